Background: an optimization exercise with open tools, aiming at small area. Do not read the settings as production practice. Where RTL was checked, it was by simulation tests only, not by an equivalence proof against the original. The runs stand in the order in which they began. Some may have run side by side, so a run need not build on the results above it, and the first need not be the original design. Some runs may be left out. An edit can pass the tests and still lose a function that they never use. The RTL of runs 1 to 4, 7, 12, 13 and 15 was laid out without a check of its function.

<file path="flow/config.mk">
export PLATFORM = sky130hd
export DESIGN_NAME = impl_top
export DESIGN_NICKNAME = impl_top
export VERILOG_FILES = /design/flow/design.v
export SDC_FILE = /design/flow/constraint.sdc
export NUM_CORES = 4
export LEC_CHECK = 0
export CAP_MARGIN = 20
export CORE_MARGIN = 2
export CORE_UTILIZATION = 40
export SLEW_MARGIN = 20
</file>
<file path="flow/constraint.sdc">
create_clock -name core_clock -period 10.0 [get_ports {clk}]
set_input_delay 2.0000 -clock core_clock [delete_from_list [all_inputs] [get_ports {clk}]]
set_output_delay 2.0000 -clock core_clock [all_outputs]
set_load 0.01 [all_outputs]
</file>
<file path="flow/design.v">
module uart_rx(
input  wire       clk          ,  
input  wire       resetn       ,  
input  wire       uart_rxd     ,  
input  wire       uart_rx_en   ,  
output wire       uart_rx_break,  
output wire       uart_rx_valid,  
output wire       uart_rx_fe,		 
output reg			uart_rx_pe,		 
output reg  [PAYLOAD_BITS-1:0] uart_rx_data  
);
parameter   BIT_RATE        = 100_000;  
localparam  BIT_P           = 1_000_000_000 * 1/BIT_RATE;  
parameter   CLK_HZ          =    50_000_000;
localparam  CLK_P           = 1_000_000_000 * 1/CLK_HZ;  
localparam INVERTED  = 0;
localparam DATA_BITS = 8;
localparam PARITY_BIT = 1;
localparam STOP_BITS  = 2;
parameter PAYLOAD_BITS = DATA_BITS+PARITY_BIT+STOP_BITS;
localparam       CYCLES_PER_BIT     = BIT_P / CLK_P;
localparam       COUNT_REG_LEN      = 1+$clog2(CYCLES_PER_BIT);
reg rxd_reg;
reg rxd_reg_0;
wire uart_rxd_inv;
assign uart_rxd_inv = (INVERTED) ? ~uart_rxd : uart_rxd;
reg [PAYLOAD_BITS-1:0] recieved_data;
reg [COUNT_REG_LEN-1:0] cycle_counter;
reg [3:0] bit_counter;
reg bit_sample;
reg [2:0] fsm_state;
reg [2:0] n_fsm_state;
localparam FSM_IDLE = 0;
localparam FSM_START= 1;
localparam FSM_RECV = 2;
localparam FSM_STOP = 3;
assign uart_rx_break = uart_rx_valid && ~|recieved_data;
assign uart_rx_valid = fsm_state == FSM_STOP && n_fsm_state == FSM_IDLE;
always @(posedge clk) begin
    if(!resetn) begin
        uart_rx_data  <= {PAYLOAD_BITS{1'b0}};
    end else if (fsm_state == FSM_STOP) begin
        uart_rx_data  <= recieved_data;
    end
end
wire next_bit     = cycle_counter == CYCLES_PER_BIT ||
                        fsm_state       == FSM_STOP && 
                        cycle_counter   == CYCLES_PER_BIT/2;
wire payload_done = bit_counter   == PAYLOAD_BITS  ;
always @(*) begin : p_n_fsm_state
    case(fsm_state)
        FSM_IDLE : n_fsm_state = rxd_reg      ? FSM_IDLE : FSM_START;
        FSM_START: n_fsm_state = next_bit     ? FSM_RECV : FSM_START;
        FSM_RECV : n_fsm_state = payload_done ? FSM_STOP : FSM_RECV ;
        FSM_STOP : n_fsm_state = next_bit     ? FSM_IDLE : FSM_STOP ;
        default  : n_fsm_state = FSM_IDLE;
    endcase
end
integer i;
always @(posedge clk) begin : p_recieved_data
    if(!resetn) begin
        recieved_data <= {PAYLOAD_BITS{1'b0}};
    end else if(fsm_state == FSM_IDLE             ) begin
        recieved_data <= {PAYLOAD_BITS{1'b0}};
    end else if(fsm_state == FSM_RECV && next_bit ) begin
        recieved_data[PAYLOAD_BITS-1] <= bit_sample;
        for ( i = PAYLOAD_BITS-2; i >= 0; i = i - 1) begin
            recieved_data[i] <= recieved_data[i+1];
        end
    end
end
always @(posedge clk) begin : p_bit_counter
    if(!resetn) begin
        bit_counter <= 4'b0;
    end else if(fsm_state != FSM_RECV) begin
        bit_counter <= {COUNT_REG_LEN{1'b0}};
    end else if(fsm_state == FSM_RECV && next_bit) begin
        bit_counter <= bit_counter + 1'b1;
    end
end
always @(posedge clk) begin : p_bit_sample
    if(!resetn) begin
        bit_sample <= 1'b0;
    end else if (cycle_counter == CYCLES_PER_BIT/2) begin
        bit_sample <= rxd_reg;
    end
end
always @(posedge clk) begin : p_cycle_counter
    if(!resetn) begin
        cycle_counter <= {COUNT_REG_LEN{1'b0}};
    end else if(next_bit) begin
        cycle_counter <= {COUNT_REG_LEN{1'b0}};
    end else if(fsm_state == FSM_START || 
                fsm_state == FSM_RECV  || 
                fsm_state == FSM_STOP   ) begin
        cycle_counter <= cycle_counter + 1'b1;
    end
end
always @(posedge clk) begin : p_fsm_state
    if(!resetn) begin
        fsm_state <= FSM_IDLE;
    end else begin
        fsm_state <= n_fsm_state;
    end
end
always @(posedge clk) begin : p_rxd_reg
    if(!resetn) begin
        rxd_reg     <= 1'b1;
        rxd_reg_0   <= 1'b1;
    end else if(uart_rx_en) begin
        rxd_reg     <= rxd_reg_0;
        rxd_reg_0   <= uart_rxd_inv;
    end
end
wire parity;
assign parity = ^(uart_rx_data[PAYLOAD_BITS-STOP_BITS-PARITY_BIT-1:0]);
always @(uart_rx_data) begin
    if (parity == uart_rx_data[PAYLOAD_BITS-STOP_BITS-1])
        uart_rx_pe <= 1'b0;  
    else 
        uart_rx_pe <= PARITY_BIT ? 1'b1 : 1'b0;  
end
assign uart_rx_fe = STOP_BITS-1 ? ~&uart_rx_data[PAYLOAD_BITS-1:PAYLOAD_BITS-2] : ~uart_rx_data[PAYLOAD_BITS-1];
endmodule
module uart_tx(
input  wire         clk         ,  
input  wire         resetn      ,  
output wire         uart_txd    ,  
output wire         uart_tx_busy,  
input  wire         uart_tx_en  ,  
input  wire [PAYLOAD_BITS-1:0]   uart_tx_data   
);
parameter   BIT_RATE        = 100_000;  
localparam  BIT_P           = 1_000_000_000 * 1/BIT_RATE;  
parameter   CLK_HZ          =    50_000_000;
localparam  CLK_P           = 1_000_000_000 * 1/CLK_HZ;  
parameter   PAYLOAD_BITS    = 0;  
parameter   STOP_BITS       = 0;  
localparam       CYCLES_PER_BIT     = BIT_P / CLK_P;
localparam       COUNT_REG_LEN      = 1+$clog2(CYCLES_PER_BIT);
reg txd_reg;
reg [PAYLOAD_BITS-1:0] data_to_send;
reg [COUNT_REG_LEN-1:0] cycle_counter;
reg [3:0] bit_counter;
reg [2:0] fsm_state;
reg [2:0] n_fsm_state;
localparam FSM_IDLE = 0;
localparam FSM_START= 1;
localparam FSM_SEND = 2;
localparam FSM_STOP = 3;
assign uart_tx_busy = fsm_state != FSM_IDLE;
assign uart_txd     = txd_reg;
wire next_bit     = cycle_counter == CYCLES_PER_BIT;
wire payload_done = bit_counter   == PAYLOAD_BITS  ;
wire stop_done    = bit_counter   == STOP_BITS && fsm_state == FSM_STOP;
always @(*) begin : p_n_fsm_state
    case(fsm_state)
        FSM_IDLE : n_fsm_state = uart_tx_en   ? FSM_START: FSM_IDLE ;
        FSM_START: n_fsm_state = next_bit     ? FSM_SEND : FSM_START;
        FSM_SEND : n_fsm_state = payload_done ? FSM_STOP : FSM_SEND ;
        FSM_STOP : n_fsm_state = stop_done    ? FSM_IDLE : FSM_STOP ;
        default  : n_fsm_state = FSM_IDLE;
    endcase
end
integer i;
always @(posedge clk) begin : p_data_to_send
    if(!resetn) begin
        data_to_send <= {PAYLOAD_BITS{1'b0}};
    end else if(fsm_state == FSM_IDLE && uart_tx_en) begin
        data_to_send <= uart_tx_data;
    end else if(fsm_state       == FSM_SEND       && next_bit ) begin
        for ( i = PAYLOAD_BITS-2; i >= 0; i = i - 1) begin
            data_to_send[i] <= data_to_send[i+1];
        end
    end
end
always @(posedge clk) begin : p_bit_counter
    if(!resetn) begin
        bit_counter <= 4'b0;
    end else if(fsm_state != FSM_SEND && fsm_state != FSM_STOP) begin
        bit_counter <= {COUNT_REG_LEN{1'b0}};
    end else if(fsm_state == FSM_SEND && n_fsm_state == FSM_STOP) begin
        bit_counter <= {COUNT_REG_LEN{1'b0}};
    end else if(fsm_state == FSM_STOP&& next_bit) begin
        bit_counter <= bit_counter + 1'b1;
    end else if(fsm_state == FSM_SEND && next_bit) begin
        bit_counter <= bit_counter + 1'b1;
    end
end
always @(posedge clk) begin : p_cycle_counter
    if(!resetn) begin
        cycle_counter <= {COUNT_REG_LEN{1'b0}};
    end else if(next_bit) begin
        cycle_counter <= {COUNT_REG_LEN{1'b0}};
    end else if(fsm_state == FSM_START || 
                fsm_state == FSM_SEND  || 
                fsm_state == FSM_STOP   ) begin
        cycle_counter <= cycle_counter + 1'b1;
    end
end
always @(posedge clk) begin : p_fsm_state
    if(!resetn) begin
        fsm_state <= FSM_IDLE;
    end else begin
        fsm_state <= n_fsm_state;
    end
end
always @(posedge clk) begin : p_txd_reg
    if(!resetn) begin
        txd_reg <= 1'b1;
    end else if(fsm_state == FSM_IDLE) begin
        txd_reg <= 1'b1;
    end else if(fsm_state == FSM_START) begin
        txd_reg <= 1'b0;
    end else if(fsm_state == FSM_SEND) begin
        txd_reg <= data_to_send[0];
    end else if(fsm_state == FSM_STOP) begin
        txd_reg <= 1'b1;
    end
end
endmodule
module monitor_rx (
input  wire       clk        ,  
input  wire       sw_0       ,  
input  wire [PAYLOAD_BITS-1:0] uart_rx_data, 
input  wire       uart_rx_break,  
input  wire       uart_rx_valid,  
input  wire       uart_tx_busy,	 
output wire [7:0] led				 
);
parameter   PAYLOAD_BITS    = 0;
parameter   STOP_BITS       = 0;
reg  [PAYLOAD_BITS-1:0]  led_reg;
assign      led = led_reg;
always @(posedge clk) begin
    if(!sw_0) begin
        led_reg <= 8'hF0;
    end else if(uart_rx_valid) begin
        led_reg <= uart_rx_data[PAYLOAD_BITS-1:0];
    end
end
endmodule
module sbus_puzzle (
   input wire clk,						 
   input wire resetn,					 
   input wire uart_rx_valid,			 
   input wire uart_rx_fe,				 
   input wire uart_rx_pe,				 
   input wire [7:0] uart_rx_data,	 
	output reg [SHIFT_REG_LEN-1:0] sbus_frame,  
   output reg sbus_frame_valid		 
);
   localparam SHIFT_REG_LEN = 200;
   reg [SHIFT_REG_LEN-1:0] sbus_reg;
   always @(posedge clk or negedge resetn) begin
      if (!resetn) begin
         sbus_reg <= {SHIFT_REG_LEN{1'b1}};
      end else if (uart_rx_valid) begin
         sbus_reg <= {uart_rx_data, sbus_reg[SHIFT_REG_LEN-1:8]};
		end
	end
   always @(posedge clk or negedge resetn) begin
      if (!resetn) begin
         sbus_frame <= {SHIFT_REG_LEN{1'b1}};
         sbus_frame_valid <= 1'b1;  
      end else if
			((sbus_reg[7:0]==8'b11110000) 
			&& (sbus_reg[SHIFT_REG_LEN-1:SHIFT_REG_LEN-8]==8'b0))
		begin
				sbus_frame <= sbus_reg;
            sbus_frame_valid <= 1'b0;
		end else begin
            sbus_frame_valid <= 1'b1;
		end
   end
endmodule
module impl_top (
input               clk     ,  
input               sw_0    ,  
input   wire        uart_rxd,  
output  wire        uart_txd,  
output  wire [7:0]  led,		 
output  wire uart_rx_break,	 
output  wire uart_rx_valid,	 
output  wire uart_tx_busy,		 
output  wire uart_rx_fe,		 
output  wire uart_rx_pe,		 
output  wire [PAYLOAD_BITS-1:0] uart_rx_data,  
output  wire [SHIFT_REG_LEN-1:0] sbus_frame,  
output  wire sbus_frame_valid	 
);
parameter CLK_HZ = 50000000;
parameter BIT_RATE =   100000;
parameter PAYLOAD_BITS = 11;  
parameter SHIFT_REG_LEN = 200;  
parameter STOP_BITS = 0; 		 
wire [PAYLOAD_BITS-1:0]  uart_tx_data;
wire        uart_tx_en;
assign uart_tx_data = uart_rx_data;
assign uart_tx_en   = uart_rx_valid;
uart_rx #(
.BIT_RATE(BIT_RATE),
.PAYLOAD_BITS(PAYLOAD_BITS),
.CLK_HZ  (CLK_HZ  )
) i_uart_rx(
.clk          (clk          ),  
.resetn       (sw_0         ),  
.uart_rxd     (uart_rxd     ),  
.uart_rx_en   (1'b1         ),  
.uart_rx_break(uart_rx_break),  
.uart_rx_valid(uart_rx_valid),  
.uart_rx_fe(uart_rx_fe),		 
.uart_rx_pe(uart_rx_pe),		 
.uart_rx_data (uart_rx_data )   
);
uart_tx #(
.BIT_RATE(BIT_RATE),
.PAYLOAD_BITS(PAYLOAD_BITS),
.CLK_HZ  (CLK_HZ  )
) i_uart_tx(
.clk          (clk          ),
.resetn       (sw_0         ),
.uart_txd     (uart_txd     ),
.uart_tx_en   (uart_tx_en   ),
.uart_tx_busy (uart_tx_busy ),
.uart_tx_data (uart_tx_data ) 
);
monitor_rx #(
.PAYLOAD_BITS(PAYLOAD_BITS),
.STOP_BITS(STOP_BITS)
) i_monitor_rx(
.clk			(clk          ),  
.sw_0			(sw_0         ),  
.uart_rx_break(uart_rx_break),  
.uart_rx_valid(uart_rx_valid),  
.uart_rx_data (uart_rx_data ),  
.uart_tx_busy (uart_tx_busy),  
.led (led)							 
);
sbus_puzzle i_sbus_puzzle(
.clk				(clk          ),  
.resetn			(sw_0         ),  
.uart_rx_valid(uart_rx_valid),  
.uart_rx_fe(uart_rx_fe),		 
.uart_rx_pe(uart_rx_pe),		 
.uart_rx_data(uart_rx_data),	 
.sbus_frame(sbus_frame),				 
.sbus_frame_valid(sbus_frame_valid)	 
);
endmodule
</file>
<file path="flow/run.sh">
#!/bin/bash
# synth_recipe.tcl (not shown) runs the flow's synth.tcl, then flattens the netlist and writes it again
# the make line also repeats each setting of config.mk as NAME=value (left out here)
make -C /OpenROAD-flow-scripts/flow DESIGN_CONFIG=/design/flow/config.mk WORK_HOME=/design/flow/orfs CLKGATE_MAP_FILE= SYNTH_SCRIPT=/design/flow/synth_recipe.tcl finish
</file>
==> run_results.csv, run 1 <==
group,metric,value,unit
global_routing,grt_pass1_vias,12200,
floorplanning,core-area,46600,sq um
floorplanning,chip_width,221,um
placement,hpwl,25.5,mm
timing,fin_skew,18.7,ps
global_routing,grt-ovfl-total,0,
cts,cts.htree.levels,2,
route,drt-initial-drc-count,752,
critical_path,count_of_buffering_cells_on_the_critical_path_with_inverters_included,4,
yosys,simple_gate_share_of_the_synthesized_area,16.4,%
finish,post_route_cells_drive_above_1_share,36.3,%
yosys,dominant_combinational_cell_family_by_area_after_synthesis,"simple AND/OR/NAND/NOR gates",
status,run_status,"complete, no violations",
critical_path,endpoint,"uart_rx_valid",
floorplanning,io_pins,229,
timing,timing_worst_slew_pin_value,896,ps
cts,cts_buffer_depth,3,
global_routing,grt_start_max_net_pins,167,
yosys,synth_cells,1647,
yosys,ys_async_sr_fraction,83.9,%
yosys,post_synth_xor_area_fraction,1.30,%
timing,slew_headroom,40.2,%
floorplanning,floorplan.die.height,221,um
critical_path,r2r_start,"i_uart_rx.cycle_counter[0]",
finish,antenna_cells_inserted,0,
yosys,yosys-mux-area-fraction,12.3,%
placement,dpl-instance-area,21500,sq um
cts,cts_buffers,51,
critical_path,crit_path_max_incr_delay,760,ps
route,via_per_inst,4.80,
critical_path,worst_ep_arrival_time,3790,ps
finish,stdcell_area,23200,sq um
timing,fin_setup_tns,0,ps
finish,area.growth.synth_to_final,22.9,%
critical_path,r2r.worst_path.cells,9,
cts,tritoncts,"done",
timing,period_minus_slack,5790,ps
critical_path,cp.required,8000,ps
timing,fin_crit_sh,57.9,%
timing,finalMaxSlewViolations,0,
timing,final-setup-viol-count,0,
worst_hold_path,min-delay-path-class,"reg -> reg",
critical_path,critPathSlowestCell,"buf_4",
yosys,library_cell_with_the_largest_summed_area_after_synthesis,"dfstp_2",
cts,cts_resized,0,
finish,footprint_of_the_multi_input_gates,6200,sq um
critical_path,critPathLaunchType,"flip-flop",
critical_path,worstSetupPathType,"reg -> out",
critical_path,crit_cells,7,
timing,rsz0062_at_grt,"false",
route,detail_route.first_pass.iterations,5,
yosys,unique_cell_type_count_in_the_yosys_netlist,55,
global_routing,antenna_found_initial,0,
yosys,synth_seq_area_share,64.1,%
route,dr_total_vias,12000,
timing,worst_hold_margin,451,ps
cts,cts_root_buffer,"clkbuf_16",
cts,cts_hold_repair.buffers,0,
critical_path,timing.critical_path.cells,"inv_1 -> ha_1 -> nand4b_4 -> a211o_4 -> buf_4 -> inv_6 -> clkdlybuf4s50_1",
yosys,synth_seq_cells,478,
critical_path,crit_path_end_kind,"output port",
cts,clk_transition_reported_paths,60,ps
yosys,avg_inst_size_synth,11.4,sq um
critical_path,critical-path-top-delay-family,"buffers and inverters",
placement,gpl.final_weighted_congestion,0.775,
finish,fin_cells,2501,
run,cap_violations,0,
critical_path,crit_path_max_fanout,74,
cts,cts.sink_count,478,
critical_path,worst-r2r-setup-slack,6220,ps
global_routing,global_route.usage.total,16.8,%
cts,insertion_delay,580,ps
placement,placed_cells,2407,
finish,finish.net_count,1865,
yosys,ys_warn_count,5,
critical_path,cp-startpoint,"i_uart_rx.cycle_counter[0]",
placement,io_buffers,228,
timing,max_freq,173,MHz
route,drt-wirelength-per-cell,16.4,um
yosys,synth.top_cells.by_area,"dfstp_2 56%, nand2_1 13%, mux2_2 11%",
global_routing,grt_pass1_wl,67.4,mm
route,post_detailed_route_drc_marker_count,0,
floorplanning,start_util,40.5,%
yosys,syn-cell-area,18900,sq um
yosys,synth-compound-area-share,2.32,%
finish,sequential_cell_area,12100,sq um
floorplanning,rows,79,
cts,post-cts-setup-buffer-count,0,
yosys,synthAdderAreaFrac,0.531,%
yosys,synth_top_area_share,55.9,%
route,ant_nets,0,
floorplanning,dieArea,48900,sq um
timing,finalHoldViolations,0,
yosys,synth_edf_count,0,
critical_path,r2r_end,"i_monitor_rx.led_reg[5]",
yosys,ys.flop_type,"dfstp_2",
finish,num-fill-cells,4183,
route,aggregate_routed_wire_length,41.0,mm
## synth_stat cells (2+ instances only)
library cell,number
xor2_1,9
nor2b_1,4
clkbuf_1,18
and4_1,3
nand3_1,11
o2111ai_1,2
buf_6,21
inv_1,14
dfxtp_1,77
nor3_1,5
dfstp_2,401
and2_1,13
a21boi_1,5
or3_1,2
a21oi_1,17
xnor2_1,19
nor4_1,5
nor2_1,43
and3_1,3
nand3b_1,2
nand2b_1,9
nand4_1,7
o21ai_0,18
a21boi_0,11
nand2_1,645
mux2_2,184
ha_1,8
mux2i_1,23
buf_2,42
## layout make-up
| cell class | count | share of cell area (%) |
|---|---|---|
| Tap cell | 607 | 3.28 |
| Clock buffer | 75 | 6.56 |
| Timing Repair Buffer | 237 | 10.3 |
| Sequential cell | 478 | 52.1 |
| Clock inverter | 18 | 0.659 |
| Multi-Input combinational cell | 1071 | 26.8 |
| Inverter | 15 | 0.265 |
## per-stage QoR
| step | setup WS [ps] | utilization (%) |
|---|---|---|
| after floorplan | 6410 | - |
| after global placement | 4810 | 46.1 |
| after detailed placement | 4800 | 46.1 |
| after CTS | 4130 | 49.7 |
| after global routing | 3910 | 49.8 |
| final | 4210 | 49.8 |
## cell usage in the layout (no fill, tap or decap), types with 3 or more instances in the layout
| cell | netlist | routed |
|---|---|---|
| nand2_1 | 645 | 645 |
| dfstp_2 | 401 | 401 |
| clkdlybuf4s50_1 | 0 | 227 |
| mux2_2 | 184 | 184 |
| dfxtp_1 | 77 | 77 |
| clkbuf_16 | 0 | 53 |
| nor2_1 | 43 | 43 |
| mux2i_1 | 23 | 23 |
| xnor2_1 | 19 | 19 |
| o21ai_0 | 18 | 17 |
| a21oi_1 | 17 | 17 |
| inv_1 | 14 | 14 |
| and2_1 | 13 | 13 |
| clkinv_2 | 0 | 12 |
| nand3_1 | 11 | 11 |
| a21boi_0 | 11 | 11 |
| clkbuf_8 | 0 | 11 |
| clkbuf_1 | 18 | 11 |
| xor2_1 | 9 | 9 |
| nand2b_1 | 9 | 9 |
| ha_1 | 8 | 8 |
| nand4_1 | 7 | 7 |
| nor3_1 | 5 | 5 |
| nor4_1 | 5 | 5 |
| a21boi_1 | 5 | 5 |
| buf_4 | 1 | 5 |
| nor2b_1 | 4 | 4 |
| and3_1 | 3 | 3 |
| and4_1 | 3 | 3 |
| buf_12 | 0 | 3 |
## worst min path at each step
stage | cells past startpoint | from | to
floorplan | 1 | i_uart_rx.rxd_reg_0 | i_uart_rx.rxd_reg
global placement | 1 | i_uart_rx.rxd_reg_0 | i_uart_rx.rxd_reg
detailed placement | 1 | i_uart_rx.rxd_reg_0 | i_uart_rx.rxd_reg
CTS | 1 | i_uart_rx.rxd_reg_0 | i_uart_rx.rxd_reg
global route | 1 | i_uart_rx.rxd_reg_0 | i_uart_rx.rxd_reg
finish | 1 | i_uart_rx.rxd_reg_0 | i_uart_rx.rxd_reg
## logic make-up after synthesis
family	count (synthesis)
simple gates	760
flops	478
mux	208
buf+inv	98
compound gates	67
xor+xnor	28
fa+ha+maj	8
## routing by layer
metal  wire length [um]  up-vias  track usage, %
met5                  0        -               0
met4                768        0            4.31
met3               1760       55            3.57
met2              19400      213            26.8
met1              19100     5976            23.2
li1                   -     5763               -
Power of run 1 is not shown: the default activity estimate is doubtful for this run.
==> run 2, diff against run 1 <==
==> flow/design.v (replaced) <==
module impl_top (
input               clk     ,
input               sw_0    ,
input   wire        uart_rxd,
output  wire        uart_txd,
output  wire [7:0]  led,
output  wire uart_rx_break,
output  wire uart_rx_valid,
output  wire uart_tx_busy,
output  wire uart_rx_fe,
output  wire uart_rx_pe,
output  wire [10:0] uart_rx_data,
output  wire [199:0] sbus_frame,
output  wire sbus_frame_valid
);
wire rst = !sw_0;
reg rxd_0, rxd_1;
always @(posedge clk) begin
    if (rst) begin
        rxd_0 <= 1'b1;
        rxd_1 <= 1'b1;
    end else begin
        rxd_0 <= uart_rxd;
        rxd_1 <= rxd_0;
    end
end
reg [9:0] r_cnt;
reg [3:0] r_ph;
wire r_idle = r_ph == 4'd0;
wire r_stop = r_ph == 4'd14;
wire r_c500 = r_cnt == 10'd500;
wire r_c250 = r_cnt == 10'd250;
wire r_valid = r_stop && r_c250;
always @(posedge clk) begin
    if (rst || r_idle || r_c500 || r_valid)
        r_cnt <= 10'd0;
    else
        r_cnt <= r_cnt + 1'b1;
end
always @(posedge clk) begin
    if (rst)
        r_ph <= 4'd0;
    else if (r_idle) begin
        if (!rxd_1) r_ph <= 4'd1;
    end else if (r_ph == 4'd13)
        r_ph <= 4'd14;
    else if (r_stop) begin
        if (r_c250) r_ph <= 4'd0;
    end else if (r_c500)
        r_ph <= r_ph + 1'b1;
end
reg [10:0] r_sr;
always @(posedge clk) begin
    if (r_c250 && !r_stop)
        r_sr <= {rxd_1, r_sr[10:1]};
end
reg r_sel;
always @(posedge clk) begin
    r_sel <= sw_0 && r_stop;
end
reg seen;
always @(posedge clk) begin
    if (rst)
        seen <= 1'b0;
    else if (r_valid)
        seen <= 1'b1;
end
reg [10:0] d_reg;
always @(posedge clk) begin
    if (rst)
        d_reg <= 11'h0F0;
    else if (r_valid)
        d_reg <= r_sr;
end
assign uart_rx_data = r_sel ? r_sr
                            : {d_reg[10:8], d_reg[7:4] & {4{seen}}, d_reg[3:0]};
assign led = d_reg[7:0];
assign uart_rx_valid = r_valid;
assign uart_rx_break = r_valid && ~|r_sr;
assign uart_rx_pe = ^uart_rx_data[8:0];
assign uart_rx_fe = ~&uart_rx_data[10:9];
reg [9:0] t_cnt;
reg [3:0] t_ph;
wire t_idle = t_ph == 4'd0;
wire t_c500 = t_cnt == 10'd500;
always @(posedge clk) begin
    if (rst || t_c500)
        t_cnt <= 10'd0;
    else
        t_cnt <= t_cnt + !t_idle;
end
always @(posedge clk) begin
    if (rst)
        t_ph <= 4'd0;
    else if (t_idle) begin
        if (r_valid) t_ph <= 4'd1;
    end else if (t_ph == 4'd13)
        t_ph <= 4'd14;
    else if (t_ph == 4'd14)
        t_ph <= 4'd0;
    else if (t_c500)
        t_ph <= t_ph + 1'b1;
end
reg t_bit;
always @(*) begin
    case (t_ph)
        4'd2 : t_bit = d_reg[0];
        4'd3 : t_bit = d_reg[1];
        4'd4 : t_bit = d_reg[2];
        4'd5 : t_bit = d_reg[3];
        4'd6 : t_bit = d_reg[4];
        4'd7 : t_bit = d_reg[5];
        4'd8 : t_bit = d_reg[6];
        4'd9 : t_bit = d_reg[7];
        4'd10: t_bit = d_reg[8];
        4'd11: t_bit = d_reg[9];
        4'd12: t_bit = d_reg[10];
        4'd13: t_bit = d_reg[10];
        4'd1 : t_bit = 1'b0;
        default: t_bit = 1'b1;
    endcase
end
reg txd_reg;
always @(posedge clk) begin
    if (rst)
        txd_reg <= 1'b1;
    else
        txd_reg <= t_bit;
end
assign uart_txd = txd_reg;
assign uart_tx_busy = !t_idle;
wire [183:0] w_n;     
reg         w_hdr;    
reg [183:0] f_n;      
reg         f_cap;    
reg         f_vld_n;
wire [7:0] w_in_n = ~{d_reg[7:1], d_reg[0] | !seen};
reg [22:0]  w0_n;     
reg [160:0] wx_n;     
always @(posedge clk or negedge sw_0) begin
    if (!sw_0)
        w0_n <= 23'd0;
    else if (r_valid)
        w0_n <= {w_in_n[0], w0_n[22:1]};
end
always @(posedge clk) begin
    if (r_valid)
        wx_n <= {w_in_n[7:1], wx_n[160:7]};
end
genvar k;
generate
    for (k = 0; k < 23; k = k + 1) begin : g_win
        assign w_n[8*k+7:8*k] = {wx_n[7*k+6:7*k], w0_n[k]};
    end
endgenerate
always @(posedge clk) begin
    if (rst)
        w_hdr <= 1'b0;
    else if (r_valid)
        w_hdr <= w_n[7:0] == 8'h0F;
end
wire match = w_hdr && d_reg[7:0] == 8'h00;
always @(posedge clk) begin
    if (match)
        f_n <= w_n;
end
always @(posedge clk) begin
    if (rst) begin
        f_cap   <= 1'b0;
        f_vld_n <= 1'b1;
    end else begin
        f_cap   <= f_cap | match;
        f_vld_n <= !match;
    end
end
assign sbus_frame = {{8{!f_cap}}, ~(f_n & {184{f_cap}}), 4'hF, {4{!f_cap}}};
assign sbus_frame_valid = f_vld_n;
endmodule
==> run_results.csv, run 2 <==
group,metric,value,unit
status,run_status,"complete, no violations",
yosys,yosysMostFrequentCell,"edfxtp_1",
critical_path,crit_path_max_fanout,43,
floorplanning,io_pins,229,
timing,worst_hold_margin,407,ps
placement,io_buffers,224,
cts,cts_root_buffer,"clkbuf_16",
timing,timing_worst_slew_pin_value,938,ps
route,ant_nets,0,
finish,most_frequent_cells_in_the_layout,"356 x edfxtp_1, 299 x nand2_1, 223 x clkdlybuf4s50_1",
finish,antenna_cells_inserted,0,
critical_path,crit_path_end_kind,"output port",
global_routing,global_route.usage.total,14.6,%
global_routing,grt_pass1_wl,44.2,mm
route,aggregate_routed_wire_length,28.8,mm
timing,finalMaxSlewViolations,0,
finish,post_route_cells_drive_above_1_share,6.90,%
route,dr_total_vias,8081,
finish,finish.net_count,1205,
critical_path,critPathSlowestCell,"and3_4",
route,drt-initial-drc-count,612,
yosys,syn-cell-area,15000,sq um
yosys,synth_seq_cells,426,
yosys,avg_inst_size_synth,15.3,sq um
yosys,dominant_combinational_cell_family_by_area_after_synthesis,"simple AND/OR/NAND/NOR gates",
finish,footprint_of_the_multi_input_gates,2400,sq um
critical_path,timing.critical_path.cells,"inv_1 -> ha_1 -> nand4bb_1 -> nor2_1 -> and3_4 -> and4_1 -> clkdlybuf4s50_1",
yosys,synth_cells,983,
timing,slew_headroom,37.5,%
timing,final-setup-viol-count,0,
critical_path,worst_ep_arrival_time,3110,ps
yosys,synth_top_area_share,71.3,%
finish,most_common_cell_after_layout_fill_and_taps_aside,"edfxtp_1",
global_routing,grt-ovfl-total,0,
yosys,library_cell_with_the_largest_summed_area_after_synthesis,"edfxtp_1",
route,via_per_inst,4.76,
yosys,unique_cell_type_count_in_the_yosys_netlist,56,
cts,cts.sink_count,426,
critical_path,crit_path_max_incr_delay,640,ps
floorplanning,chip_width,198,um
finish,max_flop_register,"f_n",
global_routing,antenna_found_initial,0,
yosys,synth.top_cells.by_area,"edfxtp_1 71%, nand2_1 7.5%, dfxtp_1 6.3%",
yosys,ys_async_sr_fraction,5.40,%
timing,max_freq,196,MHz
critical_path,worstSetupPathType,"reg -> out",
floorplanning,start_util,40.8,%
cts,tritoncts,"done",
timing,fin_setup_tns,0,ps
critical_path,critPathLaunchType,"flip-flop",
yosys,synthAdderAreaFrac,0.417,%
cts,insertion_delay,530,ps
yosys,yosys-mux-area-fraction,0.843,%
placement,hpwl,17.5,mm
run,cap_violations,0,
floorplanning,dieArea,39100,sq um
critical_path,count_of_buffering_cells_on_the_critical_path_with_inverters_included,2,
floorplanning,core-area,36800,sq um
yosys,synth-compound-area-share,2.23,%
yosys,simple_gate_share_of_the_synthesized_area,10.8,%
cts,cts.htree.levels,2,
finish,area.growth.synth_to_final,26.2,%
finish,largest_reg_flops,184,
worst_hold_path,min-delay-path-class,"reg -> reg",
cts,cts_resized,0,
floorplanning,floorplan.die.height,198,um
yosys,synth_seq_area_share,81.4,%
placement,gpl.final_weighted_congestion,0.794,
route,drt-wirelength-per-cell,17.0,um
timing,period_minus_slack,5110,ps
timing,final_critical_path_setup_slack,4890,ps
yosys,synth_edf_count,356,
yosys,ys_warn_count,1,
global_routing,grt_pass1_vias,7894,
timing,fin_crit_sh,51.1,%
floorplanning,rows,70,
cts,cts_hold_repair.buffers,0,
finish,num-fill-cells,3095,
yosys,ys.flop_type,"edfxtp_1",
route,detail_route.first_pass.iterations,5,
global_routing,grt_start_max_net_pins,187,
critical_path,cp.required,8000,ps
finish,sequential_cell_area,12200,sq um
cts,clk_transition_reported_paths,60,ps
yosys,synth_common_cells,"356 x edfxtp_1, 299 x nand2_1, 47 x dfxtp_1",
timing,rsz0062_at_grt,"false",
critical_path,critical-path-top-delay-family,"simple AND/OR/NAND/NOR gates",
cts,cts_buffer_depth,3,
yosys,post_synth_xor_area_fraction,1.43,%
placement,place_worst_setup_slack,5120,ps
timing,finalHoldViolations,0,
cts,post-cts-setup-buffer-count,0,
route,post_detailed_route_drc_marker_count,0,
timing,fin_skew,14.4,ps
cts,cts_buffers,43,
-- run 2: kinds of logic after synthesis --
kind of cell / after synthesis
XOR/XNOR: 23
buffers and inverters: 85
flip-flops: 426
AND/OR/NAND/NOR: 386
adder cells (fa/ha/maj): 5
other: 1
multiplexers: 9
AO/OA/AOI/OAI: 48
-- run 2: final cells by class --
cell class                 instances  area share (%)
multi-input combinational        475            12.7
clock inverter                    19           0.760
sequential                       426            64.5
timing repair buffer             233            12.5
tap                              468            3.09
inverter                          18           0.357
clock buffer                      60            6.13
-- run 2: worst reg2reg max path, stage by stage, from the launching register on --
cell       delay (ps)
dfxtp_1           350
inv_1              90
ha_1              150
nand4bb_1         160
nor2_1            300
and3_4            640
buf_4             790
-- run 2: through the flow --
step / std cells / cell area (sq um) / util, %
6_report: 1699 / 18900 / 51.4
5_1_grt: 1699 / 18900 / 51.4
3_5_place_dp: 1618 / 17600 / 47.7
2_1_floorplan: 986 / 15000 / -
4_1_cts: 1697 / 18900 / 51.3
3_3_place_gp: 1618 / 17600 / 47.7
-- run 2: layer usage --
layer  track usage (%)  vias up  wire [um]  part of all wire, %
met5                 0        -          0                    0
met4              4.43        0        665                  2.3
met3              3.19       47       1870                  6.5
met2              22.7      279      13000                   45
met1              20.7     3899      13300                   46
li1                  -     3856          -                    -
-- run 2: path summary, 6_finish.rpt --
check                           slack (ps)  cells past startpoint     start             to
worst min register to register         410                      1     rxd_0          rxd_1
worst max register to register        7070                      6  r_cnt[0]       wx_n[53]
max in group asynchronous             7990                      2      sw_0        w0_n[6]
worst min-delay path                   410                      1     rxd_0          rxd_1
worst max-delay path                  4890                      7  r_cnt[0]  uart_rx_break
min in group asynchronous             1590                      2      sw_0       w0_n[21]
Power of run 2 is not shown: the default activity estimate is doubtful for this run.
==> run 3, diff against run 2 <==
==> flow/flow/run.sh (new file) <==
#!/bin/bash
# Standard ORFS flow with smaller port buffers and a lighter clock tree.
set -euo pipefail
bash standard.sh \
  "BUFFER_PORTS_ARGS=-buffer_cell sky130_fd_sc_hd__buf_1" \
  "CTS_ARGS=-sink_clustering_enable -repair_clock_nets -dont_use_dummy_load -buf_list {sky130_fd_sc_hd__clkbuf_2 sky130_fd_sc_hd__clkbuf_4 sky130_fd_sc_hd__clkbuf_8}" \
  finish > flow.log 2>&1
==> flow/standard.sh (new file) <==
#!/bin/bash
# synth_recipe.tcl (not shown) runs the flow's synth.tcl, then flattens the netlist and writes it again
# the make line also repeats each setting of config.mk as NAME=value (left out here)
make -C /OpenROAD-flow-scripts/flow DESIGN_CONFIG=/design/flow/config.mk WORK_HOME=/design/flow/orfs CLKGATE_MAP_FILE= SYNTH_SCRIPT=/design/flow/synth_recipe.tcl "${@:-finish}"
removed: flow/run.sh
==> run_results.csv, run 3 <==
group,metric,value,unit
status,run_status,"complete, no violations",
cts,cts_buffers,69,
yosys,synth.top_cells.by_area,"edfxtp_1 71%, nand2_1 7.5%, dfxtp_1 6.3%",
yosys,synth_seq_cells,426,
route,detail_route.first_pass.iterations,5,
yosys,synth_cells,983,
timing,slew_headroom,34.5,%
critical_path,cp-startpoint,"r_cnt[0]",
finish,post_route_cells_drive_above_1_share,7.95,%
worst_hold_path,min-delay-path-class,"reg -> reg",
critical_path,critPathSlowestCell,"and3_4",
cts,cts_root_buffer,"clkbuf_8",
yosys,syn-cell-area,15000,sq um
yosys,synth_common_cells,"356 x edfxtp_1, 299 x nand2_1, 47 x dfxtp_1",
cts,clk_transition_reported_paths,50,ps
floorplanning,chip_width,198,um
placement,hpwl,17.3,mm
yosys,synth_edf_count,356,
critical_path,crit_path_max_fanout,56,
cts,cts_resized,0,
route,via_per_inst,4.83,
global_routing,antenna_found_initial,0,
critical_path,r2r_end,"wx_n[132]",
timing,worst_hold_margin,409,ps
global_routing,grt-ovfl-total,0,
finish,area.growth.synth_to_final,14.3,%
floorplanning,floorplan.die.height,198,um
worst_hold_path,cell_count_of_the_worst_hold_path,1,
critical_path,worst-r2r-setup-slack,6370,ps
floorplanning,core-area,36800,sq um
floorplanning,io_pins,229,
global_routing,grt_pass1_vias,7936,
worst_hold_path,min_from,"rxd_0",
timing,period_minus_slack,5600,ps
timing,fin_setup_tns,0,ps
critical_path,r2r.worst_path.cells,7,
route,dr_total_vias,8161,
yosys,library_cell_with_the_largest_summed_area_after_synthesis,"edfxtp_1",
yosys,ys_warn_count,1,
floorplanning,dieArea,39100,sq um
yosys,synth_seq_area_share,81.4,%
route,aggregate_routed_wire_length,28.6,mm
route,post_detailed_route_drc_marker_count,0,
finish,largest_reg_flops,184,
placement,gpl.final_weighted_congestion,0.793,
critical_path,critPathLaunchType,"flip-flop",
yosys,avg_inst_size_synth,15.3,sq um
floorplanning,rows,70,
floorplanning,start_util,40.8,%
yosys,ys_async_sr_fraction,5.40,%
timing,fin_crit_sh,56.0,%
placement,io_buffers,224,
critical_path,worstSetupPathType,"reg -> out",
global_routing,grt_start_max_net_pins,187,
worst_hold_path,min_to,"rxd_1",
route,drt-initial-drc-count,534,
cts,cts_buffer_depth,3,
critical_path,timing.critical_path.cells,"inv_1 -> ha_1 -> nand4bb_1 -> nor2_1 -> and3_4 -> buf_4 -> and4_1 -> buf_1",
global_routing,grt_pass1_wl,43.8,mm
critical_path,worst_ep_arrival_time,3600,ps
timing,timing_worst_slew_pin_value,982,ps
timing,fin_skew,57.7,ps
critical_path,crit_path_max_incr_delay,720,ps
yosys,yosysMostFrequentCell,"edfxtp_1",
timing,final-setup-viol-count,0,
route,drt-wirelength-per-cell,16.9,um
cts,tritoncts,"done",
yosys,ys.flop_type,"edfxtp_1",
yosys,unique_cell_type_count_in_the_yosys_netlist,56,
global_routing,global_route.usage.total,14.7,%
route,ant_nets,0,
finish,fin_cells,1688,
cts,post-cts-setup-buffer-count,0,
timing,finalHoldViolations,0,
critical_path,r2r_start,"r_cnt[0]",
cts,cts.htree.levels,3,
timing,rsz0062_at_grt,"false",
critical_path,crit_path_end_kind,"output port",
timing,finalMaxSlewViolations,0,
placement,placed_cells,1618,
finish,finish.net_count,1230,
run,cap_violations,0,
timing,max_freq,178,MHz
finish,most_frequent_cells_in_the_layout,"356 x edfxtp_1, 299 x nand2_1, 223 x buf_1",
finish,antenna_cells_inserted,0,
finish,most_common_cell_after_layout_fill_and_taps_aside,"edfxtp_1",
cts,cts.sink_count,426,
finish,max_flop_register,"f_n",
cts,insertion_delay,590,ps
yosys,synth_top_area_share,71.3,%
critical_path,cp.required,8000,ps
cts,cts_hold_repair.buffers,0,
-- run 3: cell counts after synthesis --
No cell type changed its count.
-- run 3: cells by family after synthesis --
group / count (synthesis) / share of synthesized area (%)
DFF: 426 / 81.4
and+or+nand+nor: 386 / 10.8
buffers and inverters: 85 / 2.88
AOI/OAI and AO/OA: 48 / 2.23
xor gates and xnor gates: 23 / 1.43
muxes: 9 / 0.843
adders and majority gates: 5 / 0.417
other: 1 / 0.0250
-- run 3: how the worst max path moves through the flow --
stage | to
after floorplan | uart_rx_break
after global placement | uart_rx_break
after detailed placement | uart_rx_break
after CTS | uart_rx_break
after global routing | uart_rx_break
final | uart_rx_break
-- run 3: through the flow --
| stage | cell area, sq um | utilization, % | setup WS, ps |
|---|---|---|---|
| after global placement | 16200 | 44.0 | 4950 |
| after detailed placement | 16200 | 44.0 | 4900 |
| final | 17100 | 46.6 | 4400 |
| after CTS | 17100 | 46.5 | 4270 |
| after global routing | 17100 | 46.6 | 3990 |
| after floorplan | 15000 | - | 2520 |
-- run 3: layer usage --
| layer | up-vias | GRT usage (%) | wire length (um) |
|---|---|---|---|
| li1 | 3860 | - | - |
| met1 | 3942 | 20.2 | 12700 |
| met2 | 325 | 22.5 | 13200 |
| met3 | 34 | 3.86 | 2190 |
| met4 | 0 | 5.49 | 466 |
| met5 | - | 0 | 0 |
-- run 3: worst max-delay path: cells and delay by family (launching register included) --
kind	cells	cell delay [ps]
adder cells (fa/ha/maj)	1	140
buffers and inverters	3	940
flip-flops	1	340
AND/OR/NAND/NOR	4	1510
-- run 3: cell type report --
class / count / area [sq um]
fill: 3287 / 19600
tap: 468 / 586
timing repair buffer: 232 / 935
inverter: 18 / 67.6
clock buffer: 69 / 950
multi-input combinational: 475 / 2400
sequential: 426 / 12200
Power of run 3 is not shown: the default activity estimate is doubtful for this run.
==> run 4, diff against run 3 <==
==> flow/run.sh (new file) <==
#!/bin/bash
# synth_recipe.tcl (not shown) runs the flow's synth.tcl, then flattens the netlist and writes it again
# the make line also repeats each setting of config.mk as NAME=value (left out here)
make -C /OpenROAD-flow-scripts/flow DESIGN_CONFIG=/design/flow/config.mk WORK_HOME=/design/flow/orfs CLKGATE_MAP_FILE= SYNTH_SCRIPT=/design/flow/synth_recipe.tcl finish
--- a/flow/config.mk
+++ b/flow/config.mk
@@ -7,2 +7,3 @@
 export LEC_CHECK = 0
+export ABC_AREA = 1
 export CAP_MARGIN = 20
removed: flow/flow/run.sh
removed: flow/standard.sh
==> run_results.csv, run 4 <==
group,metric,value,unit
worst_hold_path,cell_count_of_the_worst_hold_path,1,
critical_path,cp.required,8000,ps
yosys,synth_top_area_share,70.7,%
yosys,synth_seq_area_share,80.7,%
timing,fin_setup_tns,0,ps
floorplanning,dieArea,39400,sq um
critical_path,r2r.worst_path.cells,8,
timing,final-setup-viol-count,0,
finish,post_route_cells_drive_above_1_share,8.18,%
critical_path,worst-r2r-setup-slack,6160,ps
cts,cts_hold_repair.buffers,0,
route,dr_total_vias,8347,
global_routing,grt_pass1_wl,46.0,mm
cts,cts.sink_count,426,
finish,num-fill-cells,3214,
timing,period_minus_slack,5220,ps
floorplanning,start_util,40.3,%
timing,timing_worst_slew_pin_value,1100,ps
worst_hold_path,min-delay-path-class,"reg -> reg",
global_routing,antenna_found_initial,0,
timing,max_freq,192,MHz
timing,final_critical_path_setup_slack,4780,ps
finish,max_flop_register,"f_n",
cts,cts_resized,0,
yosys,ys_async_sr_fraction,5.40,%
cts,clk_transition_reported_paths,60,ps
critical_path,r2r_end,"wx_n[113]",
finish,most_common_cell_after_layout_fill_and_taps_aside,"edfxtp_1",
placement,placed_cells,1729,
placement,gpl.final_weighted_congestion,0.819,
floorplanning,core-area,37500,sq um
yosys,synth_common_cells,"356 x edfxtp_1, 294 x nand2_1, 55 x inv_1",
route,aggregate_routed_wire_length,29.9,mm
timing,fin_skew,20.3,ps
yosys,ys.flop_type,"edfxtp_1",
cts,cts_root_buffer,"clkbuf_16",
critical_path,crit_path_max_incr_delay,860,ps
cts,cts_buffer_depth,3,
timing,slew_headroom,26.5,%
yosys,synth.top_cells.by_area,"edfxtp_1 71%, nand2_1 7.3%, dfxtp_1 6.2%",
floorplanning,rows,71,
yosys,ys_warn_count,1,
critical_path,worstSetupPathType,"reg -> out",
route,drt-wirelength-per-cell,16.6,um
critical_path,timing.critical_path.cells,"buf_4 -> inv_1 -> clkdlybuf4s50_1",
floorplanning,floorplan.die.height,198,um
global_routing,global_route.usage.total,15.1,%
timing,fin_crit_sh,52.2,%
finish,area.growth.synth_to_final,26.7,%
critical_path,crit_path_end_kind,"output port",
cts,cts.htree.levels,2,
floorplanning,io_pins,229,
placement,place_worst_setup_slack,5090,ps
critical_path,critPathSlowestCell,"dfxtp_4",
critical_path,count_of_buffering_cells_on_the_critical_path_with_inverters_included,3,
critical_path,critPathLaunchType,"flip-flop",
finish,largest_reg_flops,184,
route,ant_nets,0,
yosys,avg_inst_size_synth,14.5,sq um
finish,most_frequent_cells_in_the_layout,"356 x edfxtp_1, 294 x nand2_1, 223 x clkdlybuf4s50_1",
finish,fin_cells,1807,
route,detail_route.first_pass.iterations,4,
run,cap_violations,0,
finish,finish.net_count,1271,
route,drt-initial-drc-count,587,
worst_hold_path,min_to,"rxd_1",
floorplanning,chip_width,198,um
placement,hpwl,19.1,mm
yosys,synth_edf_count,356,
yosys,synth_cells,1041,
global_routing,grt_start_max_net_pins,180,
critical_path,worst_ep_arrival_time,3220,ps
critical_path,critical-path-top-delay-family,"buffers and inverters",
placement,io_buffers,224,
global_routing,grt_pass1_vias,8077,
yosys,unique_cell_type_count_in_the_yosys_netlist,45,
status,run_status,"complete, no violations",
cts,tritoncts,"done",
timing,finalMaxSlewViolations,0,
yosys,synth_seq_cells,426,
yosys,library_cell_with_the_largest_summed_area_after_synthesis,"edfxtp_1",
critical_path,r2r_start,"r_cnt[0]",
cts,post-cts-setup-buffer-count,0,
yosys,yosysMostFrequentCell,"edfxtp_1",
timing,rsz0062_at_grt,"false",
cts,cts_buffers,43,
timing,finalHoldViolations,0,
global_routing,grt-ovfl-total,0,
cts,insertion_delay,530,ps
worst_hold_path,min_from,"rxd_0",
route,post_detailed_route_drc_marker_count,0,
finish,antenna_cells_inserted,0,
route,via_per_inst,4.62,
critical_path,crit_path_max_fanout,110,
yosys,syn-cell-area,15100,sq um
run 4: cell count changes in the layout (fill, tap and decap cells not counted), sizes merged, moves of 13 or more:
cell / previous run / this run
inv: 18 / 63
clkdlybuf4s50: 0 / 223
o21ai: 15 / 45
nor2: 38 / 54
nand3: 13 / 28
xnor2: 17 / 4
clkinv: 0 / 19
a21boi: 13 / 0
buf: 231 / 6
clkbuf: 70 / 45
run 4: cell type report:
class / instances / area, sq um / share of cell area, %
Timing Repair Buffer: 229 / 2290 / 11.9
Clock buffer: 45 / 1080 / 5.66
Inverter: 60 / 233 / 1.21
Tap cell: 511 / 639 / 3.34
Multi-Input combinational cell: 503 / 2370 / 12.4
Sequential cell: 426 / 12200 / 63.7
Clock inverter: 33 / 332 / 1.73
run 4: how the worst max path moves through the flow:
stage | from | end | slack [ps] | cells after the start
6_report | f_cap | sbus_frame[196] | 4780 | 3
5_1_grt | f_cap | sbus_frame[193] | 4400 | 3
4_1_cts | f_cap | sbus_frame[196] | 4560 | 3
3_5_place_dp | f_cap | sbus_frame[196] | 5090 | 3
3_3_place_gp | f_cap | sbus_frame[1] | 5170 | 3
2_1_floorplan | d_reg[6] | f_n[0] | 3120 | 3
run 4: stage by stage:
stage / hold WS, ps / area [sq um] / util (%)
after global routing: 437 / 19200 / 51.1
after floorplan: 393 / 15100 / -
after global placement: 398 / 17700 / 47.3
final: 417 / 19200 / 51.1
after CTS: 420 / 19200 / 51.1
after detailed placement: 406 / 17700 / 47.3
run 4: worst register-to-register path, cell delays in order, from the launching register on:
cell     delay [ps]
dfxtp_1         340
inv_1            90
ha_1            180
nand3_1          80
nor2_1          210
nand3_4         480
inv_8           570
buf_4           820
buf_4           690
run 4: routing by layer:
| layer | GRT usage (%) | share of wire, % | up-vias |
|---|---|---|---|
| li1 | - | - | 4031 |
| met1 | 20.5 | 43 | 4031 |
| met2 | 24.8 | 49 | 236 |
| met3 | 3.29 | 6.2 | 49 |
| met4 | 4.28 | 2.2 | 0 |
| met5 | 0 | 0 | - |
run 4: kinds of logic after synthesis:
kind of cell | Yosys count | synth area share (%)
flops | 426 | 80.7
fa+ha+maj | 5 | 0.414
compound gates | 75 | 2.95
other cells | 1 | 0.0248
xor+xnor | 11 | 0.637
simple gates | 408 | 11.5
buf+inv | 115 | 3.77
Power of run 4 is not shown: the default activity estimate is doubtful for this run.
==> run 5, diff against run 4 <==
--- a/flow/design.v
+++ b/flow/design.v
@@ -26,3 +26,3 @@
 end
-reg [9:0] r_cnt;
+reg [8:0] r_cnt;
 reg [3:0] r_ph;
@@ -30,4 +30,4 @@
 wire r_stop = r_ph == 4'd14;
-wire r_c500 = r_cnt == 10'd500;
-wire r_c250 = r_cnt == 10'd250;
+wire r_c500 = r_cnt == 9'd500;
+wire r_c250 = r_cnt == 9'd250;
 wire r_valid = r_stop && r_c250;
@@ -35,3 +35,3 @@
     if (rst || r_idle || r_c500 || r_valid)
-        r_cnt <= 10'd0;
+        r_cnt <= 9'd0;
     else
@@ -81,9 +81,9 @@
 assign uart_rx_fe = ~&uart_rx_data[10:9];
-reg [9:0] t_cnt;
+reg [8:0] t_cnt;
 reg [3:0] t_ph;
 wire t_idle = t_ph == 4'd0;
-wire t_c500 = t_cnt == 10'd500;
+wire t_c500 = t_cnt == 9'd500;
 always @(posedge clk) begin
     if (rst || t_c500)
-        t_cnt <= 10'd0;
+        t_cnt <= 9'd0;
     else
==> flow/flow/run.sh (new file) <==
#!/bin/bash
# The standard ORFS flow (standard.sh, standard synthesis unchanged)
# with two changes: port buffers use the smallest buffer cell, and the clock
# tree is built from clkbuf_4 cells in small sink clusters, without dummy loads.
set -euo pipefail
bash standard.sh \
  "BUFFER_PORTS_ARGS=-buffer_cell sky130_fd_sc_hd__buf_1" \
  "CTS_ARGS=-sink_clustering_enable -repair_clock_nets -dont_use_dummy_load -buf_list sky130_fd_sc_hd__clkbuf_4 -sink_clustering_size 8 -sink_clustering_max_diameter 60" \
  finish > flow.log 2>&1
==> flow/standard.sh (new file) <==
#!/bin/bash
# synth_recipe.tcl (not shown) runs the flow's synth.tcl, then flattens the netlist and writes it again
# the make line also repeats each setting of config.mk as NAME=value (left out here)
make -C /OpenROAD-flow-scripts/flow DESIGN_CONFIG=/design/flow/config.mk WORK_HOME=/design/flow/orfs CLKGATE_MAP_FILE= SYNTH_SCRIPT=/design/flow/synth_recipe.tcl "${@:-finish}"
--- a/flow/config.mk
+++ b/flow/config.mk
@@ -7,3 +7,2 @@
 export LEC_CHECK = 0
-export ABC_AREA = 1
 export CAP_MARGIN = 20
removed: flow/run.sh
==> run_results.csv, run 5 <==
group,metric,value,unit
status,run_status,"complete, no violations",
yosys,ys_warn_count,1,
global_routing,global_route.usage.total,14.5,%
critical_path,cp.required,8000,ps
yosys,yosysMostFrequentCell,"edfxtp_1",
floorplanning,floorplan.die.height,197,um
route,via_per_inst,4.79,
global_routing,top_usage_layer,"met2",
floorplanning,dieArea,38800,sq um
critical_path,r2r_end,"wx_n[3]",
yosys,simple_gate_share_of_the_synthesized_area,10.5,%
finish,most_common_cell_after_layout_fill_and_taps_aside,"edfxtp_1",
placement,io_buffers,224,
route,drt-initial-drc-count,561,
timing,slew_headroom,26.9,%
yosys,synth_common_cells,"356 x edfxtp_1, 294 x nand2_1, 45 x dfxtp_1",
yosys,synth_cells,960,
yosys,synth_seq_cells,424,
yosys,unique_cell_type_count_in_the_yosys_netlist,57,
yosys,synthAdderAreaFrac,0.420,%
global_routing,grt_pass1_wl,43.5,mm
yosys,synth.top_cells.by_area,"edfxtp_1 72%, nand2_1 7.4%, dfxtp_1 6.0%",
timing,fin_setup_tns,0,ps
yosys,ys.flop_type,"edfxtp_1",
floorplanning,core-area,36700,sq um
finish,finish.net_count,1200,
finish,footprint_of_the_multi_input_gates,2370,sq um
global_routing,antenna_found_initial,2,
placement,gpl.final_weighted_congestion,0.778,
timing,fin_skew,72.3,ps
yosys,yosys-mux-area-fraction,0.755,%
finish,sequential_cell_area,12200,sq um
critical_path,crit_path_end_kind,"output port",
yosys,synth_seq_area_share,81.6,%
timing,finalHoldViolations,0,
worst_hold_path,cell_count_of_the_worst_hold_path,0,
timing,max_freq,190,MHz
run,cap_violations,0,
yosys,dominant_combinational_cell_family_by_area_after_synthesis,"simple AND/OR/NAND/NOR gates",
timing,finalMaxSlewViolations,0,
floorplanning,rows,70,
yosys,post_synth_xor_area_fraction,1.41,%
timing,period_minus_slack,5260,ps
placement,hpwl,17.7,mm
critical_path,crit_path_max_fanout,89,
global_routing,global_route.usage.met1,20.0,%
worst_hold_path,min_to,"wx_n[148]",
route,ant_nets,0,
route,detail_route.first_pass.iterations,5,
global_routing,grt_start_max_net_pins,186,
yosys,library_cell_with_the_largest_summed_area_after_synthesis,"edfxtp_1",
route,post_detailed_route_drc_marker_count,0,
cts,cts.sink_count,424,
cts,cts_resized,0,
global_routing,met2_usage,23.3,%
critical_path,worstSetupPathType,"reg -> out",
cts,cts_root_buffer,"clkbuf_4",
timing,rsz0062_at_grt,"false",
global_routing,grt_pass1_vias,7668,
placement,dpl-instance-area,16100,sq um
timing,final-setup-viol-count,0,
route,dr_total_vias,7944,
cts,cts_buffers,59,
finish,area.growth.synth_to_final,10.9,%
finish,largest_reg_flops,184,
timing,timing_worst_slew_pin_value,1100,ps
yosys,avg_inst_size_synth,15.5,sq um
critical_path,r2r_start,"r_cnt[0]",
finish,most_frequent_cells_in_the_layout,"356 x edfxtp_1, 294 x nand2_1, 223 x buf_1",
cts,clk_transition_reported_paths,90,ps
yosys,synth-compound-area-share,2.59,%
yosys,synth_top_area_share,71.7,%
timing,fin_crit_sh,52.6,%
finish,max_flop_register,"f_n",
route,drt-wirelength-per-cell,17.1,um
worst_hold_path,min_from,"wx_n[155]",
yosys,syn-cell-area,14900,sq um
floorplanning,chip_width,197,um
floorplanning,start_util,40.6,%
cts,post-cts-setup-buffer-count,0,
cts,cts_hold_repair.buffers,0,
cts,cts.htree.levels,2,
global_routing,grt_util_met3,3.19,%
route,aggregate_routed_wire_length,28.4,mm
worst_hold_path,min-delay-path-class,"reg -> reg",
cts,insertion_delay,720,ps
cts,tritoncts,"done",
finish,stdcell_area,16500,sq um
yosys,synth_edf_count,356,
floorplanning,io_pins,229,
critical_path,r2r.worst_path.cells,6,
critical_path,worst_ep_arrival_time,3260,ps
critical_path,critPathLaunchType,"flip-flop",
cts,cts_buffer_depth,3,
finish,post_route_cells_drive_above_1_share,7.06,%
finish,num-fill-cells,3346,
global_routing,grt-ovfl-total,0,
critical_path,worst-r2r-setup-slack,6390,ps
yosys,ys_async_sr_fraction,5.42,%
## run 5: cell types whose count changed in the layout (fill, tap and decap cells not counted), moves of 26 or more
cell             previous run  this run
clkdlybuf4s50_1           223         0
inv_1                      55        16
clkbuf_4                    0        59
buf_1                       0       223
clkbuf_16                  43         0
o21ai_0                    35         9
## run 5: cells by family after synthesis
logic type,count (synthesis)
flops,424
simple gates,373
buf+inv,78
compound gates,52
xor+xnor,19
mux,8
fa+ha+maj,5
other cells,1
## run 5: stage by stage
step                instances  utilization, %  hold WS, ps  setup slack (ps)
detailed placement       1599            43.8          392              5440
global placement         1599            43.8          393              5500
floorplan                 963               -          386              3100
global route             1659            45.0          410              4410
CTS                      1658            45.0          388              4590
finish                   1659            45.0          389              4740
## run 5: per-layer routing
layer / part of all wire, % / up-vias
met5: 0 / -
met4: 1.7 / 0
met3: 5.7 / 40
met2: 48 / 230
met1: 45 / 3855
li1: - / 3819
## run 5: how the worst max path moves through the flow
stage,start,endpoint,cells past startpoint
global route,r_cnt[0],uart_rx_valid,6
floorplan,d_reg[5],f_n[0],3
detailed placement,r_cnt[0],uart_rx_valid,6
global placement,r_cnt[0],uart_rx_valid,6
finish,r_cnt[0],uart_rx_valid,6
CTS,r_cnt[0],uart_rx_valid,6
## run 5: critical path, cell delays in order (launching register included)
cell and delay [ps]:
dfxtp_1 350, inv_1 90, ha_1 150, and4bb_2 310, nand3_2 600, inv_8 750
buf_1 210
## run 5: area by class of cell
cell class	count	share of cell area [%]
multi-input cells	461	14.3
clock buffers	59	2.68
flip-flops and latches	424	73.6
inverters	17	0.431
diodes	1	0.0151
well taps	468	3.54
repair buffers	229	5.40
Power of run 5 is not shown: the default activity estimate is doubtful for this run.
==> run 6, diff against run 5 <==
--- a/flow/config.mk
+++ b/flow/config.mk
@@ -9,3 +9,3 @@
 export CORE_MARGIN = 2
-export CORE_UTILIZATION = 40
+export CORE_UTILIZATION = 65
 export SLEW_MARGIN = 20
==> run_results.csv, run 6 <==
group,metric,value,unit
status,run_status,"complete, no violations",
floorplanning,rows,55,
yosys,avg_inst_size_synth,15.5,sq um
cts,post-cts-setup-buffer-count,0,
cts,insertion_delay,660,ps
finish,post_route_cells_drive_above_1_share,6.90,%
cts,tritoncts,"done",
yosys,yosysMostFrequentCell,"edfxtp_1",
yosys,ys_async_sr_fraction,5.42,%
finish,area.growth.synth_to_final,9.28,%
yosys,syn-cell-area,14900,sq um
timing,finalHoldViolations,0,
cts,cts_buffer_depth,3,
cts,cts_hold_repair.buffers,0,
critical_path,crit_path_max_fanout,132,
cts,cts_buffers,58,
route,detail_route.first_pass.iterations,5,
yosys,yosys-mux-area-fraction,0.755,%
placement,hpwl,15.5,mm
yosys,dominant_combinational_cell_family_by_area_after_synthesis,"simple AND/OR/NAND/NOR gates",
cts,clk_transition_reported_paths,90,ps
yosys,synth_common_cells,"356 x edfxtp_1, 294 x nand2_1, 45 x dfxtp_1",
cts,cts_root_buffer,"clkbuf_4",
route,aggregate_routed_wire_length,25.1,mm
yosys,synth_edf_count,356,
placement,gpl.final_weighted_congestion,0.832,
cts,cts.sink_count,424,
floorplanning,core-area,22600,sq um
route,via_per_inst,5.35,
yosys,ys_warn_count,1,
timing,slew_headroom,35.1,%
yosys,post_synth_xor_area_fraction,1.41,%
critical_path,cp.required,8000,ps
finish,finish.net_count,1198,
critical_path,critPathLaunchType,"flip-flop",
worst_hold_path,min_from,"rxd_0",
floorplanning,start_util,66.0,%
global_routing,grt-ovfl-total,0,
yosys,synthAdderAreaFrac,0.420,%
floorplanning,dieArea,24200,sq um
timing,finalMaxSlewViolations,0,
yosys,synth_top_area_share,71.7,%
finish,most_common_cell_after_layout_fill_and_taps_aside,"edfxtp_1",
critical_path,worstSetupPathType,"reg -> out",
worst_hold_path,min-delay-path-class,"reg -> reg",
route,ant_nets,0,
finish,most_frequent_cells_in_the_layout,"356 x edfxtp_1, 294 x nand2_1, 223 x buf_1",
global_routing,antenna_found_initial,1,
cts,cts_resized,0,
floorplanning,floorplan.die.height,155,um
finish,largest_reg_flops,184,
yosys,synth_cells,960,
yosys,synth.top_cells.by_area,"edfxtp_1 72%, nand2_1 7.4%, dfxtp_1 6.0%",
cts,cts.htree.levels,2,
timing,final-setup-viol-count,0,
yosys,synth_seq_cells,424,
route,post_detailed_route_drc_marker_count,0,
global_routing,global_route.usage.total,20.7,%
timing,max_freq,189,MHz
timing,fin_skew,20.8,ps
yosys,synth_seq_area_share,81.6,%
yosys,ys.flop_type,"edfxtp_1",
yosys,simple_gate_share_of_the_synthesized_area,10.5,%
yosys,library_cell_with_the_largest_summed_area_after_synthesis,"edfxtp_1",
global_routing,grt_start_max_net_pins,184,
floorplanning,chip_width,155,um
timing,fin_setup_tns,0,ps
timing,period_minus_slack,5290,ps
yosys,synth-compound-area-share,2.59,%
floorplanning,io_pins,229,
timing,timing_worst_slew_pin_value,970,ps
placement,io_buffers,224,
route,drt-initial-drc-count,706,
timing,rsz0062_at_grt,"false",
timing,fin_crit_sh,52.9,%
critical_path,crit_path_end_kind,"output port",
critical_path,worst_ep_arrival_time,3290,ps
yosys,unique_cell_type_count_in_the_yosys_netlist,57,
global_routing,grt_pass1_vias,7264,
critical_path,cp-startpoint,"r_cnt[0]",
critical_path,r2r_start,"r_cnt[0]",
finish,max_flop_register,"f_n",
route,drt-wirelength-per-cell,17.0,um
finish,num-fill-cells,1489,
run,cap_violations,0,
route,dr_total_vias,7887,
global_routing,grt_pass1_wl,38.4,mm
-- run 6: cell count changes in the layout (fill, tap and decap cells not counted), sizes merged --
cell / previous run / this run
buf: 228 / 227
clkbuf: 60 / 59
-- run 6: through the flow --
stage | area, sq um | hold WS [ps] | setup slack, ps | std cells | util (%)
5_1_grt | 16300 | 443 | 4350 | 1474 | 72.2
3_3_place_gp | 15900 | 393 | 5360 | 1415 | 70.2
6_report | 16300 | 416 | 4710 | 1474 | 72.2
2_1_floorplan | 14900 | 386 | 3100 | 963 | -
4_1_cts | 16300 | 421 | 4580 | 1473 | 72.2
3_5_place_dp | 15900 | 400 | 5320 | 1415 | 70.2
-- run 6: area by class of cell --
class / count / area [sq um] / area share, %
timing repair buffer: 228 / 885 / 5.43
clock buffer: 58 / 435 / 2.67
tap: 285 / 357 / 2.19
sequential: 424 / 12200 / 74.7
inverter: 17 / 71.3 / 0.438
antenna: 1 / 2.50 / 0.0154
multi-input combinational: 461 / 2370 / 14.5
-- run 6: cells by family after synthesis --
group	Yosys count
adders and majority gates	5
DFF	424
and+or+nand+nor	373
muxes	8
other	1
xor gates and xnor gates	19
AOI/OAI and AO/OA	52
buffers and inverters	78
-- run 6: path summary, 6_finish.rpt --
kind / to / slack, ps / depth (start not counted)
worst max-delay path: uart_rx_valid / 4710 / 6
worst min-delay path: rxd_1 / 420 / 1
worst max register to register: w_hdr / 6290 / 8
worst min register to register: rxd_1 / 420 / 1
max in group asynchronous: w0_n[4] / 8120 / 2
min in group asynchronous: w0_n[11] / 1460 / 2
-- run 6: critical path: stages, from the launching register on --
cell and delay (ps):
dfxtp_1 340, inv_1 80, ha_1 140, and4bb_2 300
nand3_2 590, inv_8 890, buf_1 230
-- run 6: per-layer routing --
metal	part of all wire, %	routed length, um	GRT usage (%)	vias to the layer above
met4	1.9	480	6.07	0
met2	48	12100	33.0	291
li1	-	-	-	3809
met1	44	11000	30.0	3744
met5	0	0	0	-
met3	6.2	1550	3.84	43
Power of run 6 is not shown: the default activity estimate is doubtful for this run.
==> run 7, diff against run 6 <==
--- a/flow/design.v
+++ b/flow/design.v
@@ -18,9 +18,4 @@
 always @(posedge clk) begin
-    if (rst) begin
-        rxd_0 <= 1'b1;
-        rxd_1 <= 1'b1;
-    end else begin
-        rxd_0 <= uart_rxd;
-        rxd_1 <= rxd_0;
-    end
+    rxd_0 <= uart_rxd | rst;
+    rxd_1 <= rxd_0;
 end
@@ -30,10 +25,10 @@
 wire r_stop = r_ph == 4'd14;
-wire r_c500 = r_cnt == 9'd500;
-wire r_c250 = r_cnt == 9'd250;
+wire r_c500 = r_cnt == 9'd67;
+wire r_c250 = r_cnt == 9'd358;
 wire r_valid = r_stop && r_c250;
 always @(posedge clk) begin
-    if (rst || r_idle || r_c500 || r_valid)
+    if (r_idle || r_c500 || r_valid)
         r_cnt <= 9'd0;
     else
-        r_cnt <= r_cnt + 1'b1;
+        r_cnt <= {r_cnt[7:0], ~(r_cnt[8] ^ r_cnt[4])};
 end
@@ -58,3 +53,3 @@
 always @(posedge clk) begin
-    r_sel <= sw_0 && r_stop;
+    r_sel <= r_stop;
 end
@@ -84,8 +79,8 @@
 wire t_idle = t_ph == 4'd0;
-wire t_c500 = t_cnt == 9'd500;
+wire t_c500 = t_cnt == 9'd67;
 always @(posedge clk) begin
-    if (rst || t_c500)
+    if (t_c500)
         t_cnt <= 9'd0;
     else
-        t_cnt <= t_cnt + !t_idle;
+        t_cnt <= t_idle ? {7'd0, seen, seen} : {t_cnt[7:0], ~(t_cnt[8] ^ t_cnt[4])};
 end
@@ -124,6 +119,3 @@
 always @(posedge clk) begin
-    if (rst)
-        txd_reg <= 1'b1;
-    else
-        txd_reg <= t_bit;
+    txd_reg <= t_bit;
 end
@@ -167,9 +159,9 @@
 always @(posedge clk) begin
-    if (rst) begin
-        f_cap   <= 1'b0;
-        f_vld_n <= 1'b1;
-    end else begin
-        f_cap   <= f_cap | match;
-        f_vld_n <= !match;
-    end
+    if (rst)
+        f_cap <= 1'b0;
+    else
+        f_cap <= f_cap | match;
+end
+always @(posedge clk) begin
+    f_vld_n <= !match;
 end
--- a/flow/flow/run.sh
+++ b/flow/flow/run.sh
@@ -7,3 +7,3 @@
   "BUFFER_PORTS_ARGS=-buffer_cell sky130_fd_sc_hd__buf_1" \
-  "CTS_ARGS=-sink_clustering_enable -repair_clock_nets -dont_use_dummy_load -buf_list sky130_fd_sc_hd__clkbuf_4 -sink_clustering_size 8 -sink_clustering_max_diameter 60" \
+  "CTS_ARGS=-sink_clustering_enable -repair_clock_nets -dont_use_dummy_load -buf_list sky130_fd_sc_hd__clkbuf_4 -sink_clustering_size 10 -sink_clustering_max_diameter 60" \
   finish > flow.log 2>&1
==> run_results.csv, run 7 <==
group,metric,value,unit
yosys,library_cell_with_the_largest_summed_area_after_synthesis,"edfxtp_1",
timing,fin_crit_sh,53.1,%
status,run_status,"complete, no violations",
floorplanning,dieArea,23700,sq um
placement,io_buffers,224,
yosys,syn-cell-area,14600,sq um
critical_path,r2r.worst_path.cells,5,
yosys,simple_gate_share_of_the_synthesized_area,10.2,%
critical_path,critPathLaunchType,"flip-flop",
cts,post-cts-setup-buffer-count,0,
worst_hold_path,min_to,"rxd_1",
global_routing,global_route.usage.total,20.9,%
cts,cts.htree.levels,2,
worst_hold_path,min-delay-path-class,"reg -> reg",
yosys,yosysMostFrequentCell,"edfxtp_1",
global_routing,grt_start_max_net_pins,187,
yosys,dominant_combinational_cell_family_by_area_after_synthesis,"simple AND/OR/NAND/NOR gates",
timing,timing_worst_slew_pin_value,1110,ps
critical_path,critPathSlowestCell,"inv_8",
floorplanning,core-area,22000,sq um
critical_path,worst_ep_arrival_time,3310,ps
critical_path,count_of_buffering_cells_on_the_critical_path_with_inverters_included,3,
yosys,synthAdderAreaFrac,0,%
yosys,ys_warn_count,1,
cts,cts_root_buffer,"clkbuf_4",
critical_path,r2r_start,"r_ph[1]",
yosys,synth-compound-area-share,2.18,%
route,via_per_inst,5.37,
yosys,post_synth_xor_area_fraction,0.669,%
timing,fin_setup_tns,0,ps
placement,gpl.final_weighted_congestion,0.764,
floorplanning,io_pins,229,
placement,placed_cells,1359,
critical_path,crit_path_end_kind,"output port",
global_routing,grt_pass1_vias,7259,
timing,finalHoldViolations,0,
finish,stdcell_area,15900,sq um
yosys,synth_cells,914,
route,ant_nets,0,
finish,finish.net_count,1133,
yosys,synth_common_cells,"356 x edfxtp_1, 288 x nand2_1, 45 x dfxtp_1",
worst_hold_path,min_from,"rxd_0",
floorplanning,rows,54,
timing,rsz0062_at_grt,"false",
route,drt-wirelength-per-cell,17.7,um
floorplanning,floorplan.die.height,154,um
cts,cts_hold_repair.buffers,0,
route,detail_route.first_pass.iterations,5,
finish,num-fill-cells,1439,
route,drt-initial-drc-count,598,
cts,insertion_delay,660,ps
yosys,synth_seq_area_share,83.4,%
finish,most_common_cell_after_layout_fill_and_taps_aside,"edfxtp_1",
yosys,ys.flop_type,"edfxtp_1",
yosys,avg_inst_size_synth,16.0,sq um
finish,max_flop_register,"f_n",
cts,cts_buffer_depth,3,
yosys,ys_async_sr_fraction,5.42,%
finish,post_route_cells_drive_above_1_share,6.83,%
critical_path,crit_path_max_incr_delay,600,ps
run,cap_violations,0,
yosys,synth_seq_cells,424,
finish,largest_reg_flops,184,
cts,tritoncts,"done",
critical_path,r2r_end,"wx_n[48]",
worst_hold_path,cell_count_of_the_worst_hold_path,0,
placement,dpl-instance-area,15500,sq um
floorplanning,start_util,66.5,%
cts,clk_transition_reported_paths,120,ps
yosys,unique_cell_type_count_in_the_yosys_netlist,51,
placement,hpwl,15.0,mm
cts,cts_buffers,48,
timing,finalMaxSlewViolations,0,
timing,final_critical_path_setup_slack,4690,ps
timing,slew_headroom,26.1,%
finish,most_frequent_cells_in_the_layout,"356 x edfxtp_1, 288 x nand2_1, 223 x buf_1",
cts,cts_resized,0,
route,post_detailed_route_drc_marker_count,0,
critical_path,cp.required,8000,ps
yosys,synth_edf_count,356,
critical_path,worstSetupPathType,"reg -> out",
critical_path,timing.critical_path.cells,"and4b_1 -> nand4_1 -> buf_4 -> inv_8 -> buf_1",
global_routing,grt-ovfl-total,0,
critical_path,crit_path_max_fanout,125,
yosys,synth.top_cells.by_area,"edfxtp_1 73%, nand2_1 7.4%, dfxtp_1 6.2%",
yosys,yosys-mux-area-fraction,0.917,%
route,dr_total_vias,7564,
placement,place_worst_setup_slack,5320,ps
timing,final-setup-viol-count,0,
cts,cts.sink_count,424,
critical_path,critical-path-top-delay-family,"buffers and inverters",
global_routing,grt_pass1_wl,38.4,mm
floorplanning,chip_width,154,um
critical_path,worst-r2r-setup-slack,6270,ps
timing,max_freq,188,MHz
finish,fin_cells,1409,
finish,area.growth.synth_to_final,9.06,%
route,aggregate_routed_wire_length,25.0,mm
yosys,synth_top_area_share,73.3,%
timing,fin_skew,48.8,ps
global_routing,antenna_found_initial,1,
timing,period_minus_slack,5310,ps
-- run 7: cell count changes after synthesis, sizes merged, moves of 5 or more --
cell    delta
nor2      -22
clkbuf     +9
and3       +7
nand2      -6
xnor2      -6
ha         -5
inv        -5
nand3      -5
-- run 7: worst max path at each step --
stage	start	endpoint	cells past startpoint
CTS	r_ph[1]	uart_rx_valid	5
floorplan	r_ph[0]	uart_rx_valid	6
finish	r_ph[1]	uart_rx_valid	5
global route	r_ph[1]	uart_rx_valid	5
detailed placement	r_ph[1]	uart_rx_valid	5
global placement	r_ph[1]	uart_rx_valid	5
-- run 7: cell families (layout without fill, tap and decap cells) --
kind of cell	after synthesis	in the layout
multiplexers	9	9
other	1	5
buffers and inverters	78	289
flip-flops	424	424
AO/OA/AOI/OAI	47	47
XOR/XNOR	8	8
AND/OR/NAND/NOR	347	347
-- run 7: cell type report --
cell class,count,area [sq um],area share (%)
flip-flops and latches,424,12200,76.5
diodes,1,2.50,0.0157
clock buffers,48,360,2.26
multi-input cells,415,2070,13.0
repair buffers,229,912,5.73
well taps,280,350,2.20
inverters,12,52.6,0.330
-- run 7: per-stage QoR --
| stage | util [%] | hold slack [ps] |
|---|---|---|
| 6_report | 72.5 | 354 |
| 3_5_place_dp | 70.7 | 322 |
| 5_1_grt | 72.5 | 352 |
| 4_1_cts | 72.3 | 339 |
| 2_1_floorplan | - | 310 |
| 3_3_place_gp | 70.7 | 314 |
-- run 7: metal layers --
layer | wire length (um) | vias up | GRT usage [%] | part of all wire (%)
li1 | - | 3627 | - | -
met1 | 10900 | 3636 | 29.3 | 44
met4 | 527 | 0 | 6.14 | 2.1
met3 | 1920 | 33 | 5.47 | 7.7
met5 | 0 | - | 0 | 0
met2 | 11600 | 268 | 33.2 | 47
Power of run 7 is not shown: the default activity estimate is doubtful for this run.
==> run 8, diff against run 7 <==
--- a/flow/design.v
+++ b/flow/design.v
@@ -24,3 +24,3 @@
 wire r_idle = r_ph == 4'd0;
-wire r_stop = r_ph == 4'd14;
+wire r_stop = r_ph == 4'd13;
 wire r_c500 = r_cnt == 9'd67;
@@ -34,13 +34,8 @@
 end
+wire r_adv = (r_idle && !rxd_1) || r_c500;
 always @(posedge clk) begin
-    if (rst)
+    if (rst || r_valid)
         r_ph <= 4'd0;
-    else if (r_idle) begin
-        if (!rxd_1) r_ph <= 4'd1;
-    end else if (r_ph == 4'd13)
-        r_ph <= 4'd14;
-    else if (r_stop) begin
-        if (r_c250) r_ph <= 4'd0;
-    end else if (r_c500)
-        r_ph <= r_ph + 1'b1;
+    else
+        r_ph <= r_ph + r_adv;
 end
@@ -53,3 +48,3 @@
 always @(posedge clk) begin
-    r_sel <= r_stop;
+    r_sel <= r_stop && r_cnt != 9'd0;
 end
@@ -62,11 +57,17 @@
 end
-reg [10:0] d_reg;
+reg [7:0] d_lo;      
+reg [2:0] d_hi;
 always @(posedge clk) begin
     if (rst)
-        d_reg <= 11'h0F0;
+        d_lo <= 8'hF0;
     else if (r_valid)
-        d_reg <= r_sr;
+        d_lo <= r_sr[7:0];
 end
+always @(posedge clk) begin
+    if (r_valid)
+        d_hi <= r_sr[10:8];
+end
+wire [10:0] d_reg = {d_hi, d_lo};
 assign uart_rx_data = r_sel ? r_sr
-                            : {d_reg[10:8], d_reg[7:4] & {4{seen}}, d_reg[3:0]};
+                            : {d_reg[10:4] & {7{seen}}, d_reg[3:0]};
 assign led = d_reg[7:0];
@@ -86,13 +87,9 @@
 end
+wire t_tail = t_ph == 4'd13;
+wire t_adv = (t_idle && r_valid) || t_c500;
 always @(posedge clk) begin
-    if (rst)
+    if (rst || (t_tail && t_cnt[0]))
         t_ph <= 4'd0;
-    else if (t_idle) begin
-        if (r_valid) t_ph <= 4'd1;
-    end else if (t_ph == 4'd13)
-        t_ph <= 4'd14;
-    else if (t_ph == 4'd14)
-        t_ph <= 4'd0;
-    else if (t_c500)
-        t_ph <= t_ph + 1'b1;
+    else
+        t_ph <= t_ph + t_adv;
 end
@@ -112,3 +109,3 @@
         4'd12: t_bit = d_reg[10];
-        4'd13: t_bit = d_reg[10];
+        4'd13: t_bit = d_reg[10] | t_cnt[0];
         4'd1 : t_bit = 1'b0;
--- a/flow/config.mk
+++ b/flow/config.mk
@@ -9,3 +9,3 @@
 export CORE_MARGIN = 2
-export CORE_UTILIZATION = 65
+export CORE_UTILIZATION = 80
 export SLEW_MARGIN = 20
==> run_results.csv, run 8 <==
group,metric,value,unit
critical_path,critPathSlowestCell,"buf_4",
yosys,library_cell_with_the_largest_summed_area_after_synthesis,"edfxtp_1",
finish,max_flop_register,"f_n",
critical_path,crit_path_max_fanout,83,
cts,cts_resized,0,
yosys,unique_cell_type_count_in_the_yosys_netlist,46,
finish,area.growth.synth_to_final,9.27,%
timing,fin_skew,86.3,ps
critical_path,worstSetupPathType,"reg -> out",
global_routing,global_route.usage.total,27.8,%
yosys,synth_seq_area_share,84.4,%
yosys,ys_async_sr_fraction,5.42,%
cts,cts_buffer_depth,3,
timing,fin_crit_sh,51.4,%
yosys,avg_inst_size_synth,16.2,sq um
cts,cts_hold_repair.buffers,0,
placement,io_buffers,224,
route,drt-initial-drc-count,805,
cts,tritoncts,"done",
floorplanning,io_pins,229,
yosys,ys.flop_type,"edfxtp_1",
run,cap_violations,0,
floorplanning,start_util,81.0,%
route,post_detailed_route_drc_marker_count,0,
floorplanning,chip_width,138,um
timing,max_freq,195,MHz
placement,hpwl,17.0,mm
timing,rsz0062_at_grt,"false",
critical_path,crit_path_end_kind,"output port",
yosys,synth_cells,894,
route,via_per_inst,5.77,
route,detail_route.first_pass.iterations,7,
critical_path,worst_ep_arrival_time,3140,ps
cts,cts_root_buffer,"clkbuf_4",
floorplanning,rows,49,
yosys,synth_top_area_share,74.6,%
finish,antenna_cells_inserted,0,
critical_path,crit_path_max_incr_delay,780,ps
status,run_status,"complete, no violations",
global_routing,grt_pass1_wl,41.0,mm
placement,place_worst_setup_slack,5520,ps
timing,slew_headroom,29.2,%
cts,cts_buffers,48,
yosys,ys_warn_count,1,
yosys,syn-cell-area,14400,sq um
yosys,yosysMostFrequentCell,"edfxtp_1",
finish,largest_reg_flops,184,
yosys,synth_seq_cells,424,
timing,finalMaxSlewViolations,0,
route,aggregate_routed_wire_length,26.5,mm
route,drt-wirelength-per-cell,19.6,um
yosys,synth_common_cells,"359 x edfxtp_1, 288 x nand2_1, 42 x dfxtp_1",
timing,fin_setup_tns,0,ps
global_routing,grt_start_max_net_pins,98,
finish,post_route_cells_drive_above_1_share,5.96,%
floorplanning,core-area,17800,sq um
cts,cts.htree.levels,2,
cts,clk_transition_reported_paths,100,ps
placement,gpl.final_weighted_congestion,0.835,
floorplanning,dieArea,19100,sq um
timing,finalHoldViolations,0,
global_routing,antenna_found_initial,0,
worst_hold_path,min-delay-path-class,"reg -> reg",
route,ant_nets,0,
critical_path,timing.critical_path.cells,"nand4b_1 -> or2_2 -> nor3_4 -> buf_4 -> and4_1 -> buf_1",
route,dr_total_vias,7806,
finish,finish.net_count,1134,
yosys,synth.top_cells.by_area,"edfxtp_1 75%, nand2_1 7.5%, dfxtp_1 5.8%",
placement,dpl-instance-area,15400,sq um
global_routing,grt_pass1_vias,7679,
cts,cts.sink_count,424,
timing,timing_worst_slew_pin_value,1060,ps
global_routing,grt-ovfl-total,0,
cts,post-cts-setup-buffer-count,0,
timing,final-setup-viol-count,0,
critical_path,critPathLaunchType,"flip-flop",
critical_path,critical-path-top-delay-family,"simple AND/OR/NAND/NOR gates",
finish,most_frequent_cells_in_the_layout,"359 x edfxtp_1, 288 x nand2_1, 223 x buf_1",
timing,period_minus_slack,5140,ps
cts,insertion_delay,670,ps
finish,stdcell_area,15800,sq um
finish,most_common_cell_after_layout_fill_and_taps_aside,"edfxtp_1",
critical_path,count_of_buffering_cells_on_the_critical_path_with_inverters_included,2,
timing,final_critical_path_setup_slack,4860,ps
yosys,synth_edf_count,359,
floorplanning,floorplan.die.height,138,um
critical_path,cp.required,8000,ps
-- run 8: final cells by class --
class	instances	area [sq um]
Tap cell	229	287
Sequential cell	424	12200
Clock buffer	48	360
Multi-Input combinational cell	409	1980
Fill cell	742	2060
Inverter	12	45.0
Timing Repair Buffer	232	906
-- run 8: worst reg2reg max path: cells and delay by family (launching register included) --
family                 cells  cell delay, ps
buffers and inverters      2            1830
AND/OR/NAND/NOR            3             840
flip-flops                 1             350
-- run 8: logic make-up after synthesis --
group	Yosys count	share of synthesized area, %
AND/OR/NAND/NOR	354	10.4
other	1	0.0260
multiplexers	5	0.364
buffers and inverters	64	2.15
adder cells (fa/ha/maj)	4	0.347
flip-flops	424	84.4
XOR/XNOR	11	0.953
AO/OA/AOI/OAI	31	1.29
-- run 8: path summary, 6_finish.rpt --
path / slack (ps) / end / depth (start not counted) / start
max: 4860 / uart_rx_break / 6 / r_cnt[0]
min in group asynchronous: 1430 / w0_n[14] / 1 / sw_0
min: 350 / rxd_1 / 0 / rxd_0
max in group asynchronous: 7990 / w0_n[16] / 1 / sw_0
max reg2reg: 6480 / wx_n[130] / 5 / r_cnt[0]
min reg2reg: 350 / rxd_1 / 0 / rxd_0
-- run 8: through the flow --
step                      hold WS [ps]  util [%]  instances
after floorplan                    310         -        897
after global placement             316      86.4       1306
after detailed placement           326      86.4       1306
after CTS                          348      88.4       1354
after global routing               354      88.5       1354
final                              347      88.5       1354
-- run 8: routing by layer --
metal	track usage (%)	vias to the layer above	wire [um]
li1	-	3571	-
met1	37.7	3775	10100
met2	46.6	403	13500
met3	6.30	57	2200
met4	8.38	0	688
met5	0	-	0
Power of run 8 is not shown: the default activity estimate is doubtful for this run.
==> run 9, diff against run 8 <==
--- a/flow/config.mk
+++ b/flow/config.mk
@@ -9,3 +9,3 @@
 export CORE_MARGIN = 2
-export CORE_UTILIZATION = 80
+export CORE_UTILIZATION = 65
 export SLEW_MARGIN = 20
==> run_results.csv, run 9 <==
group,metric,value,unit
status,run_status,"complete, no violations",
timing,slew_headroom,32.0,%
finish,post_route_cells_drive_above_1_share,6.04,%
cts,tritoncts,"done",
floorplanning,chip_width,153,um
timing,finalMaxSlewViolations,0,
critical_path,r2r_start,"d_lo[3]",
floorplanning,start_util,66.2,%
yosys,synth_common_cells,"359 x edfxtp_1, 288 x nand2_1, 42 x dfxtp_1",
global_routing,antenna_found_initial,1,
critical_path,crit_path_max_incr_delay,860,ps
route,via_per_inst,5.29,
route,met3_length,1.54,mm
global_routing,grt_pass1_wl,38.1,mm
worst_hold_path,cell_count_of_the_worst_hold_path,0,
finish,largest_reg_flops,184,
route,detail_route.first_pass.iterations,7,
cts,cts_resized,0,
yosys,yosysMostFrequentCell,"edfxtp_1",
worst_hold_path,min-delay-path-class,"reg -> reg",
timing,fin_setup_tns,0,ps
timing,worst_hold_margin,338,ps
critical_path,r2r_end,"f_n[77]",
route,drt-initial-drc-count,693,
critical_path,worst_ep_arrival_time,2840,ps
cts,insertion_delay,670,ps
cts,cts.htree.levels,2,
floorplanning,floorplan.die.height,153,um
cts,cts.sink_count,424,
cts,cts_root_buffer,"clkbuf_4",
route,dr_total_vias,7438,
timing,finalHoldViolations,0,
finish,most_common_cell_after_layout_fill_and_taps_aside,"edfxtp_1",
timing,period_minus_slack,4840,ps
critical_path,critical-path-top-delay-family,"buffers and inverters",
cts,post-cts-setup-buffer-count,0,
finish,most_frequent_cells_in_the_layout,"359 x edfxtp_1, 288 x nand2_1, 223 x buf_1",
timing,max_freq,207,MHz
yosys,library_cell_with_the_largest_summed_area_after_synthesis,"edfxtp_1",
route,route.top_layer_used,"met4",
cts,clk_transition_reported_paths,100,ps
floorplanning,core-area,21800,sq um
worst_hold_path,min_from,"rxd_0",
finish,num-fill-cells,1386,
worst_hold_path,min_to,"rxd_1",
floorplanning,dieArea,23400,sq um
critical_path,critPathSlowestCell,"dfxtp_4",
yosys,synth_edf_count,359,
yosys,ys_async_sr_fraction,5.42,%
global_routing,grt-ovfl-total,0,
floorplanning,io_pins,229,
timing,rsz0062_at_grt,"false",
yosys,synth_cells,894,
finish,finish.net_count,1134,
route,drt-wirelength-per-cell,17.4,um
route,met1Wirelength,10.7,mm
timing,fin_crit_sh,48.4,%
critical_path,worstSetupPathType,"reg -> out",
critical_path,crit_path_end_kind,"output port",
critical_path,crit_path_max_fanout,112,
global_routing,grt_start_max_net_pins,113,
yosys,synth_seq_cells,424,
placement,gpl.final_weighted_congestion,0.842,
yosys,ys.flop_type,"edfxtp_1",
placement,io_buffers,224,
yosys,synth_top_area_share,74.6,%
critical_path,count_of_buffering_cells_on_the_critical_path_with_inverters_included,2,
critical_path,cp.required,8000,ps
yosys,syn-cell-area,14400,sq um
finish,max_flop_register,"f_n",
placement,hpwl,15.2,mm
route,aggregate_routed_wire_length,24.5,mm
cts,cts_buffer_depth,3,
route,post_detailed_route_drc_marker_count,0,
route,ant_nets,0,
timing,timing_worst_slew_pin_value,1020,ps
timing,final-setup-viol-count,0,
finish,area.growth.synth_to_final,9.74,%
yosys,ys_warn_count,1,
yosys,synth_seq_area_share,84.4,%
route,dr_wl_met2,11.8,mm
yosys,unique_cell_type_count_in_the_yosys_netlist,46,
yosys,avg_inst_size_synth,16.2,sq um
critical_path,r2r.worst_path.cells,5,
run,cap_violations,0,
timing,fin_skew,52.7,ps
critical_path,critPathLaunchType,"flip-flop",
yosys,synth.top_cells.by_area,"edfxtp_1 75%, nand2_1 7.5%, dfxtp_1 5.8%",
cts,cts_hold_repair.buffers,0,
cts,cts_buffers,48,
global_routing,grt_pass1_vias,7211,
critical_path,worst-r2r-setup-slack,6970,ps
floorplanning,rows,54,
global_routing,global_route.usage.total,20.7,%
critical_path,timing.critical_path.cells,"buf_4 -> nand2_1 -> buf_1",
-- run 9: cell counts after synthesis --
Identical to the previous run, type by type.
-- run 9: layout make-up --
| class | instances | area (sq um) | area share [%] |
|---|---|---|---|
| timing repair buffer | 232 | 902 | 5.69 |
| antenna | 1 | 2.50 | 0.0158 |
| clock buffer | 48 | 360 | 2.27 |
| tap | 280 | 350 | 2.21 |
| sequential | 424 | 12200 | 77.0 |
| multi-input combinational | 409 | 1990 | 12.5 |
| inverter | 12 | 45.0 | 0.284 |
-- run 9: worst max path at each step --
stage | end | slack, ps | cells past startpoint | from
floorplan | uart_rx_break | 2490 | 4 | r_cnt[0]
global placement | sbus_frame[143] | 5850 | 3 | f_cap
detailed placement | sbus_frame[112] | 5790 | 3 | f_cap
CTS | sbus_frame[112] | 5070 | 3 | f_cap
global route | sbus_frame[143] | 4890 | 3 | f_cap
finish | sbus_frame[143] | 5160 | 3 | f_cap
-- run 9: cell families (layout without fill, tap and decap cells) --
| logic type | count (synthesis) | count (layout) | synth area share [%] |
|---|---|---|---|
| buffers and inverters | 64 | 292 | 2.15 |
| adders and majority gates | 4 | 4 | 0.347 |
| AOI/OAI and AO/OA | 31 | 31 | 1.29 |
| DFF | 424 | 424 | 84.4 |
| and+or+nand+nor | 354 | 354 | 10.4 |
| muxes | 5 | 5 | 0.364 |
| xor gates and xnor gates | 11 | 11 | 0.953 |
| other | 1 | 5 | 0.0260 |
-- run 9: through the flow --
step / area (sq um) / cells / util (%) / setup WS [ps]
2_1_floorplan: 14500 / 897 / - / 2490
3_3_place_gp: 15500 / 1357 / 71.0 / 5850
3_5_place_dp: 15500 / 1357 / 71.0 / 5790
4_1_cts: 15800 / 1405 / 72.6 / 5070
5_1_grt: 15800 / 1406 / 72.6 / 4890
6_report: 15800 / 1406 / 72.6 / 5160
-- run 9: metal layers --
metal / vias to the layer above / track usage, %
met5: - / 0
met4: 0 / 5.86
met3: 33 / 4.51
met2: 249 / 32.8
met1: 3573 / 29.9
li1: 3583 / -
Power of run 9 is not shown: the default activity estimate is doubtful for this run.
==> run 10, diff against run 9 <==
--- a/flow/flow/run.sh
+++ b/flow/flow/run.sh
@@ -8,2 +8,3 @@
   "CTS_ARGS=-sink_clustering_enable -repair_clock_nets -dont_use_dummy_load -buf_list sky130_fd_sc_hd__clkbuf_4 -sink_clustering_size 10 -sink_clustering_max_diameter 60" \
+  "RECOVER_POWER=100" \
   finish > flow.log 2>&1
==> run_results.csv, run 10 <==
group,metric,value,unit
global_routing,grt_pass1_vias,7211,
cts,tritoncts,"done",
global_routing,antenna_found_initial,1,
timing,slew_headroom,-147,%
cts,cts_resized,0,
timing,finalHoldViolations,0,
yosys,ys_async_sr_fraction,5.42,%
critical_path,count_of_buffering_cells_on_the_critical_path_with_inverters_included,2,
yosys,ys_warn_count,1,
timing,rsz0062_at_grt,"false",
yosys,yosysMostFrequentCell,"edfxtp_1",
critical_path,critical-path-top-delay-family,"flip-flops",
yosys,synth_cells,894,
placement,io_buffers,224,
cts,cts.sink_count,424,
cts,cts_buffer_depth,3,
global_routing,grt_util_met3,4.51,%
cts,clk_transition_reported_paths,100,ps
timing,fin_crit_sh,68.7,%
route,via_per_inst,5.32,
global_routing,global_route.usage.total,20.7,%
finish,num-fill-cells,1398,
yosys,synth_common_cells,"359 x edfxtp_1, 288 x nand2_1, 42 x dfxtp_1",
cts,post-cts-setup-buffer-count,0,
critical_path,worst_ep_arrival_time,4870,ps
route,post_detailed_route_drc_marker_count,0,
route,aggregate_routed_wire_length,24.5,mm
yosys,syn-cell-area,14400,sq um
status,so.violations,"capacitance limit, slew limit",
critical_path,worstSetupPathType,"reg -> out",
timing,fin_setup_tns,0,ps
route,drt-wirelength-per-cell,17.4,um
global_routing,top_usage_layer,"met2",
yosys,unique_cell_type_count_in_the_yosys_netlist,46,
timing,timing_worst_slew_pin_value,3710,ps
floorplanning,io_pins,229,
critical_path,cp.required,8000,ps
floorplanning,core-area,21800,sq um
yosys,synth_seq_cells,424,
route,dr_total_vias,7480,
finish,post_route_cells_drive_above_1_share,4.62,%
cts,cts_hold_repair.buffers,0,
route,drt-initial-drc-count,631,
yosys,synth_seq_area_share,84.4,%
finish,area.growth.synth_to_final,9.23,%
cts,cts_buffers,48,
critical_path,crit_path_max_incr_delay,2060,ps
timing,finalMaxSlewViolations,598,
placement,hpwl,15.2,mm
finish,most_frequent_cells_in_the_layout,"359 x edfxtp_1, 288 x nand2_1, 223 x buf_1",
floorplanning,floorplan.die.height,153,um
floorplanning,dieArea,23400,sq um
run,cap_violations,10,
finish,largest_reg_flops,184,
global_routing,grt_pass1_wl,38.1,mm
yosys,ys.flop_type,"edfxtp_1",
cts,cts_root_buffer,"clkbuf_4",
global_routing,met2_usage,32.8,%
finish,fin_util,72.3,%
floorplanning,start_util,66.2,%
cts,cts.htree.levels,2,
critical_path,crit_path_max_fanout,112,
placement,place_worst_setup_slack,5790,ps
yosys,library_cell_with_the_largest_summed_area_after_synthesis,"edfxtp_1",
timing,final-setup-viol-count,0,
floorplanning,chip_width,153,um
critical_path,critPathLaunchType,"flip-flop",
timing,fin_skew,54.4,ps
critical_path,timing.critical_path.cells,"clkbuf_2 -> nand2_1 -> buf_1",
global_routing,grt_start_max_net_pins,113,
route,ant_nets,0,
route,detail_route.first_pass.iterations,7,
finish,sequential_cell_area,12200,sq um
status,run_status,"complete, but fails checks",
yosys,avg_inst_size_synth,16.2,sq um
yosys,synth.top_cells.by_area,"edfxtp_1 75%, nand2_1 7.5%, dfxtp_1 5.8%",
finish,most_common_cell_after_layout_fill_and_taps_aside,"edfxtp_1",
critical_path,critPathSlowestCell,"dfxtp_1",
timing,max_freq,146,MHz
global_routing,global_route.usage.met1,29.9,%
timing,period_minus_slack,6870,ps
yosys,synth_edf_count,359,
finish,footprint_of_the_multi_input_gates,1940,sq um
global_routing,grt-ovfl-total,0,
floorplanning,rows,54,
cts,insertion_delay,670,ps
timing,final_critical_path_setup_slack,3130,ps
critical_path,crit_path_end_kind,"output port",
finish,finish.net_count,1134,
placement,gpl.final_weighted_congestion,0.842,
timing,worst_hold_margin,337,ps
finish,max_flop_register,"f_n",
worst_hold_path,min-delay-path-class,"reg -> reg",
yosys,synth_top_area_share,74.6,%
run 10: cell counts after synthesis:
No cell type changed its count.
run 10: metrics by stage:
step / area [sq um] / instances
final: 15800 / 1406
after global routing: 15800 / 1406
after CTS: 15800 / 1405
after detailed placement: 15500 / 1357
after global placement: 15500 / 1357
after floorplan: 14500 / 897
run 10: path summary, 6_finish.rpt:
| path | startpoint | to | slack [ps] | depth (start not counted) |
|---|---|---|---|---|
| max | f_cap | sbus_frame[143] | 3130 | 3 |
| min | rxd_0 | rxd_1 | 340 | 0 |
| max reg2reg | d_lo[3] | f_n[77] | 3400 | 5 |
| min reg2reg | rxd_0 | rxd_1 | 340 | 0 |
| max in group asynchronous | sw_0 | w0_n[8] | 7030 | 1 |
| min in group asynchronous | sw_0 | w0_n[14] | 1850 | 1 |
run 10: logic make-up after synthesis:
logic type | synth area share (%)
mux | 0.364
flops | 84.4
xor+xnor | 0.953
other cells | 0.0260
compound gates | 1.29
simple gates | 10.4
fa+ha+maj | 0.347
buf+inv | 2.15
run 10: per-layer routing:
layer	vias to the layer above	routed length, um
met5	-	0
met4	0	382
met3	33	1600
met2	256	11900
met1	3609	10600
li1	3582	-
run 10: area by class of cell:
cell class	instances	share of cell area (%)
Antenna cell	1	0.0159
Clock buffer	48	2.28
Inverter	12	0.286
Multi-Input combinational cell	409	12.3
Sequential cell	424	77.3
Tap cell	280	2.22
Timing Repair Buffer	232	5.55
Power of run 10 is not shown: the default activity estimate is doubtful for this run.
==> run 11, diff against run 10 <==
==> flow/flow/run.sh (replaced) <==
#!/bin/bash
# The standard flow (standard.sh) with three changes:
#  - after the standard synthesis (unchanged, so every register keeps its
#    name and cell), the combinational cells are mapped again by ABC with an
#    area-oriented script (resyn.log); the flip-flops are not touched;
#  - port buffers use the smallest buffer cell;
#  - the clock tree is built from clkbuf_4 cells in small sink clusters,
#    without dummy loads.
set -euo pipefail
KNOBS=(
  "BUFFER_PORTS_ARGS=-buffer_cell sky130_fd_sc_hd__buf_1"
  "CTS_ARGS=-sink_clustering_enable -repair_clock_nets -dont_use_dummy_load -buf_list sky130_fd_sc_hd__clkbuf_4 -sink_clustering_size 10 -sink_clustering_max_diameter 60"
)
bash standard.sh "${KNOBS[@]}" synth > flow_synth.log 2>&1

RES=orfs/results/$FLOW_PLATFORM/impl_top/base
LIB=$FLOW_HOME/platforms/$FLOW_PLATFORM/lib/sky130_fd_sc_hd__tt_025C_1v80.lib
YOSYS=$(command -v yosys || echo "$FLOW_HOME/../tools/install/yosys/bin/yosys")
python3 flow/cellmodels.py "$LIB" cellmodels.v > cellmodels.log 2>&1
cp $RES/1_2_yosys.v 1_2_yosys_standard.v
cat > abc_area.script <<EOS
strash
dch -f
amap
topo
EOS
cat > resyn.ys <<EOS
read_liberty -lib $LIB
read_verilog 1_2_yosys_standard.v
hierarchy -top $FLOW_TOP
techmap -map cellmodels.v
opt -purge
techmap
opt -purge
abc -liberty $LIB -dont_use *lpflow* -dont_use *probe* -script abc_area.script
opt_clean -purge
hilomap -singleton -hicell sky130_fd_sc_hd__conb_1 HI -locell sky130_fd_sc_hd__conb_1 LO
insbuf -buf sky130_fd_sc_hd__buf_4 A X
check -assert -mapped
stat -liberty $LIB
write_verilog -noattr -nohex -nodec 1_2_yosys_resyn.v
EOS
"$YOSYS" -s resyn.ys > resyn.log 2>&1
cp 1_2_yosys_resyn.v $RES/1_2_yosys.v
rm -f $RES/1_synth.odb $RES/1_synth.sdc

bash standard.sh "${KNOBS[@]}" finish > flow.log 2>&1
==> flow/flow/cellmodels.py (new file) <==
#!/usr/bin/env python3
"""Write Verilog models of the liberty's combinational cells (for yosys techmap).

usage: cellmodels.py LIBERTY OUT.v
Cells with a ff, latch or statetable group, or an output without a function,
are left out, so flip-flops stay as they are.
"""
import re
import sys

lib, out = sys.argv[1], sys.argv[2]
txt = open(lib).read()


def group_end(s, i):
    depth = 1
    while depth:
        c = s[i]
        if c == '{':
            depth += 1
        elif c == '}':
            depth -= 1
        i += 1
    return i


def conv(f):
    f = f.replace('!', '~').replace('+', '|').replace('*', '&')
    return re.sub(r'(\w+|\))\s+(?=[\w(~])', r'\1&', f)


mods = []
for m in re.finditer(r'\n\s*cell\s*\(\s*"?(\w+)"?\s*\)\s*\{', txt):
    name = m.group(1)
    body = txt[m.end():group_end(txt, m.end())]
    if re.search(r'\b(ff|latch|statetable)\s*\(', body):
        continue
    pins = []
    for pm in re.finditer(r'\n\s*pin\s*\(\s*"?(\w+)"?\s*\)\s*\{', body):
        pb = body[pm.end():group_end(body, pm.end())]
        d = re.search(r'direction\s*:\s*"?(\w+)"?', pb)
        f = re.search(r'\n\s*function\s*:\s*"([^"]*)"', pb)
        pins.append((pm.group(1), d.group(1) if d else None, f.group(1) if f else None))
    ins = [p for p in pins if p[1] == 'input']
    outs = [p for p in pins if p[1] == 'output']
    if not outs or any(p[2] is None for p in outs):
        continue
    s = 'module %s(%s);\n' % (name, ', '.join(p[0] for p in ins + outs))
    s += ''.join('  input %s;\n' % p[0] for p in ins)
    s += ''.join('  output %s;\n  assign %s = %s;\n' % (p[0], p[0], conv(p[2])) for p in outs)
    mods.append(s + 'endmodule\n')
open(out, 'w').write('\n'.join(mods))
print('%d cell models written to %s' % (len(mods), out))
==> run_results.csv, run 11 <==
group,metric,value,unit
status,run_status,"complete, no violations",
yosys,syn-cell-area,14100,sq um
critical_path,r2r_start,"r_cnt[8]",
finish,area.growth.synth_to_final,10.8,%
placement,dpl-instance-area,15300,sq um
critical_path,crit_path_max_fanout,12,
finish,stdcell_area,15600,sq um
timing,fin_setup_tns,0,ps
route,dr_total_vias,7426,
finish,post_route_cells_drive_above_1_share,5.32,%
placement,hpwl,14.2,mm
cts,clk_transition_reported_paths,110,ps
floorplanning,io_pins,229,
route,drt-wirelength-per-cell,16.9,um
global_routing,grt_start_max_net_pins,182,
global_routing,global_route.usage.total,19.8,%
run,cap_violations,0,
timing,worst_hold_margin,339,ps
route,ant_nets,0,
critical_path,worstSetupPathType,"reg -> out",
floorplanning,core-area,21200,sq um
timing,max_freq,198,MHz
cts,cts_hold_repair.buffers,0,
cts,post-cts-setup-buffer-count,0,
timing,timing_worst_slew_pin_value,938,ps
cts,cts_buffer_depth,3,
global_routing,grt_pass1_vias,6638,
critical_path,worst-r2r-setup-slack,6510,ps
finish,finish.net_count,1095,
floorplanning,floorplan.die.height,151,um
yosys,avg_inst_size_synth,17.1,sq um
critical_path,endpoint,"uart_rx_pe",
critical_path,critPathLaunchType,"flip-flop",
critical_path,r2r_end,"t_ph[3]",
critical_path,crit_path_end_kind,"output port",
finish,most_frequent_cells_in_the_layout,"359 x edfxtp_1, 223 x buf_1, 190 x nand2_1",
worst_hold_path,min-delay-path-class,"reg -> reg",
cts,cts_buffers,48,
route,aggregate_routed_wire_length,23.1,mm
finish,most_common_cell_after_layout_fill_and_taps_aside,"edfxtp_1",
finish,sequential_cell_area,12200,sq um
timing,finalHoldViolations,0,
cts,tritoncts,"done",
route,detail_route.first_pass.iterations,4,
critical_path,r2r.worst_path.cells,8,
placement,io_buffers,224,
cts,cts_root_buffer,"clkbuf_4",
finish,largest_reg_flops,184,
route,drt-initial-drc-count,582,
timing,final-setup-viol-count,0,
floorplanning,dieArea,22900,sq um
timing,rsz0062_at_grt,"false",
timing,finalMaxSlewViolations,0,
cts,insertion_delay,640,ps
floorplanning,start_util,66.8,%
critical_path,cp-startpoint,"r_sel",
global_routing,grt-ovfl-total,0,
cts,cts.sink_count,424,
timing,fin_skew,47.5,ps
floorplanning,rows,53,
cts,cts.htree.levels,2,
timing,slew_headroom,37.4,%
yosys,ys_warn_count,1,
timing,period_minus_slack,5050,ps
placement,gpl.final_weighted_congestion,0.911,
finish,footprint_of_the_multi_input_gates,1680,sq um
yosys,synth_cells,825,
route,via_per_inst,5.43,
global_routing,grt_pass1_wl,34.4,mm
finish,num-fill-cells,1343,
floorplanning,chip_width,151,um
timing,fin_crit_sh,50.5,%
finish,fin_util,74.0,%
critical_path,worst_ep_arrival_time,3050,ps
route,post_detailed_route_drc_marker_count,0,
global_routing,antenna_found_initial,1,
cts,cts_resized,0,
critical_path,cp.required,8000,ps
worst_hold_path,cell_count_of_the_worst_hold_path,0,
finish,max_flop_register,"f_n",
[run 11: cell count changes in the layout (fill, tap and decap cells not counted), sizes merged, moves of 6 or more]
cell,delta
o22ai,+11
and2,-16
o22a,+22
inv,-11
a211oi,+6
nor3,+9
nand2,-98
nor2,+24
clkbuf,-7
clkinv,+42
[run 11: cell type report]
class	count	area share, %
timing repair buffer	229	5.70
sequential	424	78.0
antenna	2	0.0320
clock buffer	48	2.30
multi-input combinational	346	10.7
inverter	43	1.08
tap	275	2.20
[run 11: worst max-delay path, stage by stage (launching register included)]
cell and delay (ps):
dfxtp_1 570, clkinv_1 380, o22ai_1 320, clkinv_1 140, o22ai_1 230, nor2_1 60, a21oi_1 160, nor2_1 60
a21oi_1 150, xor2_1 160, buf_1 160
[run 11: worst min-delay path by stage]
stage                from    end  slack [ps]
floorplan           rxd_0  rxd_1         310
global placement    rxd_0  rxd_1         310
detailed placement  rxd_0  rxd_1         310
CTS                 rxd_0  rxd_1         340
global route        rxd_0  rxd_1         340
finish              rxd_0  rxd_1         340
[run 11: through the flow]
step / setup slack [ps] / std cells
global route: 4660 / 1367
global placement: 5780 / 1317
finish: 4950 / 1367
detailed placement: 5690 / 1317
CTS: 4910 / 1365
floorplan: 1790 / 828
[run 11: routing by layer]
layer  track usage (%)  share of wire (%)
met1              29.1                 43
met2              30.6                 48
met3              3.92                7.1
met4              6.36                2.2
met5                 0                  0
Power of run 11 is not shown: the default activity estimate is doubtful for this run.
==> run 12, diff against run 11 <==
--- a/flow/design.v
+++ b/flow/design.v
@@ -128,4 +128,4 @@
 reg [160:0] wx_n;     
-always @(posedge clk or negedge sw_0) begin
-    if (!sw_0)
+always @(posedge clk) begin
+    if (rst)
         w0_n <= 23'd0;
==> run_results.csv, run 12 <==
group,metric,value,unit
finish,fin_util,73.8,%
cts,cts_buffer_depth,3,
global_routing,grt_start_max_net_pins,194,
critical_path,worst-r2r-setup-slack,7000,ps
timing,rsz0062_at_grt,"false",
critical_path,critPathLaunchType,"flip-flop",
critical_path,worstSetupPathType,"reg -> out",
route,aggregate_routed_wire_length,23.5,mm
finish,finish.net_count,1122,
finish,fin_cells,1394,
finish,most_common_cell_after_layout_fill_and_taps_aside,"edfxtp_1",
worst_hold_path,min-delay-path-class,"reg -> reg",
floorplanning,rows,53,
worst_hold_path,min_from,"rxd_0",
timing,fin_setup_tns,0,ps
cts,cts_buffers,48,
floorplanning,io_pins,229,
timing,timing_worst_slew_pin_value,1040,ps
finish,most_frequent_cells_in_the_layout,"359 x edfxtp_1, 224 x buf_1, 197 x nand2_1",
cts,cts_resized,0,
timing,final_critical_path_setup_slack,4960,ps
global_routing,global_route.usage.total,19.8,%
cts,tritoncts,"done",
floorplanning,core-area,21200,sq um
finish,num-fill-cells,1379,
placement,hpwl,14.4,mm
floorplanning,start_util,66.5,%
cts,cts.htree.levels,2,
global_routing,grt_pass1_vias,6803,
cts,insertion_delay,660,ps
route,post_detailed_route_drc_marker_count,0,
route,drt-initial-drc-count,593,
timing,finalHoldViolations,0,
placement,gpl.final_weighted_congestion,0.942,
finish,area.growth.synth_to_final,11.0,%
placement,io_buffers,224,
yosys,avg_inst_size_synth,16.5,sq um
global_routing,grt_pass1_wl,34.6,mm
route,dr_total_vias,7547,
critical_path,crit_path_max_fanout,14,
yosys,synth_cells,852,
finish,largest_reg_flops,184,
floorplanning,floorplan.die.height,151,um
cts,clk_transition_reported_paths,110,ps
route,via_per_inst,5.41,
yosys,ys_warn_count,1,
worst_hold_path,cell_count_of_the_worst_hold_path,0,
floorplanning,dieArea,22800,sq um
cts,cts_root_buffer,"clkbuf_4",
timing,final-setup-viol-count,0,
route,detail_route.first_pass.iterations,5,
run,cap_violations,0,
floorplanning,chip_width,151,um
timing,finalMaxSlewViolations,0,
critical_path,r2r_end,"f_n[26]",
placement,place_worst_setup_slack,5640,ps
status,run_status,"complete, no violations",
cts,cts_hold_repair.buffers,0,
global_routing,antenna_found_initial,1,
finish,post_route_cells_drive_above_1_share,5.10,%
critical_path,worst_ep_arrival_time,3040,ps
finish,max_flop_register,"f_n",
yosys,syn-cell-area,14100,sq um
global_routing,grt-ovfl-total,0,
critical_path,cp.required,8000,ps
timing,slew_headroom,30.6,%
critical_path,r2r.worst_path.cells,7,
cts,cts.sink_count,424,
cts,post-cts-setup-buffer-count,0,
placement,placed_cells,1343,
worst_hold_path,min_to,"rxd_1",
timing,period_minus_slack,5040,ps
route,drt-wirelength-per-cell,16.8,um
critical_path,r2r_start,"d_lo[3]",
route,ant_nets,0,
timing,fin_skew,73.6,ps
timing,fin_crit_sh,50.4,%
critical_path,crit_path_end_kind,"output port",
timing,max_freq,198,MHz
[run 12: changes by cell type in the layout (fill, tap and decap cells not counted), sizes merged, moves of 8 or more]
cell and delta:
dfrtp -23, dfxtp +23, nor2 +18, nor3 -8, o22a -20, o22ai +26
[run 12: through the flow]
stage	hold WS (ps)	instance area, sq um
3_5_place_dp	315	15200
2_1_floorplan	310	14100
6_report	347	15600
5_1_grt	370	15600
3_3_place_gp	312	15200
4_1_cts	352	15600
[run 12: critical path, cell delays in order, from the launching register on]
cell and delay [ps]:
dfxtp_1 380, clkinv_1 100, nor4_1 310, nand3_1 210
nor3_4 290, clkinv_1 370, nor2_1 250, nor4b_1 310
buf_1 190
[run 12: layout make-up]
cell class                 instances  area [sq um]  area share (%)
sequential                       424         12100            77.4
timing repair buffer             229           911            5.84
antenna                            2          5.00          0.0321
tap                              275           344            2.20
inverter                          46           178            1.14
multi-input combinational        370          1720            11.0
clock buffer                      48           360            2.31
[run 12: worst max path at each step]
stage	slack [ps]	start	endpoint
after floorplan	260	r_cnt[8]	uart_rx_break
after global placement	5800	r_cnt[8]	uart_rx_break
after detailed placement	5640	r_cnt[8]	uart_rx_break
after CTS	4910	r_cnt[8]	uart_rx_break
after global routing	4700	r_cnt[8]	uart_rx_break
final	4960	r_cnt[8]	uart_rx_break
[run 12: per-layer routing]
layer	GRT usage [%]	routed length [um]	part of all wire [%]	up-vias
li1	-	-	-	3637
met1	27.9	10100	43	3576
met2	31.4	11200	48	286
met3	4.31	1630	7.0	48
met4	7.06	529	2.3	0
met5	0	0	0	-
Power of run 12 is not shown: the default activity estimate is doubtful for this run.
==> run 13, diff against run 12 <==
--- a/flow/design.v
+++ b/flow/design.v
@@ -120,15 +120,15 @@
 assign uart_tx_busy = !t_idle;
-wire [183:0] w_n;     
+wire [183:0] w;       
 reg         w_hdr;    
-reg [183:0] f_n;      
+reg [183:0] f;        
 reg         f_cap;    
 reg         f_vld_n;
-wire [7:0] w_in_n = ~{d_reg[7:1], d_reg[0] | !seen};
-reg [22:0]  w0_n;     
-reg [160:0] wx_n;     
+wire [7:0] w_in = {d_reg[7:1], d_reg[0] | !seen};
+reg [22:0]  w0;       
+reg [160:0] wx;       
 always @(posedge clk) begin
     if (rst)
-        w0_n <= 23'd0;
+        w0 <= {23{1'b1}};
     else if (r_valid)
-        w0_n <= {w_in_n[0], w0_n[22:1]};
+        w0 <= {w_in[0], w0[22:1]};
 end
@@ -136,3 +136,3 @@
     if (r_valid)
-        wx_n <= {w_in_n[7:1], wx_n[160:7]};
+        wx <= {w_in[7:1], wx[160:7]};
 end
@@ -141,3 +141,3 @@
     for (k = 0; k < 23; k = k + 1) begin : g_win
-        assign w_n[8*k+7:8*k] = {wx_n[7*k+6:7*k], w0_n[k]};
+        assign w[8*k+7:8*k] = {wx[7*k+6:7*k], w0[k]};
     end
@@ -148,3 +148,3 @@
     else if (r_valid)
-        w_hdr <= w_n[7:0] == 8'h0F;
+        w_hdr <= w[7:0] == 8'hF0;
 end
@@ -152,4 +152,6 @@
 always @(posedge clk) begin
-    if (match)
-        f_n <= w_n;
+    if (rst)
+        f <= {184{1'b1}};
+    else if (match)
+        f <= w;
 end
@@ -164,3 +166,3 @@
 end
-assign sbus_frame = {{8{!f_cap}}, ~(f_n & {184{f_cap}}), 4'hF, {4{!f_cap}}};
+assign sbus_frame = {{8{!f_cap}}, f, 4'hF, {4{!f_cap}}};
 assign sbus_frame_valid = f_vld_n;
==> run_results.csv, run 13 <==
group,metric,value,unit
status,run_status,"complete, no violations",
timing,fin_skew,65.5,ps
global_routing,global_route.usage.total,24.1,%
critical_path,r2r_end,"wx[78]",
placement,dpl-instance-area,14600,sq um
timing,finalMaxSlewViolations,0,
cts,clk_transition_reported_paths,100,ps
critical_path,cp.required,8000,ps
cts,cts_buffers,48,
critical_path,count_of_buffering_cells_on_the_critical_path_with_inverters_included,3,
route,detail_route.first_pass.iterations,5,
cts,cts_root_buffer,"clkbuf_4",
finish,most_common_cell_after_layout_fill_and_taps_aside,"dfxtp_1",
route,drt-wirelength-per-cell,19.4,um
yosys,ys_warn_count,1,
timing,final-setup-viol-count,0,
finish,largest_reg_flops,184,
critical_path,r2r_start,"r_cnt[5]",
global_routing,grt-ovfl-total,0,
timing,fin_setup_tns,0,ps
route,post_detailed_route_drc_marker_count,0,
global_routing,grt_pass1_vias,8029,
critical_path,critPathLaunchType,"flip-flop",
yosys,avg_inst_size_synth,15.5,sq um
timing,period_minus_slack,5340,ps
timing,fin_crit_sh,53.4,%
cts,cts_hold_repair.buffers,0,
critical_path,worstSetupPathType,"reg -> out",
floorplanning,rows,52,
finish,max_flop_register,"f",
critical_path,endpoint,"uart_rx_break",
floorplanning,io_pins,229,
critical_path,r2r.worst_path.cells,7,
critical_path,worst_ep_arrival_time,3340,ps
floorplanning,start_util,66.5,%
finish,post_route_cells_drive_above_1_share,5.66,%
placement,gpl.final_weighted_congestion,0.867,
route,drt-initial-drc-count,816,
route,dr_total_vias,8720,
floorplanning,dieArea,21900,sq um
critical_path,critical-path-top-delay-family,"simple AND/OR/NAND/NOR gates",
timing,max_freq,187,MHz
global_routing,antenna_found_initial,1,
worst_hold_path,min-delay-path-class,"reg -> reg",
critical_path,worst-r2r-setup-slack,6440,ps
critical_path,cp-startpoint,"r_cnt[5]",
cts,cts_resized,0,
critical_path,crit_path_max_incr_delay,550,ps
floorplanning,chip_width,148,um
timing,finalHoldViolations,0,
cts,tritoncts,"done",
route,via_per_inst,6.22,
critical_path,crit_path_max_fanout,24,
run,cap_violations,0,
critical_path,critPathSlowestCell,"nor2_4",
critical_path,path_common_cell,"clkinv_1",
cts,cts.htree.levels,2,
cts,cts_buffer_depth,3,
timing,timing_worst_slew_pin_value,1140,ps
timing,slew_headroom,24.1,%
finish,most_frequent_cells_in_the_layout,"247 x dfxtp_1, 224 x buf_1, 180 x a221o_1",
route,ant_nets,0,
finish,stdcell_area,15000,sq um
timing,worst_hold_margin,386,ps
global_routing,grt_pass1_wl,42.8,mm
cts,post-cts-setup-buffer-count,0,
timing,rsz0062_at_grt,"false",
critical_path,timing.critical_path.cells,"clkinv_1 -> nor3_1 -> nand3_1 -> or2_0 -> nor2_4 -> clkinv_1 -> nor4_1 -> buf_1",
route,aggregate_routed_wire_length,27.2,mm
finish,fin_cells,1402,
placement,hpwl,16.1,mm
cts,insertion_delay,710,ps
floorplanning,core-area,20300,sq um
finish,area.growth.synth_to_final,11.1,%
cts,cts.sink_count,424,
floorplanning,floorplan.die.height,148,um
placement,io_buffers,224,
global_routing,grt_start_max_net_pins,102,
placement,placed_cells,1353,
finish,finish.net_count,1136,
critical_path,crit_path_end_kind,"output port",
yosys,syn-cell-area,13500,sq um
critical_path,crit_cells,8,
yosys,synth_cells,871,
## run 13: cell count changes in the layout (fill, tap and decap cells not counted), sizes merged, moves of 10 or more
cell and delta:
dfxtp +184, edfxtp -184, a221o +180, nand2 -176, nor2 -18, o22ai -17, clkinv +12, o221ai +10
## run 13: worst min path at each step
stage	from	endpoint	slack [ps]	cells after the start
final	rxd_0	rxd_1	390	0
after global routing	wx[156]	wx[149]	410	0
after detailed placement	rxd_0	rxd_1	330	0
after floorplan	rxd_0	rxd_1	310	0
after CTS	t_cnt[2]	t_cnt[3]	390	2
after global placement	rxd_0	rxd_1	310	0
## run 13: area by class of cell
cell class                      instances  area (sq um)
Tap cell                              270           338
Multi-Input combinational cell        369          2910
Antenna cell                            1          2.50
Timing Repair Buffer                  231           897
Inverter                               59           234
Fill cell                            1411          5320
Sequential cell                       424         10200
Clock buffer                           48           360
## run 13: per-stage QoR
stage | worst slack, ps | utilization (%)
final | 4660 | 73.8
after global routing | 4380 | 73.8
after CTS | 4640 | 73.8
after detailed placement | 5360 | 72.0
after global placement | 5470 | 72.0
after floorplan | -485 | -
## run 13: metal layers
metal | track usage (%) | vias to the layer above | part of all wire, %
li1 | - | 4067 | -
met1 | 35.3 | 4271 | 44
met2 | 36.7 | 320 | 46
met3 | 5.00 | 62 | 7.4
met4 | 8.14 | 0 | 2.5
met5 | 0 | - | 0
Power of run 13 is not shown: the default activity estimate is doubtful for this run.
==> run 14, diff against run 13 <==
--- a/flow/design.v
+++ b/flow/design.v
@@ -57,17 +57,11 @@
 end
-reg [7:0] d_lo;      
-reg [2:0] d_hi;
+reg [10:0] d_reg;    
 always @(posedge clk) begin
     if (rst)
-        d_lo <= 8'hF0;
+        d_reg <= 11'h0F0;
     else if (r_valid)
-        d_lo <= r_sr[7:0];
+        d_reg <= r_sr;
 end
-always @(posedge clk) begin
-    if (r_valid)
-        d_hi <= r_sr[10:8];
-end
-wire [10:0] d_reg = {d_hi, d_lo};
 assign uart_rx_data = r_sel ? r_sr
-                            : {d_reg[10:4] & {7{seen}}, d_reg[3:0]};
+                            : {d_reg[10:8], d_reg[7:4] & {4{seen}}, d_reg[3:0]};
 assign led = d_reg[7:0];
@@ -120,3 +114,3 @@
 assign uart_tx_busy = !t_idle;
-wire [183:0] w;       
+reg  [183:0] w;       
 reg         w_hdr;    
@@ -126,20 +120,8 @@
 wire [7:0] w_in = {d_reg[7:1], d_reg[0] | !seen};
-reg [22:0]  w0;       
-reg [160:0] wx;       
 always @(posedge clk) begin
     if (rst)
-        w0 <= {23{1'b1}};
+        w <= {184{1'b1}};
     else if (r_valid)
-        w0 <= {w_in[0], w0[22:1]};
+        w <= {w_in, w[183:8]};
 end
-always @(posedge clk) begin
-    if (r_valid)
-        wx <= {w_in[7:1], wx[160:7]};
-end
-genvar k;
-generate
-    for (k = 0; k < 23; k = k + 1) begin : g_win
-        assign w[8*k+7:8*k] = {wx[7*k+6:7*k], w0[k]};
-    end
-endgenerate
 always @(posedge clk) begin
--- a/flow/flow/run.sh
+++ b/flow/flow/run.sh
@@ -3,4 +3,5 @@
 #  - after the standard synthesis (unchanged, so every register keeps its
-#    name and cell), the combinational cells are mapped again by ABC with an
-#    area-oriented script (resyn.log); the flip-flops are not touched;
+#    name and cell), the combinational cells are optimised again by ABC
+#    (deepsyn, then area-oriented mapping; resyn.log); the flip-flops are not
+#    touched;
 #  - port buffers use the smallest buffer cell;
@@ -22,2 +23,5 @@
 strash
+&get -n
+&deepsyn -T 30
+&put
 dch -f
==> run_results.csv, run 14 <==
group,metric,value,unit
critical_path,critPathLaunchType,"flip-flop",
floorplanning,io_pins,229,
critical_path,crit_path_max_fanout,4,
route,detail_route.first_pass.iterations,7,
finish,area.growth.synth_to_final,11.0,%
cts,cts_buffer_depth,3,
cts,cts_hold_repair.buffers,0,
yosys,ys_warn_count,1,
critical_path,path_common_cell,"nor4_1",
global_routing,grt_pass1_vias,8350,
critical_path,r2r_start,"r_cnt[1]",
cts,cts.sink_count,424,
placement,io_buffers,224,
timing,finalMaxSlewViolations,0,
critical_path,r2r_end,"w[86]",
critical_path,crit_path_end_kind,"output port",
timing,timing_worst_slew_pin_value,1070,ps
timing,rsz0062_at_grt,"false",
critical_path,r2r.worst_path.cells,9,
yosys,syn-cell-area,12900,sq um
floorplanning,rows,51,
route,met3_length,1.87,mm
global_routing,grt_pass1_wl,41.8,mm
route,route.top_layer_used,"met4",
worst_hold_path,min_from,"rxd_0",
cts,cts.htree.levels,2,
finish,post_route_cells_drive_above_1_share,4.41,%
timing,max_freq,197,MHz
cts,cts_root_buffer,"clkbuf_4",
placement,hpwl,16.2,mm
worst_hold_path,cell_count_of_the_worst_hold_path,0,
global_routing,global_route.usage.total,23.7,%
yosys,avg_inst_size_synth,12.8,sq um
finish,most_frequent_cells_in_the_layout,"413 x dfxtp_1, 364 x o22a_1, 224 x buf_1",
yosys,synth_cells,1013,
cts,insertion_delay,680,ps
global_routing,grt-ovfl-total,0,
finish,footprint_of_the_multi_input_gates,4030,sq um
timing,fin_setup_tns,0,ps
route,post_detailed_route_drc_marker_count,0,
critical_path,count_of_buffering_cells_on_the_critical_path_with_inverters_included,2,
finish,finish.net_count,1274,
worst_hold_path,min_to,"rxd_1",
cts,cts_buffers,48,
global_routing,antenna_found_initial,1,
timing,fin_skew,47.2,ps
route,met1Wirelength,12.0,mm
finish,most_common_cell_after_layout_fill_and_taps_aside,"dfxtp_1",
status,run_status,"complete, no violations",
critical_path,cp.required,8000,ps
timing,finalHoldViolations,0,
worst_hold_path,min-delay-path-class,"reg -> reg",
route,aggregate_routed_wire_length,26.1,mm
timing,final-setup-viol-count,0,
route,dr_wl_met2,11.8,mm
floorplanning,floorplan.die.height,145,um
route,via_per_inst,5.95,
placement,gpl.final_weighted_congestion,0.827,
critical_path,worstSetupPathType,"reg -> out",
floorplanning,start_util,66.3,%
cts,tritoncts,"done",
route,ant_nets,0,
floorplanning,core-area,19500,sq um
critical_path,crit_path_max_incr_delay,620,ps
critical_path,worst-r2r-setup-slack,5940,ps
cts,post-cts-setup-buffer-count,0,
finish,num-fill-cells,1530,
timing,period_minus_slack,5080,ps
run,cap_violations,0,
route,dr_total_vias,9137,
timing,slew_headroom,28.6,%
critical_path,timing.critical_path.cells,"nand2_1 -> nor4_1 -> nand4_1 -> nor4_1 -> clkinv_1 -> nor4_1 -> buf_1",
route,drt-wirelength-per-cell,17.0,um
floorplanning,chip_width,145,um
route,drt-initial-drc-count,546,
timing,fin_crit_sh,50.8,%
floorplanning,dieArea,21100,sq um
critical_path,critical-path-top-delay-family,"simple AND/OR/NAND/NOR gates",
cts,clk_transition_reported_paths,100,ps
finish,sequential_cell_area,8600,sq um
global_routing,grt_start_max_net_pins,105,
cts,cts_resized,0,
critical_path,critPathSlowestCell,"nor4_1",
critical_path,worst_ep_arrival_time,3080,ps
==> run 14: changes by cell type in the layout (fill, tap and decap cells not counted), moves of 3 or more <==
cell / before / now
a21oi_1: 17 / 20
a221o_1: 180 / 0
clkinv_1: 55 / 46
dfxtp_1: 247 / 413
edfxtp_1: 175 / 11
nand2_1: 21 / 12
nand3_1: 11 / 3
nor2_1: 31 / 40
nor3_1: 6 / 10
o221ai_1: 14 / 0
o22a_1: 0 / 364
o22ai_1: 20 / 16
o32ai_1: 7 / 1
or4_1: 4 / 1
==> run 14: how the worst max path moves through the flow <==
stage	start	to	slack (ps)	cells after the start
floorplan	sw_0	f_cap	2370	3
global placement	sw_0	w[38]	5400	6
detailed placement	sw_0	w[31]	5270	6
CTS	r_cnt[1]	uart_rx_break	4920	7
global route	r_sel	uart_rx_pe	4680	11
finish	r_cnt[1]	uart_rx_break	4920	7
==> run 14: per-layer routing <==
metal | global-route usage, % | vias to the layer above
met2 | 37.1 | 248
met4 | 6.47 | 0
li1 | - | 4445
met1 | 32.4 | 4395
met5 | 0 | -
met3 | 7.01 | 49
==> run 14: per-stage QoR <==
step	utilization, %	std cells	setup slack [ps]	instance area (sq um)	hold WS (ps)
after floorplan	-	1016	2370	13000	310
after global placement	71.7	1486	5400	14000	315
after detailed placement	71.7	1486	5270	14000	314
after CTS	73.6	1534	4920	14400	331
after global routing	73.6	1535	4680	14400	333
final	73.6	1535	4920	14400	329
==> run 14: final cells by class <==
cell class / count / area share (%)
diodes: 1 / 0.0174
clock buffers: 48 / 2.51
inverters: 47 / 1.26
multi-input cells: 522 / 28.0
flip-flops and latches: 424 / 59.8
well taps: 265 / 2.31
repair buffers: 228 / 6.06
Power of run 14 is not shown: the default activity estimate is doubtful for this run.
==> run 15, diff against run 14 <==
--- a/flow/design.v
+++ b/flow/design.v
@@ -43,3 +43,5 @@
 always @(posedge clk) begin
-    if (r_c250 && !r_stop)
+    if (r_idle)
+        r_sr <= 11'd0;
+    else if (r_c250 && !r_stop)
         r_sr <= {rxd_1, r_sr[10:1]};
==> run_results.csv, run 15 <==
group,metric,value,unit
floorplanning,rows,51,
cts,cts_resized,0,
cts,tritoncts,"done",
floorplanning,chip_width,145,um
route,dr_total_vias,9286,
route,dr_wl_met2,12.5,mm
global_routing,antenna_found_initial,1,
route,met1Wirelength,11.8,mm
worst_hold_path,cell_count_of_the_worst_hold_path,0,
critical_path,r2r_start,"r_cnt[3]",
critical_path,cp-startpoint,"r_cnt[3]",
cts,insertion_delay,670,ps
finish,num-fill-cells,1462,
yosys,ys_warn_count,1,
timing,final-setup-viol-count,0,
placement,gpl.final_weighted_congestion,0.910,
critical_path,cp.required,8000,ps
yosys,syn-cell-area,12900,sq um
critical_path,r2r.worst_path.cells,9,
yosys,synth_cells,1022,
critical_path,crit_path_end_kind,"output port",
route,post_detailed_route_drc_marker_count,0,
floorplanning,floorplan.die.height,145,um
cts,cts_buffers,48,
floorplanning,start_util,66.3,%
finish,finish.net_count,1287,
route,route.top_layer_used,"met4",
floorplanning,dieArea,21000,sq um
yosys,avg_inst_size_synth,12.6,sq um
timing,fin_skew,50.7,ps
critical_path,critPathLaunchType,"flip-flop",
timing,fin_setup_tns,0,ps
finish,most_common_cell_after_layout_fill_and_taps_aside,"dfxtp_1",
cts,cts.sink_count,424,
timing,period_minus_slack,4940,ps
placement,place_worst_setup_slack,5380,ps
route,met3_length,1.56,mm
critical_path,crit_path_max_fanout,4,
critical_path,worstSetupPathType,"reg -> out",
route,aggregate_routed_wire_length,26.4,mm
placement,dpl-instance-area,14000,sq um
worst_hold_path,min_from,"rxd_0",
global_routing,grt_pass1_wl,41.0,mm
critical_path,worst_ep_arrival_time,2940,ps
cts,clk_transition_reported_paths,100,ps
timing,finalMaxSlewViolations,0,
route,drt-wirelength-per-cell,17.1,um
route,drt-initial-drc-count,484,
timing,slew_headroom,32.9,%
route,via_per_inst,6.00,
placement,hpwl,16.8,mm
cts,cts.htree.levels,2,
global_routing,grt-ovfl-total,0,
timing,finalHoldViolations,0,
worst_hold_path,min_to,"rxd_1",
route,ant_nets,0,
cts,cts_buffer_depth,3,
floorplanning,core-area,19500,sq um
route,detail_route.first_pass.iterations,5,
finish,stdcell_area,14400,sq um
run,cap_violations,0,
timing,timing_worst_slew_pin_value,1010,ps
finish,area.growth.synth_to_final,11.4,%
timing,fin_crit_sh,49.4,%
timing,final_critical_path_setup_slack,5060,ps
timing,max_freq,202,MHz
cts,post-cts-setup-buffer-count,0,
global_routing,grt_pass1_vias,8279,
critical_path,worst-r2r-setup-slack,6390,ps
status,run_status,"complete, no violations",
global_routing,grt_start_max_net_pins,103,
cts,cts_root_buffer,"clkbuf_4",
critical_path,r2r_end,"w[77]",
timing,rsz0062_at_grt,"false",
worst_hold_path,min-delay-path-class,"reg -> reg",
finish,most_frequent_cells_in_the_layout,"424 x dfxtp_1, 360 x o22a_1, 224 x buf_1",
finish,post_route_cells_drive_above_1_share,4.68,%
global_routing,global_route.usage.total,24.2,%
cts,cts_hold_repair.buffers,0,
floorplanning,io_pins,229,
placement,io_buffers,224,
==> run 15: cell types whose count changed in the layout (fill, tap and decap cells not counted), moves of 4 or more <==
cell	before	now
a22oi_1	1	7
dfxtp_1	413	424
edfxtp_1	11	0
nor2_1	40	35
o22a_1	364	360
o22ai_1	16	29
==> run 15: per-stage QoR <==
step | std cells | hold WS [ps] | utilization (%)
2_1_floorplan | 1025 | 310 | -
3_3_place_gp | 1498 | 312 | 71.8
3_5_place_dp | 1499 | 315 | 72.0
4_1_cts | 1547 | 338 | 73.8
5_1_grt | 1548 | 349 | 73.8
6_report | 1548 | 332 | 73.8
==> run 15: worst max-delay path by stage <==
stage	endpoint	slack, ps	cells past startpoint
3_3_place_gp	w[68]	5440	6
2_1_floorplan	f[105]	2650	3
6_report	uart_rx_break	5060	9
5_1_grt	uart_rx_break	4690	9
4_1_cts	uart_rx_break	5010	9
3_5_place_dp	w[49]	5380	6
==> run 15: area by class of cell <==
cell class | count | area, sq um | share of cell area, %
multi-input cells | 529 | 4070 | 28.3
flip-flops and latches | 424 | 8490 | 59.1
inverters | 49 | 194 | 1.35
clock buffers | 48 | 360 | 2.51
diodes | 1 | 2.50 | 0.0174
well taps | 265 | 332 | 2.31
repair buffers | 232 | 921 | 6.41
==> run 15: metal layers <==
layer	vias up	track usage, %
li1	4510	-
met1	4440	32.0
met2	295	40.1
met3	41	4.87
met4	0	8.12
met5	-	0
==> run 15: critical path, stage by stage, from the launching register on <==
cell	delay, ps
dfxtp_1	310
clkinv_1	50
nand2_1	60
nor4_1	220
nand4_1	200
nor4_1	490
clkinv_1	280
nor2_1	170
nor4b_1	300
buf_1	210
Power of run 15 is not shown: the default activity estimate is doubtful for this run.
==> run 16, diff against run 15 <==
--- a/flow/design.v
+++ b/flow/design.v
@@ -43,5 +43,3 @@
 always @(posedge clk) begin
-    if (r_idle)
-        r_sr <= 11'd0;
-    else if (r_c250 && !r_stop)
+    if (r_c250 && !r_stop)
         r_sr <= {rxd_1, r_sr[10:1]};
--- a/flow/config.mk
+++ b/flow/config.mk
@@ -9,3 +9,3 @@
 export CORE_MARGIN = 2
-export CORE_UTILIZATION = 65
+export CORE_UTILIZATION = 75
 export SLEW_MARGIN = 20
==> run_results.csv, run 16 <==
group,metric,value,unit
status,run_status,"complete, no violations",
timing,finalHoldViolations,0,
cts,post-cts-setup-buffer-count,0,
critical_path,timing.critical_path.cells,"clkinv_1 -> o22ai_1 -> nor2_1 -> a21oi_1 -> nor2_1 -> a21oi_1 -> nand2_1 -> o21ai_0 -> nand2_1 -> o21ai_0 -> buf_1",
floorplanning,dieArea,18300,sq um
yosys,avg_inst_size_synth,12.8,sq um
route,detail_route.first_pass.iterations,5,
cts,cts_buffers,48,
timing,rsz0062_at_grt,"false",
floorplanning,start_util,75.9,%
global_routing,grt_start_max_net_pins,115,
critical_path,crit_path_end_kind,"output port",
cts,cts_hold_repair.buffers,0,
critical_path,critPathLaunchType,"flip-flop",
timing,fin_crit_sh,50.2,%
yosys,ys_warn_count,1,
floorplanning,chip_width,135,um
cts,tritoncts,"done",
timing,fin_setup_tns,0,ps
critical_path,crit_path_max_fanout,12,
critical_path,r2r_end,"w[96]",
finish,most_common_cell_after_layout_fill_and_taps_aside,"dfxtp_1",
placement,place_worst_setup_slack,5310,ps
critical_path,worst_ep_arrival_time,3020,ps
critical_path,worstSetupPathType,"reg -> out",
finish,post_route_cells_drive_above_1_share,4.56,%
placement,gpl.final_weighted_congestion,0.838,
timing,timing_worst_slew_pin_value,1050,ps
yosys,synth_cells,1013,
route,post_detailed_route_drc_marker_count,0,
timing,slew_headroom,29.8,%
run,cap_violations,0,
floorplanning,floorplan.die.height,135,um
route,via_per_inst,6.24,
timing,max_freq,199,MHz
placement,io_buffers,224,
finish,num-fill-cells,1030,
route,drt-initial-drc-count,648,
finish,area.growth.synth_to_final,10.8,%
worst_hold_path,cell_count_of_the_worst_hold_path,0,
route,aggregate_routed_wire_length,27.2,mm
route,dr_total_vias,9335,
route,drt-wirelength-per-cell,18.2,um
placement,hpwl,17.5,mm
cts,cts_resized,0,
cts,cts_buffer_depth,3,
global_routing,antenna_found_initial,1,
timing,worst_hold_margin,395,ps
finish,most_frequent_cells_in_the_layout,"413 x dfxtp_1, 364 x o22a_1, 224 x buf_1",
floorplanning,core-area,17100,sq um
global_routing,grt_pass1_vias,8671,
cts,cts.htree.levels,2,
critical_path,r2r.worst_path.cells,9,
timing,finalMaxSlewViolations,0,
worst_hold_path,min_to,"rxd_1",
floorplanning,io_pins,229,
route,ant_nets,0,
timing,final_critical_path_setup_slack,4980,ps
cts,insertion_delay,690,ps
yosys,syn-cell-area,12900,sq um
timing,period_minus_slack,5020,ps
finish,finish.net_count,1276,
critical_path,crit_path_max_incr_delay,580,ps
critical_path,critPathSlowestCell,"dfxtp_1",
critical_path,r2r_start,"r_cnt[1]",
timing,final-setup-viol-count,0,
global_routing,grt-ovfl-total,0,
cts,clk_transition_reported_paths,100,ps
worst_hold_path,min_from,"rxd_0",
critical_path,worst-r2r-setup-slack,6440,ps
floorplanning,rows,48,
critical_path,cp.required,8000,ps
global_routing,grt_pass1_wl,42.9,mm
global_routing,global_route.usage.total,28.8,%
worst_hold_path,min-delay-path-class,"reg -> reg",
timing,fin_skew,56.8,ps
cts,cts.sink_count,424,
cts,cts_root_buffer,"clkbuf_4",
## run 16: worst max-delay path by stage
stage               startpoint          to  slack [ps]  cells after the start
floorplan                 sw_0       f_cap        2370                      3
global placement          sw_0       w[88]        5390                      6
detailed placement        sw_0       w[96]        5310                      6
CTS                      r_sel  uart_rx_pe        4980                     11
global route             r_sel  uart_rx_pe        4690                     11
finish                   r_sel  uart_rx_pe        4980                     11
## run 16: area by class of cell
class,instances,area [sq um],share of cell area (%)
sequential,424,8600,60.0
inverter,47,181,1.27
multi-input combinational,522,4030,28.1
timing repair buffer,230,890,6.20
tap,225,282,1.96
antenna,1,2.50,0.0175
clock buffer,48,360,2.51
## run 16: metrics by stage
step,util [%],instances,instance area (sq um)
after CTS,84.0,1496,14300
after floorplan,-,1016,13000
after global placement,81.9,1448,14000
after detailed placement,81.9,1448,14000
final,84.1,1497,14300
after global routing,84.1,1497,14300
## run 16: metal layers
metal / wire [um] / global-route usage, % / vias to the layer above
met5: 0 / 0 / -
met4: 786 / 10.3 / 0
met3: 2010 / 8.68 / 54
met2: 12700 / 46.1 / 289
met1: 11700 / 37.4 / 4544
li1: - / - / 4448
## run 16: worst max-delay path: cells and delay by family (launching register included)
family                 cells  cell delay (ps)
and+or+nand+nor            4              300
AOI/OAI and AO/OA          5              930
buffers and inverters      2              540
DFF                        1              580
Power of run 16 is not shown: the default activity estimate is doubtful for this run.
==> run 17, diff against run 16 <==
--- a/flow/config.mk
+++ b/flow/config.mk
@@ -9,3 +9,3 @@
 export CORE_MARGIN = 2
-export CORE_UTILIZATION = 75
+export CORE_UTILIZATION = 50
 export SLEW_MARGIN = 20
==> run_results.csv, run 17 <==
group,metric,value,unit
timing,worst_hold_margin,348,ps
cts,cts_hold_repair.buffers,0,
finish,finish.net_count,1275,
cts,cts_root_buffer,"clkbuf_4",
global_routing,grt_start_max_net_pins,106,
timing,fin_setup_tns,0,ps
critical_path,worstSetupPathType,"reg -> out",
global_routing,grt-ovfl-total,0,
critical_path,worst_ep_arrival_time,3150,ps
placement,gpl.final_weighted_congestion,0.799,
timing,period_minus_slack,5150,ps
route,drt-wirelength-per-cell,17.3,um
route,post_detailed_route_drc_marker_count,0,
floorplanning,floorplan.die.height,165,um
critical_path,critPathLaunchType,"flip-flop",
finish,stdcell_area,14500,sq um
route,dr_total_vias,8998,
cts,cts_resized,0,
timing,max_freq,194,MHz
critical_path,crit_path_end_kind,"output port",
run,cap_violations,0,
timing,rsz0062_at_grt,"false",
finish,most_frequent_cells_in_the_layout,"413 x dfxtp_1, 364 x o22a_1, 224 x buf_1",
global_routing,grt_pass1_wl,43.4,mm
route,ant_nets,0,
timing,slew_headroom,31.2,%
timing,final-setup-viol-count,0,
route,via_per_inst,5.62,
floorplanning,rows,58,
timing,finalMaxSlewViolations,0,
global_routing,antenna_found_initial,1,
critical_path,cp.required,8000,ps
cts,cts_buffers,48,
route,aggregate_routed_wire_length,27.7,mm
cts,cts.sink_count,424,
global_routing,grt_pass1_vias,8101,
finish,post_route_cells_drive_above_1_share,4.49,%
placement,hpwl,17.0,mm
finish,area.growth.synth_to_final,11.8,%
worst_hold_path,cell_count_of_the_worst_hold_path,0,
floorplanning,dieArea,27200,sq um
floorplanning,start_util,51.1,%
floorplanning,core-area,25300,sq um
worst_hold_path,min-delay-path-class,"reg -> reg",
yosys,synth_cells,1013,
finish,num-fill-cells,2290,
timing,finalHoldViolations,0,
finish,most_common_cell_after_layout_fill_and_taps_aside,"dfxtp_1",
placement,io_buffers,224,
yosys,ys_warn_count,1,
status,run_status,"complete, no violations",
floorplanning,chip_width,165,um
placement,dpl-instance-area,14100,sq um
timing,fin_crit_sh,51.5,%
yosys,syn-cell-area,12900,sq um
route,detail_route.first_pass.iterations,4,
floorplanning,io_pins,229,
cts,clk_transition_reported_paths,100,ps
cts,cts.htree.levels,2,
timing,final_critical_path_setup_slack,4850,ps
critical_path,crit_path_max_fanout,4,
timing,fin_skew,69.8,ps
yosys,avg_inst_size_synth,12.8,sq um
cts,post-cts-setup-buffer-count,0,
global_routing,global_route.usage.total,19.7,%
cts,tritoncts,"done",
cts,insertion_delay,680,ps
critical_path,r2r.worst_path.cells,9,
placement,place_worst_setup_slack,5180,ps
route,drt-initial-drc-count,440,
timing,timing_worst_slew_pin_value,1030,ps
cts,cts_buffer_depth,3,
[run 17: cell type report]
class / instances / area (sq um) / area share, %
sequential: 424 / 8600 / 59.4
tap: 330 / 413 / 2.85
inverter: 47 / 181 / 1.25
clock buffer: 48 / 360 / 2.49
timing repair buffer: 229 / 882 / 6.10
multi-input combinational: 522 / 4030 / 27.9
antenna: 1 / 2.50 / 0.0173
[run 17: metal layers]
metal | global-route usage [%] | routed length [um] | up-vias
met2 | 29.8 | 11900 | 201
met3 | 5.68 | 1870 | 48
met5 | 0 | 0 | -
met1 | 27.3 | 13200 | 4297
li1 | - | - | 4452
met4 | 6.40 | 677 | 0
[run 17: worst paths after layout]
kind	slack, ps	end	start
max	4850	uart_rx_break	r_cnt[6]
max reg2reg	5790	w[10]	r_cnt[6]
min reg2reg	350	rxd_1	rxd_0
min	350	rxd_1	rxd_0
[run 17: per-stage QoR]
stage | util, % | std cells
CTS | 57.1 | 1600
detailed placement | 55.7 | 1552
finish | 57.1 | 1601
floorplan | - | 1016
global placement | 55.7 | 1552
global route | 57.1 | 1601
[run 17: critical path, cell delays in order (launching register included)]
cell and delay, ps:
dfxtp_1 370, nand2_1 80, nor4_1 230, nand4_1 160, nor4_1 670, clkinv_1 480, nor4_1 280, buf_1 230
Power of run 17 is not shown: the default activity estimate is doubtful for this run.

separate check: timing with driven ports:
The results above use ideal ports. As a check the final layouts listed here were re-extracted and re-timed, cells and wires unchanged. Step 1: set_driving_cell puts a clkbuf_16 on clk and a buf_2 on each other input, an assumption about the parent block. Step 2 moves the port delays by t, midway between the first and last clock arrival at a register: inputs arrive t later, outputs are due t later. That takes back most of the time a late clock gives input paths. Slacks: no drivers / after step 1 / after step 2; pairs: no drivers / after step 1.
| run | t, ns | setup WS [ns] | worst register clock-pin slew, ns | worst slew at a driven data input, ns | pins driven straight from the clock port |
|---|---|---|---|---|---|
| run 1 | 0.629 | 4.207 / 4.152 / 4.781 | 0.06 / 0.06 | 0.05 | 1 |
| run 2 | 0.577 | 4.887 / 4.836 / 5.412 | 0.06 / 0.06 | 0.04 | 1 |
| run 3 | 0.604 | 4.397 / 4.351 / 4.955 | 0.06 / 0.06 | 0.03 | 1 |
| run 4 | 0.571 | 4.783 / 4.730 / 5.301 | 0.06 / 0.06 | 0.03 | 1 |
| run 5 | 0.729 | 4.744 / 4.700 / 5.429 | 0.10 / 0.10 | 0.03 | 1 |
| run 6 | 0.696 | 4.708 / 4.667 / 5.362 | 0.09 / 0.09 | 0.03 | 1 |
| run 7 | 0.682 | 4.693 / 4.650 / 5.332 | 0.12 / 0.12 | 0.03 | 1 |
| run 8 | 0.669 | 4.862 / 4.823 / 5.493 | 0.11 / 0.11 | 0.03 | 1 |
| run 9 | 0.677 | 5.163 / 5.121 / 5.799 | 0.12 / 0.12 | 0.03 | 1 |
| run 10 | 0.677 | 3.130 / 3.089 / 3.400 | 0.12 / 0.12 | 0.03 | 1 |
| run 11 | 0.664 | 4.948 / 4.905 / 5.569 | 0.11 / 0.11 | 0.03 | 1 |
| run 12 | 0.669 | 4.957 / 4.913 / 5.582 | 0.11 / 0.11 | 0.03 | 1 |
| run 13 | 0.701 | 4.663 / 4.620 / 5.321 | 0.11 / 0.11 | 0.03 | 1 |
| run 14 | 0.695 | 4.918 / 4.877 / 5.199 | 0.11 / 0.11 | 0.03 | 1 |
| run 15 | 0.685 | 5.059 / 5.015 / 5.250 | 0.11 / 0.11 | 0.03 | 1 |
| run 16 | 0.702 | 4.981 / 4.940 / 5.387 | 0.11 / 0.11 | 0.03 | 1 |
| run 17 | 0.683 | 4.853 / 4.811 / 5.089 | 0.11 / 0.11 | 0.03 | 1 |
